This design comes from an exercise in tuning for small area on the open sky130 flow, not from production work. Where RTL was checked, it was by simulation tests only, not by an equivalence proof against the original. Runs are listed by start time; runs that overlapped did not see each other's results, and the first one shown may already differ from the original design. The series may have gaps, and a smaller design here may also do less where the tests do not look. Only the layout flow was run in run 4; the RTL was not checked for function there. No driver is modelled on the clock port, so clocking that relies on it looks cheaper here than on a real chip.

==> flow/design.v <==
module Binary2BCD #( parameter W = 18)(input [W-1:0]val, output reg [W+(W-4)/3:0]bcd);
	integer i, j;
	always @(val) begin
		for (i = 0; i <= W+(W-4)/3; i = i + 1) bcd[i] = 0;
		bcd[W-1:0] = val;
		for (i = 0; i <= W-4; i = i + 1)
			for (j = 0; j <= i / 3; j = j + 1)
				if (bcd[W - i + 4 * j -: 4] > 4)
					bcd[W - i + 4 * j -: 4] = bcd[W - i + 4 * j -: 4] + 4'd3;
	end
endmodule
module BCD2SevenSegment(input [3:0] bcd, output reg [6:0] out);
	always @(bcd) begin
		case (bcd)
			4'h0   : out = 7'b1000000;
			4'h1   : out = 7'b1111001;
			4'h2   : out = 7'b0100100;
			4'h3   : out = 7'b0110000;
			4'h4   : out = 7'b0011001;
			4'h5   : out = 7'b0010010;
			4'h6   : out = 7'b0000010;
			4'h7   : out = 7'b1111000;
			4'h8   : out = 7'b0000000;
			4'h9   : out = 7'b0011000;
			default: out = 7'bXXXXXXX;
		endcase
	end
endmodule
module DistanceSensor(input CLOCK_50, input reset, input echo, output reg trig, output [6:0] HEX3, HEX2, HEX1, HEX0);
	reg [21:0]counter;
	reg [21:0]distanceCounter;
	reg [21:0]distance;
	wire [15:0]bcd;
	always @(posedge CLOCK_50) begin
		if (reset) begin
			counter <= 0;
			distanceCounter <= 0;
			distance <= 0;
			trig <= 0;
		end else begin
			counter <= counter + 1;
			if (counter == 500) trig <= 0;
			if (echo) distanceCounter <= distanceCounter + 1;
			if (counter == 24'b1111111111111111111111) begin
				distance <= distanceCounter;
				counter <= 0;
				distanceCounter <= 0;
				trig <= 1;
			end
		end
	end
	Binary2BCD #(14) b2bcd(distance/50 >= 38000 ? 9999 : distance/50/58, bcd);
	BCD2SevenSegment seg3(bcd[15:12], HEX3);
	BCD2SevenSegment seg2(bcd[11:8], HEX2);
	BCD2SevenSegment seg1(bcd[7:4], HEX1);
	BCD2SevenSegment seg0(bcd[3:0], HEX0);
endmodule
==> flow/run.sh <==
#!/bin/bash
# synth_recipe.tcl (not shown) runs the flow's synth.tcl, then flattens the netlist and writes it again
# the make line also repeats each setting of config.mk as NAME=value (left out here)
make -C /OpenROAD-flow-scripts/flow DESIGN_CONFIG=/design/flow/config.mk WORK_HOME=/design/flow/orfs CLKGATE_MAP_FILE= SYNTH_SCRIPT=/design/flow/synth_recipe.tcl finish
==> flow/config.mk <==
export PLATFORM = sky130hd
export DESIGN_NAME = DistanceSensor
export DESIGN_NICKNAME = DistanceSensor
export VERILOG_FILES = /design/flow/design.v
export SDC_FILE = /design/flow/constraint.sdc
export NUM_CORES = 4
export LEC_CHECK = 0
export CAP_MARGIN = 20
export CORE_MARGIN = 2
export CORE_UTILIZATION = 40
export SLEW_MARGIN = 20
==> flow/constraint.sdc <==
create_clock -name core_clock -period 30.0 [get_ports {CLOCK_50}]
set_input_delay 6.0000 -clock core_clock [delete_from_list [all_inputs] [get_ports {CLOCK_50}]]
set_output_delay 6.0000 -clock core_clock [all_outputs]
set_load 0.01 [all_outputs]
==> flow_summary.rst, run 1 <==
.. list-table::
   :header-rows: 1

   * - Metric
     - Value
   * - Run status
     - finished clean
   * - Number of max-slew violations in the final report
     - 0
   * - Length of routed wiring on met1
     - about 15000 um
   * - Total standard cell area after synthesis
     - approximately 12000 sq um
   * - Number of filler cells placed in the layout
     - 2928
   * - Path depth of the worst reg2reg path
     - 9
   * - Floorplan die height
     - roughly 180 um
   * - Cell type with the highest aggregate area in the netlist
     - dfxtp_1
   * - CTS HTree Levels
     - 3
   * - Initial core utilization
     - about two fifths
   * - Average footprint of a synthesized cell
     - approximately 7 sq um
   * - Number of setup buffers added after CTS
     - 0
   * - Register clock-pin slew on the reported worst setup and hold paths
     - about 0.05 ns
   * - Maximum number of pins on one net before global-route repair
     - 27
   * - Count of antenna-violating nets left after detailed routing
     - 0
   * - Global-route wire length before repair
     - between 50000 and 60000 um
   * - Setup TNS
     - 0 ns
   * - Post-route clock skew
     - 0.00552 ns
   * - Hold violation count in the final report
     - 0
   * - Width of the die
     - 175 um
   * - Crit path time final
     - 24.56 ns
   * - Synth unique cells
     - around 130
   * - Number of global-route vias before repair
     - 10900
   * - Maximum capacitance violations
     - 0
   * - Clock net sink count
     - 66
   * - Maximum fanout encountered on the critical timing path
     - 26
   * - CTS Root Buffer Type
     - clkbuf_16
   * - Last element of the critical path
     - HEX1[4]
   * - Routed length per placed instance
     - 14.9 um
   * - Required time at the endpoint of the critical path
     - between 20 and 25 ns
   * - Clock latency at the later pin of the worst-skew pair
     - about 0.33 ns
   * - Leading register cell type out of synthesis
     - dfxtp_1
   * - Number of stages on the worst setup path
     - 61
   * - Critical path's slowest cell
     - dfxtp_1
   * - First drt pass iteration count
     - 6
   * - Count of cells resized by post-cts repair
     - 0
   * - Antenna Cells
     - 0
   * - Syn Inst Count
     - 1622
   * - Worst path setup slack after routing
     - about 5.4 ns
   * - Number of buffers inserted for hold repair after clock tree synthesis
     - 0
   * - P&R area growth vs syn
     - 6.95%
   * - Final setup violating endpoints
     - 0
   * - Endpoint of the lowest-slack register-to-register path
     - distanceCounter[1]
   * - Data arrival time of the critical path
     - 18.56 ns
   * - Worst rel slew slack
     - roughly 30%
   * - Category of the worst setup path launch point
     - flip-flop
   * - Area of all placed cells without fillers
     - approximately 13000 sq um
   * - Synth area leaders
     - dfxtp_1, ha_1, a21oi_1
   * - Worst-case hold slack
     - between 0.4 and 0.5 ns
   * - Number of top-level design ports
     - 32
   * - Class of the tightest hold or removal check
     - flip-flop to flip-flop
   * - Fmax
     - ~0.041 GHz
   * - Post-synthesis sequential area ratio
     - between 10% and 20%
   * - Initial antenna violation count
     - 0
   * - Transition at the pin with the smallest max-transition slack
     - 1.05 ns
   * - Synth async-reset ratio
     - 0%
   * - Fraction of post-synthesis cell area in the top cell type by area
     - between 10% and 20%
   * - Minimum setup slack after placement
     - 6.00 ns
   * - Largest delay share family, worst path
     - compound AO/OA/AOI/OAI gates
   * - Launch point of the critical path
     - distance[21]
   * - Total detailed-routing wirelength
     - 29700 um
   * - # rows
     - 62
   * - Share of layout cells above drive strength 1
     - under 10%
   * - Overall routing resource usage
     - a little under a fifth
   * - CP max stage delay
     - around 0.84 ns
   * - Post-synthesis register bit count
     - between 60 and 70
   * - Final nets
     - about 1700
   * - Total length of routed met3 wires
     - roughly 1400 um
   * - Via density per instance
     - 5.99
   * - Remaining global-route overflow
     - 0
   * - Synthesis warning total
     - 5
   * - Post-DP HPWL
     - ~23000 um
   * - Post-synth EDFFs
     - 0
   * - Clock tree from TritonCTS
     - done
   * - Via count
     - between 10000 and 15000
   * - Worst path bufs/invs
     - 5
   * - DIE AREA
     - between 30000 and 40000 sq um
   * - Number of remaining DRC errors
     - 0
   * - Unrepaired setup endpoints after global routing
     - no
   * - Crit path kind
     - flip-flop to output port
   * - Placeable Area
     - 28800 sq um
   * - Final GP Congestion
     - about 0.87
   * - Highest routed metal layer
     - met4
   * - Standard cell area after detailed placement
     - about 12000 sq um
   * - Maximum buffer depth of the clock tree
     - 2
   * - Drt initial violations
     - a little over 800
   * - Cts bufs inserted
     - 9
   * - Launching point of the worst reg2reg path
     - counter[4]
   * - Internal reg-to-reg setup slack
     - around 27 ns
   * - Nature of the critical path endpoint
     - output port
   * - Most used cell, CP
     - ha_1
   * - Share of the cycle needed by the critical path after routing
     - between 80 and 90%
   * - Length of routed met2 wiring
     - around 13000 um
   * - Port bufs
     - 31
per-layer routing:
metal,vias up,global-route usage (%)
li1,6038,-
met1,5514,26.8
met2,310,31.4
met3,52,2.05
met4,0,4.06
met5,-,0
flip-flops by register name, indices dropped and copies added (netlist names):
register and count:
counter 22, distance 21, distanceCounter 22, trig 1
metrics by stage:
stage	cells	utilization, %
finish	1989	43.5
floorplan	1627	-
global route	1989	43.5
global placement	1973	42.4
detailed placement	1973	42.4
CTS	1989	43.5
worst reg2reg max path, cell delays in order, from the launching register on:
cell	delay (ns)
dfxtp_1	0.37
and3_1	0.21
and3_1	0.29
nand3_1	0.22
nor2_1	0.33
nand4_1	0.13
buf_4	0.24
nand2b_1	0.58
buf_4	0.39
nor2_1	0.09
cell type report:
type                    instances  area [sq um]  area share, %
multi-input cells            1420          9800           78.3
flip-flops and latches         66          1320           10.6
well taps                     384           480           3.84
repair buffers                 34           333           2.66
clock buffers                  13           270           2.16
inverters                      69           259           2.07
clock inverters                 3          46.3          0.370
how the worst min path moves through the flow:
| stage | start | endpoint | slack (ns) | cells past startpoint |
|---|---|---|---|---|
| 2_1_floorplan | counter[0] | counter[0] | 0.43 | 1 |
| 3_3_place_gp | counter[0] | counter[0] | 0.45 | 1 |
| 3_5_place_dp | counter[0] | counter[0] | 0.46 | 1 |
| 4_1_cts | counter[0] | counter[0] | 0.47 | 1 |
| 5_1_grt | counter[0] | counter[0] | 0.48 | 1 |
| 6_report | counter[0] | counter[0] | 0.47 | 1 |
synthesized netlist by cell type (16+ instances only):
cell type and count:
a21oi_1 136, and2_1 21, nand4_1 16, and3_1 27
o21a_1 28, dfxtp_1 66, a31oi_1 24, nor2_1 174
o21ai_0 54, nor3_1 41, ha_1 73, xnor2_1 46
or3_1 16, clkbuf_1 43, a21o_1 22, xor2_1 38
a211oi_1 24, nand3_1 51, o211ai_1 26, inv_1 67
nand2_1 158, o21ai_1 16, mux2i_1 57, nand2b_1 19
placed cells by master (no fill, tap or decap), types with 46 or more instances in the layout:
master / Yosys / routed
mux2i_1: 57 / 57
ha_1: 73 / 73
nand2_1: 158 / 158
a21oi_1: 136 / 136
dfxtp_1: 66 / 66
nand3_1: 51 / 51
inv_1: 67 / 67
o21ai_0: 54 / 54
nor2_1: 174 / 174
xnor2_1: 46 / 46
logic make-up after synthesis:
kind of cell / after synthesis / synth area share [%]
xor+xnor: 85 / 6.52
simple gates: 608 / 25.4
buf+inv: 141 / 5.08
mux: 76 / 6.88
flops: 66 / 11.3
other cells: 2 / 0.0642
compound gates: 563 / 36.3
fa+ha+maj: 81 / 8.50
Power of run 1 is not shown: the default activity estimate is doubtful for this run.
==> inputs of run 2 (changes only) <==
--- a/flow/design.v
+++ b/flow/design.v
@@ -27,31 +27,80 @@
 	end
 endmodule
 module DistanceSensor(input CLOCK_50, input reset, input echo, output reg trig, output [6:0] HEX3, HEX2, HEX1, HEX0);
-	reg [21:0]counter;
-	reg [21:0]distanceCounter;
-	reg [21:0]distance;
-	wire [15:0]bcd;
+	reg [21:0] w;         
+	reg [11:0] p;         
+	reg [3:0] u, t;       
+	reg [2:0] h;          
+	reg [3:0] du, dt;     
+	reg [2:0] dh;
+	wire z20 = ~|w[20:1];
+	wire z21 = z20 & ~w[0];
+	wire wrap = z21 & w[21];                  
+	wire first = z20 & w[0] & ~w[21] & ~trig;  
+	wire fb = w[21] ^ w[20] ^ z21;
+	wire end500 = w[21] & w[16] & w[10] & ~w[18];  
+	wire sat = &h;
+	wire pend = p[11] & p[9] & p[8] & p[6] & p[4] & p[1] & p[0];                    
+	wire p499 = p[8] & p[7] & p[6] & p[5] & p[4] & p[1] & p[0];                     
+	wire q655 = h[2] & h[1] & t[2] & t[0] & u[2] & u[0];                             
 	always @(posedge CLOCK_50) begin
 		if (reset) begin
-			counter <= 0;
-			distanceCounter <= 0;
-			distance <= 0;
+			w <= 0;
 			trig <= 0;
 		end else begin
-			counter <= counter + 1;
-			if (counter == 500) trig <= 0;
-			if (echo) distanceCounter <= distanceCounter + 1;
-			if (counter == 24'b1111111111111111111111) begin
-				distance <= distanceCounter;
-				counter <= 0;
-				distanceCounter <= 0;
-				trig <= 1;
-			end
+			w <= {w[20:0], fb};
+			if (wrap) trig <= 1;
+			else if (end500) trig <= 0;
+		end
+		if (z21) begin
+			p <= {11'b0, echo & ~w[21]};
+			u <= 0; t <= 0; h <= 0;
+		end else if (echo && !sat) begin
+			if (q655 && p499) begin
+				h <= 7; t <= 9; u <= 9;
+			end else if (pend) begin
+				p <= 0;
+				if (u == 9) begin
+					u <= 0;
+					if (t == 9) begin
+						t <= 0;
+						h <= h + 1;
+					end else t <= t + 1;
+				end else u <= u + 1;
+			end else p <= p + 1;
+		end
+		if (wrap || first) begin
+			du <= u; dt <= t; dh <= h;
 		end
 	end
-	Binary2BCD #(14) b2bcd(distance/50 >= 38000 ? 9999 : distance/50/58, bcd);
-	BCD2SevenSegment seg3(bcd[15:12], HEX3);
-	BCD2SevenSegment seg2(bcd[11:8], HEX2);
-	BCD2SevenSegment seg1(bcd[7:4], HEX1);
-	BCD2SevenSegment seg0(bcd[3:0], HEX0);
+	wire dsat = &dh;
+	assign HEX2 = seg3b(dh);
+	assign HEX1 = segbcd(dt);
+	assign HEX0 = segbcd(du);
+	assign HEX3 = {~dsat, 1'b0, dsat, dsat, 3'b000};
+	function [6:0] segbcd(input [3:0] x);
+		reg A, B, C, D;
+		begin
+			{A, B, C, D} = x;
+			segbcd[0] = (~A & ~B & ~C & D) | (B & ~C & ~D);
+			segbcd[1] = B & (C ^ D);
+			segbcd[2] = ~B & C & ~D;
+			segbcd[3] = (~C & (B ^ D)) | (B & C & D);
+			segbcd[4] = D | (B & ~C);
+			segbcd[5] = (~A & ~B & (C | D)) | (B & C & D);
+			segbcd[6] = (~A & ~B & ~C) | (B & C & D);
+		end
+	endfunction
+	function [6:0] seg3b(input [2:0] x);
+		case (x)
+			3'd0: seg3b = 7'b1000000;
+			3'd1: seg3b = 7'b1111001;
+			3'd2: seg3b = 7'b0100100;
+			3'd3: seg3b = 7'b0110000;
+			3'd4: seg3b = 7'b0011001;
+			3'd5: seg3b = 7'b0010010;
+			3'd6: seg3b = 7'b0000010;
+			default: seg3b = 7'b0011000;
+		endcase
+	endfunction
 endmodule
==> run 2 against run 1 <==
  * First-iteration DRC count fell by 84%
  * Core utilization rose by 5.4 points
  * Register-to-register slack improved by 0.56 ns
  * Hold slack got worse by 0.0083 ns
  * Cell count fell by 81%
  * Critical path type unchanged
  * Sequential share of layout area rose by 30 points
  * Critical endpoint is now HEX0[5]
  * Global-route usage fell by 4.8 points
==> flow_summary.rst, run 2 <==
.. list-table::
   :header-rows: 1

   * - Metric
     - Value
   * - Run status
     - finished clean
   * - Top cell types by occurrence after synthesis
     - dfxtp_1, nor2_1, nor2b_1, nor3_1
   * - Overall routing resource usage
     - between 10% and 20%
   * - Number of buffers inserted for hold repair after clock tree synthesis
     - 0
   * - Post-synthesis sequential area ratio
     - around half
   * - Clock latency at the later pin of the worst-skew pair
     - 0.34 ns
   * - Total standard cell area after synthesis
     - roughly 2600 sq um
   * - Nature of the critical path endpoint
     - output port
   * - Synth area leaders
     - dfxtp_1, edfxtp_1, nor2b_1
   * - Clock net sink count
     - 57
   * - Cell with the most instances after synthesis
     - dfxtp_1
   * - Setup TNS
     - 0 ns
   * - Worst path setup slack after routing
     - around 22 ns
   * - Count of cells resized by post-cts repair
     - 0
   * - Average footprint of a synthesized cell
     - about 9.5 sq um
   * - Launching point of the worst reg2reg path
     - p[6]
   * - Fmax
     - roughly 0.13 GHz
   * - Category of the worst setup path launch point
     - flip-flop
   * - Crit path kind
     - flip-flop to output port
   * - Width of the die
     - 84.4 um
   * - Maximum buffer depth of the clock tree
     - 2
   * - Layer with the highest usage after global routing
     - met2
   * - Drt initial violations
     - 130
   * - Remaining global-route overflow
     - 0
   * - CP max stage delay
     - ~0.57 ns
   * - Largest delay share family, worst path
     - buffers and inverters
   * - Final nets
     - 311
   * - Maximum fanout encountered on the critical timing path
     - 5
   * - First drt pass iteration count
     - 4
   * - Post-synthesis register bit count
     - 57
   * - Post-synth EDFFs
     - 12
   * - Biggest regs
     - w (22), p (12)
   * - Total detailed-routing wirelength
     - between 4000 and 5000 um
   * - Hold Crit Start
     - w[2]
   * - Met3 GRT Util
     - ~3.8%
   * - Final setup violating endpoints
     - 0
   * - DIE AREA
     - 7120 sq um
   * - Initial core utilization
     - 40.9%
   * - Placeable Area
     - approximately 6300 sq um
   * - Crit path time final
     - slightly below 8 ns
   * - Final GP Congestion
     - around 0.80
   * - Path depth of the worst reg2reg path
     - 5
   * - Worst path bufs/invs
     - 2
   * - Via count
     - about 2000
   * - Via density per instance
     - 5.14
   * - Register clock-pin slew on the reported worst setup and hold paths
     - 0.07 ns
   * - Unrepaired setup endpoints after global routing
     - no
   * - Critical path's slowest cell
     - clkdlybuf4s50_1
   * - Maximum capacitance violations
     - 0
   * - Transition at the pin with the smallest max-transition slack
     - 1.10 ns
   * - Number of max-slew violations in the final report
     - 0
   * - Number of flip-flops in the largest register
     - 22
   * - Number of setup buffers added after CTS
     - 0
   * - CTS Root Buffer Type
     - clkbuf_8
   * - Cts bufs inserted
     - 9
   * - Clock tree from TritonCTS
     - done
   * - Syn Inst Count
     - 273
   * - Endpoint of the lowest-slack register-to-register path
     - h[2]
   * - Post-route clock skew
     - about 0.0085 ns
   * - Synthesis warning total
     - 1
   * - Number of global-route vias before repair
     - 1827
   * - Post-DP HPWL
     - between 3000 and 4000 um
   * - Share of layout cells above drive strength 1
     - between 8 and 9%
   * - Synth unique cells
     - 51
   * - Internal reg-to-reg setup slack
     - approximately 28 ns
   * - Global-route wire length before repair
     - between 8000 and 9000 um
   * - Floorplan die height
     - approximately 84 um
   * - Synth async-reset ratio
     - 0%
   * - Data arrival time of the critical path
     - between 1.5 and 2 ns
   * - Hold violation count in the final report
     - 0
   * - # rows
     - 29
   * - Required time at the endpoint of the critical path
     - between 20 and 25 ns
   * - Number of remaining DRC errors
     - 0
   * - Count of antenna-violating nets left after detailed routing
     - 0
   * - Routed length per placed instance
     - 12.1 um
   * - Minimum setup slack after placement
     - 22.19 ns
   * - Class of the tightest hold or removal check
     - flip-flop to flip-flop
   * - Critical Path, Cell by Cell
     - inv_1 -> ha_1 -> o31ai_1 -> clkdlybuf4s50_1
   * - Number of instances on the worst hold path
     - 1
   * - Sink of the worst hold path
     - w[3]
   * - Met2 routing resource usage after global routing
     - between 20% and 30%
   * - Final core area utilization
     - roughly half
   * - Worst rel slew slack
     - between 20% and 30%
   * - Port bufs
     - 27
   * - Antenna Cells
     - 0
   * - Cell type with the highest aggregate area in the netlist
     - dfxtp_1
   * - Number of top-level design ports
     - 32
   * - Most frequent standard cell in the layout excluding fill and tap cells
     - dfxtp_1
   * - Register with the highest flop count
     - w
   * - Share of the cycle needed by the critical path after routing
     - about a quarter
   * - Worst-case hold slack
     - around 0.46 ns
   * - Maximum number of pins on one net before global-route repair
     - 24
   * - Initial antenna violation count
     - 0
   * - P&R area growth vs syn
     - 19.5%
   * - GR Util met1
     - between 10% and 20%
   * - Leading cell types in the layout, fill and taps excluded
     - dfxtp_1, nor2_1, clkdlybuf4s50_1
   * - Leading register cell type out of synthesis
     - dfxtp_1
   * - Fraction of post-synthesis cell area in the top cell type by area
     - between 30% and 40%
   * - CTS HTree Levels
     - 3
-- run 2: cell types whose count changed in the layout (fill, tap and decap cells not counted), moves of 33 or more --
cell	previous run	this run
nand3_1	51	8
ha_1	73	9
inv_1	67	13
nor2_1	174	28
xor2_1	38	2
xnor2_1	46	13
nand2_1	158	11
a21oi_1	136	9
o21ai_0	54	8
mux2i_1	57	1
-- run 2: worst max path at each step --
stage	start	end	slack (ns)	cells past startpoint
final	du[0]	HEX0[5]	22.20	4
after global routing	du[0]	HEX0[5]	22.07	4
after CTS	du[0]	HEX0[5]	22.17	4
after detailed placement	echo	t[1]	22.19	5
after global placement	echo	t[1]	22.21	5
after floorplan	echo	t[1]	22.81	5
-- run 2: cell type report --
cell class	count	area, sq um
clock inverters	7	75.1
inverters	13	48.8
well taps	77	96.3
fillers	589	3230
repair buffers	29	285
clock buffers	9	124
multi-input cells	189	1200
flip-flops and latches	57	1260
-- run 2: cells by family after synthesis --
kind of cell    count (synthesis)  share of synthesized area [%]
simple gates                  119                           25.2
flops                          57                           48.8
compound gates                 41                           10.7
buf+inv                        30                           5.32
xor+xnor                       15                           5.08
fa+ha+maj                       9                           4.36
other cells                     1                          0.145
mux                             1                          0.387
-- run 2: metrics by stage --
stage	area, sq um	std cells
finish	3090	381
global route	3090	381
CTS	3090	381
detailed placement	2890	365
global placement	2890	365
floorplan	2600	276
-- run 2: per-layer routing --
| metal | wire length, um | vias up | part of all wire (%) |
|---|---|---|---|
| li1 | - | 1010 | - |
| met2 | 1950 | 43 | 42 |
| met1 | 2360 | 895 | 51 |
| met3 | 212 | 11 | 4.6 |
| met5 | 0 | - | 0 |
| met4 | 112 | 0 | 2.4 |
Power of run 2 is not shown: the default activity estimate is doubtful for this run.
==> inputs of run 3 (changes only) <==
--- a/flow/design.v
+++ b/flow/design.v
@@ -40,8 +40,9 @@
 	wire fb = w[21] ^ w[20] ^ z21;
 	wire end500 = w[21] & w[16] & w[10] & ~w[18];  
 	wire sat = &h;
-	wire pend = p[11] & p[9] & p[8] & p[6] & p[4] & p[1] & p[0];                    
-	wire p499 = p[8] & p[7] & p[6] & p[5] & p[4] & p[1] & p[0];                     
+	wire pfb = ~(p[11] ^ p[10]);
+	wire pend = ~p[0] & p[1] & ~p[2] & p[3] & p[4] & ~p[5] & p[6] & ~p[8] & p[9] & p[11];  
+	wire p499 = p[0] & ~p[3] & p[4] & ~p[5] & ~p[6] & p[9] & ~p[11];                   
 	wire q655 = h[2] & h[1] & t[2] & t[0] & u[2] & u[0];                             
 	always @(posedge CLOCK_50) begin
 		if (reset) begin
@@ -67,7 +68,7 @@
 						h <= h + 1;
 					end else t <= t + 1;
 				end else u <= u + 1;
-			end else p <= p + 1;
+			end else p <= {p[10:0], pfb};
 		end
 		if (wrap || first) begin
 			du <= u; dt <= t; dh <= h;
==> flow/flow/run.sh (new file) <==
#!/bin/bash
# Own layout flow: the standard synthesis, then a stronger area-oriented
# re-mapping of the combinational logic only (every flip-flop instance of the
# standard synthesis is kept as it is, with its name and cell type), then the
# standard ORFS layout with small port buffers and a small clock tree.
set -euo pipefail
HERE=$(pwd)
LIB=$FLOW_HOME/platforms/sky130hd/lib/sky130_fd_sc_hd__tt_025C_1v80.lib
RES=$HERE/orfs/results/$FLOW_PLATFORM/DistanceSensor/base

bash standard.sh synth > synth.log 2>&1

cp $RES/1_2_yosys.v $HERE/std_synth.v
sed -e "s#@LIB@#$LIB#g" -e "s#@IN@#$HERE/std_synth.v#" -e "s#@TOP@#$FLOW_TOP#g" \
    -e "s#@ABC@#$HERE/flow/deep.abc#" -e "s#@OUT@#$HERE/resyn.v#" flow/resyn.ys.in > resyn.ys
if yosys -l resyn.log resyn.ys > /dev/null 2>&1 && \
   yosys -l resyn_check.log -p "read_liberty -lib $LIB; read_verilog $HERE/resyn.v; hierarchy -top $FLOW_TOP; check -assert -mapped" > /dev/null 2>&1; then
  cp $HERE/resyn.v $RES/1_2_yosys.v
  rm -f $RES/1_synth.odb $RES/1_synth.sdc
else
  echo "re-mapping failed; keeping the standard synthesis" > resyn_failed.txt
fi

bash standard.sh \
  BUFFER_PORTS_ARGS="-buffer_cell sky130_fd_sc_hd__buf_1" \
  CTS_ARGS="-sink_clustering_enable -repair_clock_nets -dont_use_dummy_load -buf_list {sky130_fd_sc_hd__clkbuf_2 sky130_fd_sc_hd__clkbuf_4 sky130_fd_sc_hd__clkbuf_8} -root_buf sky130_fd_sc_hd__clkbuf_4 -sink_clustering_size 20" \
  finish > layout.log 2>&1
==> flow/flow/deep.abc (new file) <==
strash
&get -n
&deepsyn -T 30
&put
strash
&get -n
&dch -f
&nf -a
&put
topo
==> flow/flow/resyn.ys.in (new file) <==
read_liberty -ignore_miss_func @LIB@
read_verilog @IN@
hierarchy -top @TOP@
setattr -mod -set blackbox 1 sky130_fd_sc_hd__df* sky130_fd_sc_hd__edf* sky130_fd_sc_hd__sdf* sky130_fd_sc_hd__sedf* sky130_fd_sc_hd__dl*
flatten
opt_clean -purge
opt -fast
abc -liberty @LIB@ -dont_use sky130_fd_sc_hd__probe_p_8 -dont_use sky130_fd_sc_hd__probec_p_8 -dont_use sky130_fd_sc_hd__lpflow_* -script @ABC@
opt_clean -purge
hilomap -singleton -hicell sky130_fd_sc_hd__conb_1 HI -locell sky130_fd_sc_hd__conb_1 LO
insbuf -buf sky130_fd_sc_hd__buf_4 A X
opt_clean -purge
rename -hide w:*:*
rename -hide w:*/*
select -module @TOP@
stat -liberty @LIB@
write_verilog -noattr -nohex -nodec -selected @OUT@
==> flow/standard.sh (new file) <==
#!/bin/bash
# synth_recipe.tcl (not shown) runs the flow's synth.tcl, then flattens the netlist and writes it again
# the make line also repeats each setting of config.mk as NAME=value (left out here)
make -C /OpenROAD-flow-scripts/flow DESIGN_CONFIG=/design/flow/config.mk WORK_HOME=/design/flow/orfs CLKGATE_MAP_FILE= SYNTH_SCRIPT=/design/flow/synth_recipe.tcl "${@:-finish}"
removed: flow/run.sh
==> run 3 against run 2 <==
  * Worst setup slack better by 0.068 ns
  * Core utilization decreased by 2.1 points
  * Die area is 15% lower
  * Critical endpoint unchanged
  * Via count is 18% lower
  * Global-route usage shrank 0.68 points
  * First-iteration DRC count decreased by 24%
  * Maximum frequency increased by 0.88%
  * Synthesized area fell by 15%
  * Sequential cell count is the same
  * Count of clock-buffer cells in the layout stayed put
  * Cell count decreased by 17%
==> flow_summary.rst, run 3 <==
.. list-table::
   :header-rows: 1

   * - Metric
     - Value
   * - First drt pass iteration count
     - 4
   * - Global-route wire length before repair
     - between 6000 and 7000 um
   * - CP max stage delay
     - 0.46 ns
   * - Final nets
     - 252
   * - Routed length per placed instance
     - around 12 um
   * - Required time at the endpoint of the critical path
     - 24.00 ns
   * - Class of the tightest hold or removal check
     - flip-flop to flip-flop
   * - Critical Path, Cell by Cell
     - xor2_1 -> nand2_1 -> clkinv_1 -> nor2_1 -> nand2_1 -> a21oi_1 -> buf_1
   * - Internal reg-to-reg setup slack
     - approximately 27 ns
   * - Run status
     - finished clean
   * - Post-DP HPWL
     - between 2000 and 3000 um
   * - DIE AREA
     - between 6000 and 7000 sq um
   * - Placeable Area
     - 5200 sq um
   * - CTS Root Buffer Type
     - clkbuf_4
   * - Largest delay share family, worst path
     - flip-flops
   * - Register with the highest flop count
     - w
   * - Area taken by multi-input logic gates
     - 880 sq um
   * - Average footprint of a synthesized cell
     - approximately 10 sq um
   * - Most frequent standard cell in the layout excluding fill and tap cells
     - dfxtp_1
   * - Number of buffers inserted for hold repair after clock tree synthesis
     - 0
   * - Number of flip-flops in the largest register
     - 22
   * - Data arrival time of the critical path
     - around 1.7 ns
   * - CTS HTree Levels
     - 3
   * - Number of global-route vias before repair
     - 1428
   * - Syn Inst Count
     - about 210
   * - Most used cell, CP
     - nand2_1
   * - Port bufs
     - 27
   * - Initial core utilization
     - a little over two fifths
   * - Path depth of the worst reg2reg path
     - 7
   * - Number of filler cells placed in the layout
     - between 500 and 600
   * - Sink of the worst hold path
     - w[2]
   * - Count of cells resized by post-cts repair
     - 0
   * - Clock latency at the later pin of the worst-skew pair
     - 0.39 ns
   * - Maximum fanout encountered on the critical timing path
     - 6
   * - # rows
     - 26
   * - Via density per instance
     - between 5 and 6
   * - Final non-filler cell total
     - about 320
   * - Clock net sink count
     - 57
   * - Leading cell types in the layout, fill and taps excluded
     - dfxtp_1, buf_1, nor2b_1
   * - Clock tree from TritonCTS
     - done
   * - Transition at the pin with the smallest max-transition slack
     - between 0.9 and 1 ns
   * - Cts bufs inserted
     - 9
   * - Count of antenna-violating nets left after detailed routing
     - 0
   * - Highest routed metal layer
     - met4
   * - Total detailed-routing wirelength
     - 3690 um
   * - Share of the cycle needed by the critical path after routing
     - between 20 and 30%
   * - Hold Crit Start
     - w[1]
   * - Total standard cell area after synthesis
     - 2190 sq um
   * - Crit path time final
     - just under 8 ns
   * - Number of setup buffers added after CTS
     - 0
   * - Initial antenna violation count
     - 0
   * - Total length of routed met3 wires
     - about 200 um
   * - Floorplan die height
     - 77.9 um
   * - Unrepaired setup endpoints after global routing
     - no
   * - Via count
     - 1600
   * - Antenna Cells
     - 0
   * - P&R area growth vs syn
     - 11.6%
   * - Nature of the critical path endpoint
     - output port
   * - Length of routed met2 wiring
     - around 1500 um
   * - Category of the worst setup path launch point
     - flip-flop
   * - Worst rel slew slack
     - around 34%
   * - Maximum buffer depth of the clock tree
     - 2
   * - Final GP Congestion
     - around 0.76
   * - Launch point of the critical path
     - du[0]
   * - Post-route clock skew
     - around 0.021 ns
   * - Remaining global-route overflow
     - 0
   * - Endpoint of the lowest-slack register-to-register path
     - h[1]
   * - Fmax
     - 0.129 GHz
   * - Worst path bufs/invs
     - 2
   * - Maximum capacitance violations
     - 0
   * - Final setup violating endpoints
     - 0
   * - Maximum number of pins on one net before global-route repair
     - 24
   * - Number of instances on the worst hold path
     - 1
   * - Launching point of the worst reg2reg path
     - p[0]
   * - Number of remaining DRC errors
     - 0
   * - Number of top-level design ports
     - 32
   * - Cells after DPL
     - between 300 and 400
   * - Area of all placed cells without fillers
     - between 2000 and 2500 sq um
   * - Crit path kind
     - flip-flop to output port
   * - Share of layout cells above drive strength 1
     - 4.45%
   * - Worst path setup slack after routing
     - around 22 ns
   * - Number of max-slew violations in the final report
     - 0
   * - Register clock-pin slew on the reported worst setup and hold paths
     - around 0.08 ns
   * - Width of the die
     - just under 80 um
   * - Length of routed wiring on met1
     - about 1900 um
   * - Setup TNS
     - 0 ns
   * - Critical path's slowest cell
     - edfxtp_1
   * - Hold violation count in the final report
     - 0
   * - Biggest regs
     - w (22), p (12)
   * - Overall routing resource usage
     - 13.5%
   * - Standard cell area after detailed placement
     - between 2000 and 2500 sq um
   * - Drt initial violations
     - around 100
   * - Synthesis warning total
     - 1
   * - Reg area
     - roughly 1300 sq um
   * - Minimum setup slack after placement
     - approximately 22 ns
==> run 3: cell type report <==
cell class / instances / share of cell area, %
tap: 70 / 3.59
clock buffer: 9 / 2.77
inverter: 9 / 1.39
multi-input combinational: 144 / 36.1
sequential: 57 / 51.7
timing repair buffer: 28 / 4.46
==> run 3: per-layer routing <==
metal | global-route usage (%) | up-vias
met3 | 4.53 | 8
met5 | 0 | -
met4 | 8.42 | 0
li1 | - | 834
met2 | 17.5 | 44
met1 | 19.2 | 714
==> run 3: worst max-delay path by stage <==
stage	cells past startpoint	slack, ns	to
after floorplan	6	22.60	HEX0[5]
after global placement	7	22.41	h[1]
after detailed placement	7	22.38	h[1]
after CTS	7	22.24	HEX0[5]
after global routing	7	22.06	HEX0[5]
final	7	22.26	HEX0[5]
==> run 3: worst reg2reg max path, delay by kind of cell, from the launching register on <==
kind	cells	cell delay [ns]
AOI/OAI and AO/OA	2	0.26
DFF	1	0.43
and+or+nand+nor	5	1.87
==> run 3: stage by stage <==
step / utilization (%) / hold WS (ns)
CTS: 46.7 / 0.456
finish: 46.9 / 0.454
global route: 46.9 / 0.480
detailed placement: 45.4 / 0.449
global placement: 45.4 / 0.439
floorplan: - / 0.429
Power of run 3 is not shown: the default activity estimate is doubtful for this run.
==> inputs of run 4 (changes only) <==
--- a/flow/design.v
+++ b/flow/design.v
@@ -27,18 +27,18 @@
 	end
 endmodule
 module DistanceSensor(input CLOCK_50, input reset, input echo, output reg trig, output [6:0] HEX3, HEX2, HEX1, HEX0);
-	reg [21:0] w;         
+	reg [21:0] r;         
 	reg [11:0] p;         
 	reg [3:0] u, t;       
 	reg [2:0] h;          
 	reg [3:0] du, dt;     
 	reg [2:0] dh;
-	wire z20 = ~|w[20:1];
-	wire z21 = z20 & ~w[0];
-	wire wrap = z21 & w[21];                  
-	wire first = z20 & w[0] & ~w[21] & ~trig;  
-	wire fb = w[21] ^ w[20] ^ z21;
-	wire end500 = w[21] & w[16] & w[10] & ~w[18];  
+	wire ones21 = &r[20:0];
+	wire wrap = ones21 & ~r[21];              
+	wire first = ones21 & r[21] & ~trig;      
+	wire z21 = ~|(r[20:0] ^ 21'h0AAAAA);      
+	wire fb = ~(r[21] ^ r[20]) ^ z21;
+	wire end500 = r[10] & r[11] & ~r[13] & ~r[19];  
 	wire sat = &h;
 	wire pfb = ~(p[11] ^ p[10]);
 	wire pend = ~p[0] & p[1] & ~p[2] & p[3] & p[4] & ~p[5] & p[6] & ~p[8] & p[9] & p[11];  
@@ -46,15 +46,15 @@
 	wire q655 = h[2] & h[1] & t[2] & t[0] & u[2] & u[0];                             
 	always @(posedge CLOCK_50) begin
 		if (reset) begin
-			w <= 0;
+			r <= 0;
 			trig <= 0;
 		end else begin
-			w <= {w[20:0], fb};
+			r <= {~r[20:0], fb};
 			if (wrap) trig <= 1;
 			else if (end500) trig <= 0;
 		end
-		if (z21) begin
-			p <= {11'b0, echo & ~w[21]};
+		if (wrap || reset) begin
+			p <= 0;
 			u <= 0; t <= 0; h <= 0;
 		end else if (echo && !sat) begin
 			if (q655 && p499) begin
--- a/flow/flow/run.sh
+++ b/flow/flow/run.sh
@@ -23,5 +23,5 @@
 
 bash standard.sh \
   BUFFER_PORTS_ARGS="-buffer_cell sky130_fd_sc_hd__buf_1" \
-  CTS_ARGS="-sink_clustering_enable -repair_clock_nets -dont_use_dummy_load -buf_list {sky130_fd_sc_hd__clkbuf_2 sky130_fd_sc_hd__clkbuf_4 sky130_fd_sc_hd__clkbuf_8} -root_buf sky130_fd_sc_hd__clkbuf_4 -sink_clustering_size 20" \
+  CTS_ARGS="$(cat flow/cts.args)" \
   finish > layout.log 2>&1
==> flow/flow/cts.args (new file) <==
-sink_clustering_enable -repair_clock_nets -dont_use_dummy_load -buf_list {sky130_fd_sc_hd__clkbuf_8} -root_buf sky130_fd_sc_hd__clkbuf_8 -sink_clustering_size 30 -sink_clustering_max_diameter 200
==> run 4 against run 3 <==
  * First-iteration DRC count fell by 22%
  * Largest cell class unchanged
  * Register-to-register slack improved by 0.04 ns
  * Cell count increased by 4.1%
  * Design area rose by 0.15%
  * Clock skew increased by 0.0059 ns
  * Die area is 1.6% lower
  * Core utilization up 0.67 points
  * Global-route usage is 0.77 points higher
  * Synthesized area is 1.7% lower
  * Highest routed layer unchanged
  * Maximum frequency grew 1.2%
  * Hold slack got worse by 0.055 ns
  * Critical path depth is 3 lower
==> flow_summary.rst, run 4 <==
.. list-table::
   :header-rows: 1

   * - Metric
     - Value
   * - Required time at the endpoint of the critical path
     - 24.00 ns
   * - Biggest regs
     - r (22), p (12)
   * - Met2 routing resource usage after global routing
     - between 20% and 30%
   * - GR Util met1
     - 17.9%
   * - Setup TNS
     - 0 ns
   * - Maximum number of pins on one net before global-route repair
     - 25
   * - # rows
     - 26
   * - Number of flip-flops in the largest register
     - 22
   * - Transition at the pin with the smallest max-transition slack
     - roughly 1.0 ns
   * - Cts bufs inserted
     - 9
   * - Final GP Congestion
     - 0.782
   * - Run status
     - finished clean
   * - Crit path time final
     - between 7 and 8 ns
   * - DIE AREA
     - 5970 sq um
   * - Count of cells resized by post-cts repair
     - 0
   * - Maximum fanout encountered on the critical timing path
     - 5
   * - Overall routing resource usage
     - ~14%
   * - Unrepaired setup endpoints after global routing
     - no
   * - Layer with the highest usage after global routing
     - met2
   * - Routed length per placed instance
     - ~12 um
   * - Port bufs
     - 27
   * - Nature of the critical path endpoint
     - output port
   * - CTS HTree Levels
     - 3
   * - Category of the worst setup path launch point
     - flip-flop
   * - Post-DP HPWL
     - ~2700 um
   * - Clock tree from TritonCTS
     - done
   * - Number of top-level design ports
     - 32
   * - Share of the cycle needed by the critical path after routing
     - roughly a quarter
   * - Initial core utilization
     - a little over two fifths
   * - Minimum setup slack after placement
     - between 20 and 25 ns
   * - Standard cell area after detailed placement
     - about 2300 sq um
   * - Via count
     - between 1500 and 2000
   * - Worst rel slew slack
     - between 30 and 40%
   * - Placeable Area
     - 5140 sq um
   * - Hold violation count in the final report
     - 0
   * - Data arrival time of the critical path
     - 1.64 ns
   * - Worst path setup slack after routing
     - 22.36 ns
   * - Global-route wire length before repair
     - ~6600 um
   * - Antenna Cells
     - 0
   * - CTS Root Buffer Type
     - clkbuf_8
   * - Clock net sink count
     - 57
   * - Maximum buffer depth of the clock tree
     - 2
   * - Most frequent standard cell in the layout excluding fill and tap cells
     - nor2_1
   * - Class of the tightest hold or removal check
     - flip-flop to flip-flop
   * - Synthesis warning total
     - 1
   * - Register with the highest flop count
     - r
   * - Width of the die
     - just under 80 um
   * - Area of all placed cells without fillers
     - 2440 sq um
   * - Number of remaining DRC errors
     - 0
   * - Clock latency at the later pin of the worst-skew pair
     - 0.34 ns
   * - Total standard cell area after synthesis
     - 2150 sq um
   * - Number of global-route vias before repair
     - ~1400
   * - Maximum capacitance violations
     - 0
   * - Number of buffers inserted for hold repair after clock tree synthesis
     - 0
   * - Total detailed-routing wirelength
     - ~3800 um
   * - Final nets
     - between 200 and 300
   * - Via density per instance
     - 4.98
   * - Share of layout cells above drive strength 1
     - ~3.8%
   * - Count of antenna-violating nets left after detailed routing
     - 0
   * - P&R area growth vs syn
     - 13.7%
   * - Number of max-slew violations in the final report
     - 0
   * - Fmax
     - between 0.1 and 0.15 GHz
   * - Remaining global-route overflow
     - 0
   * - Final non-filler cell total
     - 330
   * - Floorplan die height
     - around 77 um
   * - Leading cell types in the layout, fill and taps excluded
     - nor2_1, dfxtp_1, buf_1
   * - Initial antenna violation count
     - 0
   * - Met3 GRT Util
     - just under 5%
   * - Post-route clock skew
     - roughly 0.026 ns
   * - Register clock-pin slew on the reported worst setup and hold paths
     - ~0.050 ns
   * - Cells after DPL
     - 321
   * - Drt initial violations
     - between 70 and 80
   * - First drt pass iteration count
     - 4
   * - Final setup violating endpoints
     - 0
   * - Average footprint of a synthesized cell
     - between 9 and 10 sq um
   * - Number of setup buffers added after CTS
     - 0
   * - Crit path kind
     - flip-flop to output port
   * - Syn Inst Count
     - around 230
==> run 4: cell count changes in the layout (fill, tap and decap cells not counted), moves of 3 or more <==
cell	delta
nor2b_1	-19
xor2_1	-3
a211oi_1	-3
clkbuf_4	-9
o21ai_0	-3
nor4b_1	-3
a31oi_1	+4
clkbuf_8	+9
nor3_1	+5
clkinv_1	+3
nor2_1	+35
o21bai_1	+3
==> run 4: area by class of cell <==
| type | instances | area [sq um] |
|---|---|---|
| fillers | 494 | 2700 |
| flip-flops and latches | 57 | 1250 |
| multi-input cells | 154 | 826 |
| clock buffers | 9 | 124 |
| repair buffers | 28 | 109 |
| well taps | 70 | 87.6 |
| inverters | 12 | 45.0 |
==> run 4: worst max-delay path: stages (launching register included) <==
cell,delay [ns]
edfxtp_1,0.43
and2_0,0.19
or3_1,0.40
and3_1,0.18
buf_1,0.12
==> run 4: final timing paths <==
path,from,end,slack (ns),cells after the start
setup / recovery,dh[2],HEX2[1],22.36,4
setup reg to reg,t[0],t[3],27.41,6
hold reg to reg,r[17],r[18],0.40,1
hold / removal,r[17],r[18],0.40,1
==> run 4: routing by layer <==
metal | routed length (um) | share of wire [%]
met3 | 174 | 4.5
met1 | 1860 | 49
met5 | 0 | 0
met4 | 124 | 3.2
met2 | 1670 | 44
==> run 4: metrics by stage <==
stage                     hold slack, ns  utilization [%]
final                              0.399             47.5
after global routing               0.417             47.5
after CTS                          0.399             47.5
after detailed placement           0.391             45.1
after global placement             0.394             45.1
after floorplan                    0.385                -
Power of run 4 is not shown: the default activity estimate is doubtful for this run.
==> inputs of run 5 (changes only) <==
--- a/flow/design.v
+++ b/flow/design.v
@@ -58,7 +58,7 @@
 			u <= 0; t <= 0; h <= 0;
 		end else if (echo && !sat) begin
 			if (q655 && p499) begin
-				h <= 7; t <= 9; u <= 9;
+				h <= 7;
 			end else if (pend) begin
 				p <= 0;
 				if (u == 9) begin
@@ -76,8 +76,8 @@
 	end
 	wire dsat = &dh;
 	assign HEX2 = seg3b(dh);
-	assign HEX1 = segbcd(dt);
-	assign HEX0 = segbcd(du);
+	assign HEX1 = dsat ? 7'b0011000 : segbcd(dt);
+	assign HEX0 = dsat ? 7'b0011000 : segbcd(du);
 	assign HEX3 = {~dsat, 1'b0, dsat, dsat, 3'b000};
 	function [6:0] segbcd(input [3:0] x);
 		reg A, B, C, D;
==> flow/flow/run.sh (replaced) <==
#!/bin/bash
# Own layout flow: the standard synthesis, then a stronger area-oriented
# re-mapping of the combinational logic only (every flip-flop instance of the
# standard synthesis is kept as it is, with its name and cell type), then the
# standard ORFS layout with small port buffers and clock buffers.
set -euo pipefail
HERE=$(pwd)
PLAT=$FLOW_HOME/platforms/$FLOW_PLATFORM
LIB=$PLAT/lib/sky130_fd_sc_hd__tt_025C_1v80.lib
RES=$HERE/orfs/results/$FLOW_PLATFORM/DistanceSensor/base
PORTBUF="BUFFER_PORTS_ARGS=-buffer_cell sky130_fd_sc_hd__buf_1"

bash standard.sh synth > synth.log 2>&1
cp $RES/1_2_yosys.v $HERE/std_synth.v

# Re-map with a few random seeds in parallel; keep the smallest netlist that
# passes yosys's check.
for S in 0 1 2 3; do
  sed -e "s#@T@#60#" -e "s#@S@#$S#" flow/deep.abc.in > deep_$S.abc
  sed -e "s#@LIB@#$LIB#g" -e "s#@IN@#$HERE/std_synth.v#" -e "s#@TOP@#$FLOW_TOP#g" \
      -e "s#@ABC@#$HERE/deep_$S.abc#" -e "s#@OUT@#$HERE/resyn_$S.v#" flow/resyn.ys.in > resyn_$S.ys
  ( yosys -l resyn_$S.log resyn_$S.ys > /dev/null 2>&1 || true ) &
done
wait
BEST=""; BESTA=""
for S in 0 1 2 3; do
  [[ -f resyn_$S.v ]] || continue
  if yosys -l resyn_check_$S.log -p "read_liberty -lib $LIB; read_verilog $HERE/resyn_$S.v; hierarchy -top $FLOW_TOP; check -assert -mapped" > /dev/null 2>&1; then
    A=$(grep 'Chip area' resyn_$S.log | awk '{print $NF}')
    if [[ -z "$BEST" ]] || awk "BEGIN{exit !($A < $BESTA)}"; then BEST=$S; BESTA=$A; fi
  fi
done
echo "best seed: ${BEST:-none} area ${BESTA:-}" > resyn_choice.txt
if [[ -n "$BEST" ]]; then
  cp $HERE/resyn_$BEST.v $RES/1_2_yosys.v
  rm -f $RES/1_synth.odb $RES/1_synth.sdc
fi

bash standard.sh "$PORTBUF" CTS_ARGS="$(cat flow/cts.args)" finish > layout.log 2>&1
==> flow/flow/cts.args (replaced) <==
-sink_clustering_enable -repair_clock_nets -dont_use_dummy_load -buf_list {sky130_fd_sc_hd__clkbuf_4} -root_buf sky130_fd_sc_hd__clkbuf_4 -sink_clustering_size 20
==> flow/flow/deep.abc.in (new file) <==
strash
&get -n
&deepsyn -T @T@ -S @S@
&put
strash
&get -n
&dch -f
&nf -a
&put
topo
removed: flow/flow/deep.abc
==> run 5 against run 4 <==
  * Critical path type unchanged
  * Sequential share of layout area grew 1.7 points
  * First-iteration DRC count shrank 2.6%
  * Critical endpoint is now HEX1[2]
  * Die area shrank 0.94%
  * Cell count shrank 3.6%
  * Synthesized cell count shrank 5.3%
  * Register-to-register slack gained 0.10 ns
  * Maximum frequency shrank 1.8%
==> flow_summary.rst, run 5 <==
.. list-table::
   :header-rows: 1

   * - Metric
     - Value
   * - Remaining global-route overflow
     - 0
   * - Setup TNS
     - 0 ns
   * - Number of flip-flops in the largest register
     - 22
   * - Number of remaining DRC errors
     - 0
   * - Sink of the worst hold path
     - r[10]
   * - Routed length per placed instance
     - around 11 um
   * - Final core area utilization
     - between 40% and 50%
   * - Clock latency at the later pin of the worst-skew pair
     - 0.38 ns
   * - Drt initial violations
     - 75
   * - Minimum setup slack after placement
     - around 22 ns
   * - Category of the worst setup path launch point
     - flip-flop
   * - Maximum capacitance violations
     - 0
   * - Crit path kind
     - flip-flop to output port
   * - Maximum number of pins on one net before global-route repair
     - 25
   * - Maximum fanout encountered on the critical timing path
     - 9
   * - Register with the highest flop count
     - r
   * - Clock net sink count
     - 57
   * - Final GP Congestion
     - between 0.7 and 0.8
   * - Area of all placed cells without fillers
     - 2360 sq um
   * - Number of global-route vias before repair
     - around 1300
   * - Fmax
     - approximately 0.13 GHz
   * - Most frequent standard cell in the layout excluding fill and tap cells
     - dfxtp_1
   * - Share of layout cells above drive strength 1
     - 4.03%
   * - Number of filler cells placed in the layout
     - just over 500
   * - Critical Path, Cell by Cell
     - and3_1 -> clkinv_1 -> nand2_1 -> or2_0 -> nor2_1 -> buf_1
   * - Register clock-pin slew on the reported worst setup and hold paths
     - 0.09 ns
   * - Count of antenna-violating nets left after detailed routing
     - 0
   * - Biggest regs
     - r (22), p (12)
   * - Maximum buffer depth of the clock tree
     - 2
   * - Via density per instance
     - roughly 5
   * - CTS HTree Levels
     - 3
   * - Class of the tightest hold or removal check
     - flip-flop to flip-flop
   * - Floorplan die height
     - between 70 and 80 um
   * - First drt pass iteration count
     - 4
   * - # rows
     - 26
   * - Critical path's slowest cell
     - edfxtp_1
   * - Hold Crit Start
     - r[9]
   * - Required time at the endpoint of the critical path
     - about 24 ns
   * - CTS Root Buffer Type
     - clkbuf_4
   * - DIE AREA
     - a little under 6000 sq um
   * - Cts bufs inserted
     - 9
   * - Overall routing resource usage
     - about an eighth
   * - Average footprint of a synthesized cell
     - roughly 10 sq um
   * - Antenna Cells
     - 0
   * - Port bufs
     - 27
   * - Total detailed-routing wirelength
     - 3650 um
   * - Via count
     - between 1500 and 2000
   * - Initial core utilization
     - between 40% and 50%
   * - Number of instances on the worst hold path
     - 1
   * - Number of max-slew violations in the final report
     - 0
   * - Unrepaired setup endpoints after global routing
     - no
   * - Total standard cell area after synthesis
     - between 2000 and 2500 sq um
   * - Transition at the pin with the smallest max-transition slack
     - 0.962 ns
   * - Nature of the critical path endpoint
     - output port
   * - Run status
     - finished clean
   * - Initial antenna violation count
     - 0
   * - CP max stage delay
     - approximately 0.47 ns
   * - Worst path setup slack after routing
     - approximately 22 ns
   * - Path depth of the worst reg2reg path
     - 7
   * - Worst rel slew slack
     - between 30% and 40%
   * - Count of cells resized by post-cts repair
     - 0
   * - Width of the die
     - between 70 and 80 um
   * - Final setup violating endpoints
     - 0
   * - Endpoint of the lowest-slack register-to-register path
     - p[4]
   * - Worst path bufs/invs
     - 2
   * - Standard cell area after detailed placement
     - 2300 sq um
   * - Internal reg-to-reg setup slack
     - ~28 ns
   * - Number of setup buffers added after CTS
     - 0
   * - P&R area growth vs syn
     - 11.2%
   * - Launching point of the worst reg2reg path
     - r[18]
   * - Number of top-level design ports
     - 32
   * - Synthesis warning total
     - 1
   * - Global-route wire length before repair
     - roughly 6000 um
   * - Placeable Area
     - approximately 5000 sq um
   * - Crit path time final
     - roughly 7.8 ns
   * - Final nets
     - approximately 250
   * - Post-route clock skew
     - between 0.02 and 0.025 ns
   * - Share of the cycle needed by the critical path after routing
     - between 20% and 30%
   * - Post-DP HPWL
     - 2620 um
   * - Leading cell types in the layout, fill and taps excluded
     - dfxtp_1, nor2_1, buf_1
   * - Hold violation count in the final report
     - 0
   * - Syn Inst Count
     - roughly 210
   * - Largest delay share family, worst path
     - simple AND/OR/NAND/NOR gates
   * - Number of buffers inserted for hold repair after clock tree synthesis
     - 0
   * - Data arrival time of the critical path
     - between 1.5 and 2 ns
   * - Clock tree from TritonCTS
     - done
run 5: how the worst max path moves through the flow:
stage / from / end / slack [ns] / cells after the start
3_5_place_dp: echo / h[1] / 21.97 / 8
4_1_cts: dh[2] / HEX0[2] / 22.18 / 6
5_1_grt: dh[2] / HEX0[2] / 22.02 / 6
2_1_floorplan: echo / h[1] / 22.37 / 7
6_report: dh[2] / HEX1[2] / 22.22 / 6
3_3_place_gp: echo / h[1] / 22.00 / 8
run 5: layer usage:
metal,vias up,share of wire (%),track usage [%],wire [um]
met5,-,0,0,0
met4,0,1.1,6.91,40
met3,4,6.6,6.47,240
met2,42,39,17.7,1420
met1,717,54,16.8,1950
li1,838,-,-,-
run 5: final cells by class:
| class | instances | area, sq um | share of cell area (%) |
|---|---|---|---|
| Clock buffer | 9 | 67.6 | 2.86 |
| Inverter | 7 | 26.3 | 1.11 |
| Multi-Input combinational cell | 147 | 823 | 34.8 |
| Sequential cell | 57 | 1250 | 52.9 |
| Tap cell | 70 | 87.6 | 3.70 |
| Timing Repair Buffer | 28 | 109 | 4.60 |
run 5: stage by stage:
step / instances / hold WS (ns)
2_1_floorplan: 216 / 0.386
3_3_place_gp: 309 / 0.390
5_1_grt: 318 / 0.429
4_1_cts: 318 / 0.398
6_report: 318 / 0.400
3_5_place_dp: 309 / 0.399
Power of run 5 is not shown: the default activity estimate is doubtful for this run.
==> inputs of run 6 (changes only) <==
==> flow/design.v (replaced) <==
module Binary2BCD #( parameter W = 18)(input [W-1:0]val, output reg [W+(W-4)/3:0]bcd);
	integer i, j;
	always @(val) begin
		for (i = 0; i <= W+(W-4)/3; i = i + 1) bcd[i] = 0;
		bcd[W-1:0] = val;
		for (i = 0; i <= W-4; i = i + 1)
			for (j = 0; j <= i / 3; j = j + 1)
				if (bcd[W - i + 4 * j -: 4] > 4)
					bcd[W - i + 4 * j -: 4] = bcd[W - i + 4 * j -: 4] + 4'd3;
	end
endmodule
module BCD2SevenSegment(input [3:0] bcd, output reg [6:0] out);
	always @(bcd) begin
		case (bcd)
			4'h0   : out = 7'b1000000;
			4'h1   : out = 7'b1111001;
			4'h2   : out = 7'b0100100;
			4'h3   : out = 7'b0110000;
			4'h4   : out = 7'b0011001;
			4'h5   : out = 7'b0010010;
			4'h6   : out = 7'b0000010;
			4'h7   : out = 7'b1111000;
			4'h8   : out = 7'b0000000;
			4'h9   : out = 7'b0011000;
			default: out = 7'bXXXXXXX;
		endcase
	end
endmodule
module DistanceSensor(input CLOCK_50, input reset, input echo, output reg trig, output [6:0] HEX3, HEX2, HEX1, HEX0);
	reg [21:0] r;
	reg [11:0] p;
	reg [3:0] u, t;
	reg [2:0] h;
	reg [3:0] du, dt;
	reg [2:0] dh;
	wire ones21 = &r[20:0];
	wire wrap = ones21 & ~r[21];              
	wire first = ones21 & r[21] & ~trig;      
	wire splice = ~|(r[20:0] ^ 21'h0AAAAA);   
	wire fb = ~(r[21] ^ r[20]) ^ splice;
	wire end500 = r[10] & r[11] & ~r[13] & ~r[19];  
	wire pfb = ~(p[11] ^ p[10]);
	wire pend = ~p[0] & p[1] & ~p[2] & p[3] & p[4] & ~p[5] & p[6] & ~p[8] & p[9] & p[11];  
	wire p499 = p[0] & ~p[3] & p[4] & ~p[5] & ~p[6] & p[9] & ~p[11];                   
	wire [3:0] un, tn;
	wire [2:0] hn;
	assign un = {((u[0] & u[1]) | (~u[1] & ~u[2] & u[3]) | (u[1] & u[2])), ((~u[0] & ~u[2]) | (~u[0] & ~u[3])), ((~u[1] & ~u[2] & ~u[3]) | (u[1] & u[2])), ((u[0] & ~u[1]) | (~u[1] & u[2] & ~u[3]))};
	assign tn = {((t[0] & t[1]) | (~t[1] & ~t[2] & t[3]) | (t[1] & t[2])), ((~t[0] & ~t[2]) | (~t[0] & ~t[3])), ((~t[1] & ~t[2] & ~t[3]) | (t[1] & t[2])), ((t[0] & ~t[1]) | (~t[1] & t[2] & ~t[3]))};
	assign hn = {((h[0] & h[1]) | (h[2])), ((~h[0] & h[1]) | (h[0] & ~h[1])), ((~h[0]))};
	wire u9 = (~u[1] & u[2] & u[3]);
	wire t9 = (~t[1] & t[2] & t[3]);
	wire sat = (h[0] & h[1] & h[2]);
	wire q655 = ((h[1] & h[2])) & ((t[0])) & ((u[0]));  
	always @(posedge CLOCK_50) begin
		if (reset) begin
			r <= 0;
			trig <= 0;
		end else begin
			r <= {~r[20:0], fb};
			if (wrap) trig <= 1;
			else if (end500) trig <= 0;
		end
		if (wrap || reset) begin
			p <= 0;
			u <= 4'd0; t <= 4'd0; h <= 3'd0;
		end else if (echo && !sat) begin
			if (q655 && p499) begin
				h <= 3'd7;
			end else if (pend) begin
				p <= 0;
				u <= un;
				if (u9) begin
					t <= tn;
					if (t9) h <= hn;
				end
			end else p <= {p[10:0], pfb};
		end
		if (wrap || first) begin
			du <= u; dt <= t; dh <= h;
		end
	end
	wire dsat = (dh[0] & dh[1] & dh[2]);
	wire [6:0] su, st, sh;
	assign su[0] = (~du[0] & du[2] & ~du[3]);
	assign su[1] = (du[0] & ~du[1]);
	assign su[2] = (du[1] & du[2] & du[3]);
	assign su[3] = (~du[0] & ~du[1] & du[2]) | (du[1] & ~du[3]);
	assign su[4] = (~du[1] & du[2]) | (du[1] & ~du[2]) | (du[1] & ~du[3]);
	assign su[5] = (du[1]);
	assign su[6] = (~du[0] & ~du[2] & ~du[3]) | (du[1] & ~du[3]);
	assign st[0] = (~dt[0] & dt[2] & ~dt[3]);
	assign st[1] = (dt[0] & ~dt[1]);
	assign st[2] = (dt[1] & dt[2] & dt[3]);
	assign st[3] = (~dt[0] & ~dt[1] & dt[2]) | (dt[1] & ~dt[3]);
	assign st[4] = (~dt[1] & dt[2]) | (dt[1] & ~dt[2]) | (dt[1] & ~dt[3]);
	assign st[5] = (dt[1]);
	assign st[6] = (~dt[0] & ~dt[2] & ~dt[3]) | (dt[1] & ~dt[3]);
	assign sh[0] = (~dh[0] & ~dh[1] & dh[2]) | (dh[0] & ~dh[1] & ~dh[2]);
	assign sh[1] = (~dh[0] & dh[1] & dh[2]) | (dh[0] & ~dh[1] & dh[2]);
	assign sh[2] = (~dh[0] & dh[1] & ~dh[2]);
	assign sh[3] = (~dh[0] & ~dh[1] & dh[2]) | (dh[0] & ~dh[1] & ~dh[2]) | (dh[0] & dh[1] & dh[2]);
	assign sh[4] = (dh[0]) | (~dh[1] & dh[2]);
	assign sh[5] = (dh[0] & ~dh[2]) | (dh[1] & ~dh[2]);
	assign sh[6] = (~dh[1] & ~dh[2]);
	assign HEX3 = {~dsat, 1'b0, dsat, dsat, 3'b000};
	assign HEX2 = sh;
	assign HEX1 = dsat ? 7'b0011000 : st;
	assign HEX0 = dsat ? 7'b0011000 : su;
endmodule
==> flow/flow/run.sh (replaced) <==
#!/bin/bash
# Own layout flow: the standard synthesis, then a stronger area-oriented
# re-mapping of the combinational logic only (every flip-flop instance of the
# standard synthesis is kept as it is, with its name and cell type), then the
# standard ORFS layout with small port buffers and clock buffers.
set -euo pipefail
HERE=$(pwd)
PLAT=$FLOW_HOME/platforms/$FLOW_PLATFORM
LIB=$PLAT/lib/sky130_fd_sc_hd__tt_025C_1v80.lib
RES=$HERE/orfs/results/$FLOW_PLATFORM/DistanceSensor/base
PORTBUF="BUFFER_PORTS_ARGS=-buffer_cell sky130_fd_sc_hd__buf_1"

bash standard.sh synth > synth.log 2>&1
cp $RES/1_2_yosys.v $HERE/std_synth.v

# Re-map with several random seeds and two mappings, four at a time; keep
# the smallest netlist that passes yosys's check.
VARIANTS=""
for S in 0 1 2 3 4 5 6 7; do for D in 0 1; do VARIANTS="$VARIANTS ${S}_${D}"; done; done
run_one() {
  local V=$1 S=${1%_*} D=${1#*_} DCH=""
  [[ $D == 1 ]] && DCH="\&dch -f"
  sed -e "s#@T@#30#" -e "s#@S@#$S#" -e "s#@DCH@#$DCH#" flow/deep.abc.in > deep_$V.abc
  sed -e "s#@LIB@#$LIB#g" -e "s#@IN@#$HERE/std_synth.v#" -e "s#@TOP@#$FLOW_TOP#g" \
      -e "s#@ABC@#$HERE/deep_$V.abc#" -e "s#@OUT@#$HERE/resyn_$V.v#" flow/resyn.ys.in > resyn_$V.ys
  yosys -l resyn_$V.log resyn_$V.ys > /dev/null 2>&1 || true
}
N=0
for V in $VARIANTS; do
  run_one $V &
  N=$((N + 1))
  if (( N % 4 == 0 )); then wait; fi
done
wait
BEST=""; BESTA=""
for V in $VARIANTS; do
  [[ -f resyn_$V.v ]] || continue
  if yosys -l resyn_check_$V.log -p "read_liberty -lib $LIB; read_verilog $HERE/resyn_$V.v; hierarchy -top $FLOW_TOP; check -assert -mapped" > /dev/null 2>&1; then
    A=$(grep 'Chip area' resyn_$V.log | awk '{print $NF}')
    echo "$V $A" >> resyn_areas.txt
    if [[ -z "$BEST" ]] || awk "BEGIN{exit !($A < $BESTA)}"; then BEST=$V; BESTA=$A; fi
  fi
done
echo "best seed: ${BEST:-none} area ${BESTA:-}" > resyn_choice.txt
if [[ -n "$BEST" ]]; then
  cp $HERE/resyn_$BEST.v $RES/1_2_yosys.v
  rm -f $RES/1_synth.odb $RES/1_synth.sdc
fi

bash standard.sh "$PORTBUF" CTS_ARGS="$(cat flow/cts.args)" finish > layout.log 2>&1
==> flow/flow/deep.abc.in (replaced) <==
strash
&get -n
&deepsyn -T @T@ -S @S@
&put
strash
&get -n
@DCH@
&nf -a -R 1000
&put
topo
--- a/flow/flow/resyn.ys.in
+++ b/flow/flow/resyn.ys.in
@@ -8,7 +8,7 @@
 abc -liberty @LIB@ -dont_use sky130_fd_sc_hd__probe_p_8 -dont_use sky130_fd_sc_hd__probec_p_8 -dont_use sky130_fd_sc_hd__lpflow_* -script @ABC@
 opt_clean -purge
 hilomap -singleton -hicell sky130_fd_sc_hd__conb_1 HI -locell sky130_fd_sc_hd__conb_1 LO
-insbuf -buf sky130_fd_sc_hd__buf_4 A X
+insbuf -buf sky130_fd_sc_hd__buf_1 A X
 opt_clean -purge
 rename -hide w:*:*
 rename -hide w:*/*
==> run 6 against run 5 <==
  * Via count fell by 3.9%
  * Design area down 2.0%
  * Sequential share of layout area rose by 1.1 points
  * Highest routed layer unchanged
==> flow_summary.rst, run 6 <==
.. list-table::
   :header-rows: 1

   * - Metric
     - Value
   * - Via density per instance
     - approximately 4.9
   * - First drt pass iteration count
     - 4
   * - Maximum number of pins on one net before global-route repair
     - 25
   * - Floorplan die height
     - around 76 um
   * - Reg area
     - 1250 sq um
   * - Crit path kind
     - flip-flop to output port
   * - P&R area growth vs syn
     - 12.2%
   * - CTS HTree Levels
     - 3
   * - Area taken by multi-input logic gates
     - 792 sq um
   * - Transition at the pin with the smallest max-transition slack
     - 0.907 ns
   * - Width of the die
     - between 70 and 80 um
   * - Number of global-route vias before repair
     - between 1000 and 1500
   * - Count of antenna-violating nets left after detailed routing
     - 0
   * - Syn Inst Count
     - around 210
   * - Number of buffers inserted for hold repair after clock tree synthesis
     - 0
   * - Final core area utilization
     - 46.0%
   * - Global-route wire length before repair
     - about 5600 um
   * - Biggest regs
     - r (22), p (12)
   * - Port bufs
     - 27
   * - Final GP Congestion
     - slightly below 0.8
   * - Class of the tightest hold or removal check
     - flip-flop to flip-flop
   * - Initial antenna violation count
     - 0
   * - CTS Root Buffer Type
     - clkbuf_4
   * - Unrepaired setup endpoints after global routing
     - no
   * - Final setup violating endpoints
     - 0
   * - Post-route clock skew
     - approximately 0.023 ns
   * - Hold violation count in the final report
     - 0
   * - Clock latency at the later pin of the worst-skew pair
     - around 0.38 ns
   * - Crit path time final
     - ~8 ns
   * - Maximum fanout encountered on the critical timing path
     - 11
   * - Count of cells resized by post-cts repair
     - 0
   * - Overall routing resource usage
     - roughly 14%
   * - Data arrival time of the critical path
     - 2.18 ns
   * - Total standard cell area after synthesis
     - between 2000 and 2500 sq um
   * - Most frequent standard cell in the layout excluding fill and tap cells
     - dfxtp_1
   * - Initial core utilization
     - roughly two fifths
   * - Remaining global-route overflow
     - 0
   * - Cts bufs inserted
     - 9
   * - Placeable Area
     - around 5000 sq um
   * - Number of setup buffers added after CTS
     - 0
   * - Maximum capacitance violations
     - 0
   * - Final nets
     - between 200 and 250
   * - Fmax
     - 0.122 GHz
   * - Register with the highest flop count
     - r
   * - Post-DP HPWL
     - 2460 um
   * - Worst-case hold slack
     - 0.418 ns
   * - Via count
     - 1539
   * - Drt initial violations
     - 61
   * - Nature of the critical path endpoint
     - output port
   * - Register clock-pin slew on the reported worst setup and hold paths
     - about 0.09 ns
   * - Category of the worst setup path launch point
     - flip-flop
   * - Number of max-slew violations in the final report
     - 0
   * - # rows
     - 26
   * - Share of layout cells above drive strength 1
     - 4.12%
   * - Average footprint of a synthesized cell
     - between 9 and 10 sq um
   * - Number of filler cells placed in the layout
     - between 500 and 600
   * - DIE AREA
     - ~5800 sq um
   * - Required time at the endpoint of the critical path
     - 24.00 ns
   * - Routed length per placed instance
     - between 10 and 15 um
   * - Number of remaining DRC errors
     - 0
   * - Share of the cycle needed by the critical path after routing
     - between 20% and 30%
   * - Antenna Cells
     - 0
   * - Total detailed-routing wirelength
     - roughly 3400 um
   * - Leading cell types in the layout, fill and taps excluded
     - dfxtp_1, nor2_1, buf_1
   * - Worst rel slew slack
     - 39.1%
   * - Synthesis warning total
     - 1
   * - Run status
     - finished clean
   * - Clock tree from TritonCTS
     - done
   * - Number of flip-flops in the largest register
     - 22
   * - Setup TNS
     - 0 ns
   * - Number of top-level design ports
     - 32
   * - Clock net sink count
     - 57
   * - Maximum buffer depth of the clock tree
     - 2
[run 6: critical path, stage by stage (launching register included)]
cell,delay (ns)
edfxtp_1,0.44
and3_1,0.42
clkinv_1,0.24
and2_0,0.24
and3_1,0.20
nor2_1,0.10
buf_1,0.15
[run 6: worst paths after layout]
| path | from | endpoint | slack, ns | depth (start not counted) |
|---|---|---|---|---|
| worst max register to register | p[0] | h[1] | 27.29 | 10 |
| worst min-delay path | r[17] | r[18] | 0.42 | 1 |
| worst max-delay path | dh[2] | HEX0[4] | 21.82 | 6 |
| worst min register to register | r[17] | r[18] | 0.42 | 1 |
[run 6: area by class of cell]
type / instances / area share, %
Timing Repair Buffer: 27 / 4.37
Tap cell: 70 / 3.78
Clock buffer: 9 / 2.91
Multi-Input combinational cell: 145 / 34.2
Sequential cell: 57 / 54.0
Inverter: 5 / 0.809
[run 6: metal layers]
layer	vias to the layer above	track usage [%]	wire [um]
li1	818	-	-
met3	9	5.56	181
met4	0	8.77	101
met1	675	15.4	1670
met5	-	0	0
met2	37	20.9	1490
[run 6: per-stage QoR]
step / setup WS (ns) / instances / area, sq um
4_1_cts: 21.77 / 313 / 2310
2_1_floorplan: 22.25 / 212 / 2080
5_1_grt: 21.57 / 313 / 2320
3_5_place_dp: 21.94 / 304 / 2250
3_3_place_gp: 21.96 / 304 / 2250
6_report: 21.82 / 313 / 2320
Power of run 6 is not shown: the default activity estimate is doubtful for this run.
==> inputs of run 7 (changes only) <==
--- a/flow/flow/run.sh
+++ b/flow/flow/run.sh
@@ -47,4 +47,4 @@
   rm -f $RES/1_synth.odb $RES/1_synth.sdc
 fi
 
-bash standard.sh "$PORTBUF" CTS_ARGS="$(cat flow/cts.args)" finish > layout.log 2>&1
+bash standard.sh "$PORTBUF" SKIP_REPAIR_TIE_FANOUT=1 CTS_ARGS="$(cat flow/cts.args)" finish > layout.log 2>&1
==> run 7 against run 6 <==
  * Cell count fell by 0.64%
  * Synthesized area did not move
  * Count of clock-buffer cells in the layout did not move
  * Sequential cell count did not move
  * Non-clock buffer count rose by 1
  * Maximum frequency rose by 0.46%
  * Synthesized cell count did not move
  * Highest routed layer unchanged
==> flow_summary.rst, run 7 <==
.. list-table::
   :header-rows: 1

   * - Metric
     - Value
   * - Run status
     - finished clean
   * - Most frequent standard cell in the layout excluding fill and tap cells
     - dfxtp_1
   * - Count of antenna-violating nets left after detailed routing
     - 0
   * - Clock net sink count
     - 57
   * - Via density per instance
     - 4.99
   * - Number of setup buffers added after CTS
     - 0
   * - Critical path's slowest cell
     - edfxtp_1
   * - Class of the tightest hold or removal check
     - flip-flop to flip-flop
   * - Total detailed-routing wirelength
     - between 3000 and 4000 um
   * - Hold violation count in the final report
     - 0
   * - Register clock-pin slew on the reported worst setup and hold paths
     - approximately 0.1 ns
   * - Maximum buffer depth of the clock tree
     - 2
   * - Number of flip-flops in the largest register
     - 22
   * - Final setup violating endpoints
     - 0
   * - First drt pass iteration count
     - 4
   * - Register with the highest flop count
     - r
   * - Number of remaining DRC errors
     - 0
   * - Overall routing resource usage
     - 13.4%
   * - Initial core utilization
     - just over 40%
   * - # rows
     - 26
   * - Number of buffers inserted for hold repair after clock tree synthesis
     - 0
   * - Clock latency at the later pin of the worst-skew pair
     - a little under 0.4 ns
   * - Remaining global-route overflow
     - 0
   * - Global-route wire length before repair
     - between 5000 and 6000 um
   * - Number of top-level design ports
     - 32
   * - Routed length per placed instance
     - about 11 um
   * - Number of global-route vias before repair
     - between 1000 and 1500
   * - Crit path time final
     - between 8 and 9 ns
   * - Via count
     - 1553
   * - Leading cell types in the layout, fill and taps excluded
     - dfxtp_1, nor2_1, buf_1
   * - Post-route clock skew
     - between 0.03 and 0.04 ns
   * - Antenna Cells
     - 0
   * - Transition at the pin with the smallest max-transition slack
     - about 0.9 ns
   * - Total standard cell area after synthesis
     - 2070 sq um
   * - Final nets
     - approximately 250
   * - Final GP Congestion
     - about 0.83
   * - Biggest regs
     - r (22), p (12)
   * - CTS Root Buffer Type
     - clkbuf_4
   * - Count of cells resized by post-cts repair
     - 0
   * - Most used cell, CP
     - and3_1
   * - Clock tree from TritonCTS
     - done
   * - CTS HTree Levels
     - 3
   * - Nature of the critical path endpoint
     - output port
   * - Port bufs
     - 27
   * - Maximum capacitance violations
     - 0
   * - Cts bufs inserted
     - 9
   * - Post-DP HPWL
     - roughly 2500 um
   * - CP max stage delay
     - around 0.43 ns
   * - Number of max-slew violations in the final report
     - 0
   * - Share of the cycle needed by the critical path after routing
     - between 20 and 30%
   * - Placeable Area
     - 5040 sq um
   * - Data arrival time of the critical path
     - 2.14 ns
   * - Unrepaired setup endpoints after global routing
     - no
   * - P&R area growth vs syn
     - 12.1%
   * - Worst rel slew slack
     - between 30% and 40%
   * - Required time at the endpoint of the critical path
     - 24.00 ns
   * - Setup TNS
     - 0 ns
   * - Crit path kind
     - flip-flop to output port
   * - Synthesis warning total
     - 1
   * - Initial antenna violation count
     - 0
   * - Maximum number of pins on one net before global-route repair
     - 25
   * - Drt initial violations
     - 86
   * - Critical Path, Cell by Cell
     - and3_1 -> clkinv_1 -> and2_0 -> and3_1 -> nor2_1 -> buf_1
   * - Category of the worst setup path launch point
     - flip-flop
   * - Syn Inst Count
     - roughly 210
   * - Width of the die
     - around 76 um
   * - Average footprint of a synthesized cell
     - ~9.9 sq um
   * - Floorplan die height
     - about 76 um
   * - Share of layout cells above drive strength 1
     - approximately 4.6%
   * - DIE AREA
     - 5760 sq um
   * - Maximum fanout encountered on the critical timing path
     - 11
   * - Fmax
     - about 0.12 GHz
==> run 7: stage by stage <==
step / worst slack [ns] / hold slack [ns] / utilization [%] / std cells / instance area, sq um
finish: 21.86 / 0.403 / 45.9 / 311 / 2310
global route: 21.62 / 0.410 / 45.9 / 311 / 2310
CTS: 21.80 / 0.404 / 45.8 / 311 / 2310
detailed placement: 22.16 / 0.401 / 44.5 / 302 / 2240
global placement: 22.14 / 0.398 / 44.5 / 302 / 2240
floorplan: 22.25 / 0.386 / - / 209 / 2070
==> run 7: final cells by class <==
type / instances / area, sq um
Clock buffer: 9 / 67.6
Fill cell: 500 / 2730
Inverter: 5 / 18.8
Multi-Input combinational cell: 142 / 781
Sequential cell: 57 / 1250
Tap cell: 70 / 87.6
Timing Repair Buffer: 28 / 109
==> run 7: routing by layer <==
layer	global-route usage, %	share of wire (%)
met3	6.75	6.1
met5	0	0
met4	7.80	2.7
met2	19.7	43
met1	15.8	48
==> run 7: worst max-delay path: cells and delay by family (launching register included) <==
kind                   cells  cell delay (ns)
and+or+nand+nor            4             0.94
buffers and inverters      2             0.38
DFF                        1             0.43
==> run 7: worst paths after layout <==
path / depth (start not counted) / slack (ns) / end / startpoint
max: 6 / 21.86 / HEX0[4] / dh[2]
min: 1 / 0.40 / r[10] / r[9]
max reg2reg: 10 / 27.38 / h[1] / p[0]
min reg2reg: 1 / 0.40 / r[10] / r[9]
Power of run 7 is not shown: the default activity estimate is doubtful for this run.
==> inputs of run 8 (changes only) <==
--- a/flow/flow/run.sh
+++ b/flow/flow/run.sh
@@ -13,10 +13,10 @@
 bash standard.sh synth > synth.log 2>&1
 cp $RES/1_2_yosys.v $HERE/std_synth.v
 
-# Re-map with several random seeds and two mappings, four at a time; keep
+# Re-map with 16 random seeds and two mappings, four at a time; keep
 # the smallest netlist that passes yosys's check.
 VARIANTS=""
-for S in 0 1 2 3 4 5 6 7; do for D in 0 1; do VARIANTS="$VARIANTS ${S}_${D}"; done; done
+for S in $(seq 0 15); do for D in 0 1; do VARIANTS="$VARIANTS ${S}_${D}"; done; done
 run_one() {
   local V=$1 S=${1%_*} D=${1#*_} DCH=""
   [[ $D == 1 ]] && DCH="\&dch -f"
==> run 8 against run 7 <==
  * Still clean
  * Count of clock-buffer cells in the layout is the same
  * Non-clock buffer count is the same
  * Register-to-register slack is essentially flat
  * Hold slack is the same
  * Die area is the same
  * Global-route usage is the same
  * Cell count is the same
  * Critical path type unchanged
  * Critical endpoint unchanged
  * Largest cell class unchanged
==> flow_summary.rst, run 8 <==
.. list-table::
   :header-rows: 1

   * - Metric
     - Value
   * - Run status
     - finished clean
   * - Remaining global-route overflow
     - 0
   * - Width of the die
     - between 70 and 80 um
   * - CTS HTree Levels
     - 3
   * - Share of layout cells above drive strength 1
     - 4.56%
   * - Syn Inst Count
     - between 200 and 250
   * - Initial antenna violation count
     - 0
   * - Nature of the critical path endpoint
     - output port
   * - P&R area growth vs syn
     - 12.1%
   * - Count of antenna-violating nets left after detailed routing
     - 0
   * - Worst rel slew slack
     - 38.3%
   * - Number of remaining DRC errors
     - 0
   * - Category of the worst setup path launch point
     - flip-flop
   * - Drt initial violations
     - 86
   * - # rows
     - 26
   * - Via count
     - roughly 1600
   * - Port bufs
     - 27
   * - Post-DP HPWL
     - 2470 um
   * - Routed length per placed instance
     - between 10 and 15 um
   * - Unrepaired setup endpoints after global routing
     - no
   * - DIE AREA
     - ~5800 sq um
   * - Number of flip-flops in the largest register
     - 22
   * - Placeable Area
     - 5040 sq um
   * - CTS Root Buffer Type
     - clkbuf_4
   * - Antenna Cells
     - 0
   * - Cts bufs inserted
     - 9
   * - First drt pass iteration count
     - 4
   * - Maximum number of pins on one net before global-route repair
     - 25
   * - Total standard cell area after synthesis
     - between 2000 and 2500 sq um
   * - Fmax
     - roughly 0.12 GHz
   * - Transition at the pin with the smallest max-transition slack
     - 0.919 ns
   * - Required time at the endpoint of the critical path
     - between 20 and 25 ns
   * - Final GP Congestion
     - 0.826
   * - Synthesis warning total
     - 1
   * - Most frequent standard cell in the layout excluding fill and tap cells
     - dfxtp_1
   * - Share of the cycle needed by the critical path after routing
     - between 20 and 30%
   * - Setup TNS
     - 0 ns
   * - Crit path kind
     - flip-flop to output port
   * - Number of buffers inserted for hold repair after clock tree synthesis
     - 0
   * - Leading cell types in the layout, fill and taps excluded
     - dfxtp_1, nor2_1, buf_1
   * - Class of the tightest hold or removal check
     - flip-flop to flip-flop
   * - Total detailed-routing wirelength
     - ~3500 um
   * - Average footprint of a synthesized cell
     - roughly 9.9 sq um
   * - Crit path time final
     - 8.14 ns
   * - Data arrival time of the critical path
     - 2.14 ns
   * - Maximum fanout encountered on the critical timing path
     - 11
   * - Number of max-slew violations in the final report
     - 0
   * - Final setup violating endpoints
     - 0
   * - Register clock-pin slew on the reported worst setup and hold paths
     - approximately 0.1 ns
   * - Maximum buffer depth of the clock tree
     - 2
   * - Post-route clock skew
     - ~0.032 ns
   * - Floorplan die height
     - approximately 76 um
   * - Count of cells resized by post-cts repair
     - 0
   * - Number of top-level design ports
     - 32
   * - Register with the highest flop count
     - r
   * - Clock tree from TritonCTS
     - done
   * - Clock net sink count
     - 57
   * - Overall routing resource usage
     - about 13%
   * - Clock latency at the later pin of the worst-skew pair
     - about 0.4 ns
   * - Hold violation count in the final report
     - 0
   * - Final nets
     - around 250
   * - Global-route wire length before repair
     - between 5000 and 6000 um
   * - Maximum capacitance violations
     - 0
   * - Via density per instance
     - 4.99
   * - Initial core utilization
     - between 40% and 50%
   * - Number of global-route vias before repair
     - roughly 1300
   * - Biggest regs
     - r (22), p (12)
   * - Number of setup buffers added after CTS
     - 0
-- run 8: stage by stage --
step           utilization (%)  std cells  hold WS (ns)  worst slack [ns]  area, sq um
6_report                  45.9        311         0.403             21.86         2310
5_1_grt                   45.9        311         0.410             21.62         2310
4_1_cts                   45.8        311         0.404             21.80         2310
3_3_place_gp              44.5        302         0.398             22.14         2240
2_1_floorplan                -        209         0.386             22.25         2070
3_5_place_dp              44.5        302         0.401             22.16         2240
-- run 8: final cells by class --
cell class	count	area [sq um]
inverter	5	18.8
multi-input combinational	142	781
fill	500	2730
sequential	57	1250
timing repair buffer	28	109
tap	70	87.6
clock buffer	9	67.6
-- run 8: path summary, 6_finish.rpt --
kind / from / to / slack [ns] / cells past startpoint
max: dh[2] / HEX0[4] / 21.86 / 6
min: r[9] / r[10] / 0.40 / 1
max reg2reg: p[0] / h[1] / 27.38 / 10
min reg2reg: r[9] / r[10] / 0.40 / 1
-- run 8: worst max-delay path, cell delays in order, from the launching register on --
cell and delay (ns):
edfxtp_1 0.43, and3_1 0.41, clkinv_1 0.23, and2_0 0.23
and3_1 0.20, nor2_1 0.10, buf_1 0.15
-- run 8: layer usage --
layer  wire length (um)  up-vias  share of wire, %  GRT usage, %
met1               1700      687                48          15.8
met3                216        9               6.1          6.75
met4                 97        0               2.7          7.80
met2               1530       44                43          19.7
li1                   -      813                 -             -
met5                  0        -                 0             0
Power of run 8 is not shown: the default activity estimate is doubtful for this run.
==> inputs of run 9 (changes only) <==
--- a/flow/flow/run.sh
+++ b/flow/flow/run.sh
@@ -13,10 +13,10 @@
 bash standard.sh synth > synth.log 2>&1
 cp $RES/1_2_yosys.v $HERE/std_synth.v
 
-# Re-map with 16 random seeds and two mappings, four at a time; keep
+# Re-map with 8 random seeds and two mappings, four at a time; keep
 # the smallest netlist that passes yosys's check.
 VARIANTS=""
-for S in $(seq 0 15); do for D in 0 1; do VARIANTS="$VARIANTS ${S}_${D}"; done; done
+for S in $(seq 0 7); do for D in 0 1; do VARIANTS="$VARIANTS ${S}_${D}"; done; done
 run_one() {
   local V=$1 S=${1%_*} D=${1#*_} DCH=""
   [[ $D == 1 ]] && DCH="\&dch -f"
@@ -47,4 +47,4 @@
   rm -f $RES/1_synth.odb $RES/1_synth.sdc
 fi
 
-bash standard.sh "$PORTBUF" SKIP_REPAIR_TIE_FANOUT=1 CTS_ARGS="$(cat flow/cts.args)" finish > layout.log 2>&1
+bash standard.sh "$PORTBUF" SKIP_REPAIR_TIE_FANOUT=1 POST_CTS_TCL=$HERE/flow/downsize_clk.tcl CTS_ARGS="$(cat flow/cts.args)" finish > layout.log 2>&1
==> flow/flow/downsize_clk.tcl (new file) <==
# Runs after clock tree synthesis (POST_CTS_TCL).
# Downsize clock buffers while every flip-flop clock pin keeps a slew under
# the limit (estimated from placement).
proc worst_clk_slew {} {
  set worst 0
  foreach pin [get_pins -hierarchical */CLK] {
    set s [get_property $pin slew_max]
    if {$s > $worst} { set worst $s }
  }
  return $worst
}
set limit 0.110
estimate_parasitics -placement
puts "downsize_clk: start worst clock slew [worst_clk_slew]"
set smaller {sky130_fd_sc_hd__clkbuf_4 sky130_fd_sc_hd__clkbuf_2 sky130_fd_sc_hd__clkbuf_1}
foreach inst [get_cells *] {
  set m [get_property $inst ref_name]
  set idx [lsearch $smaller $m]
  if {$idx < 0} continue
  set out [get_pins -of_objects $inst -filter "direction == output"]
  set net [get_nets -of_objects $out]
  if {![string match "clknet*" [get_property $net name]]} continue
  while {$idx + 1 < [llength $smaller]} {
    set cand [lindex $smaller [expr {$idx + 1}]]
    replace_cell $inst $cand
    estimate_parasitics -placement
    set w [worst_clk_slew]
    if {$w > $limit} {
      replace_cell $inst [lindex $smaller $idx]
      estimate_parasitics -placement
      break
    }
    puts "downsize_clk: [get_property $inst name] -> $cand (worst $w)"
    incr idx
  }
}
puts "downsize_clk: end worst clock slew [worst_clk_slew]"
check_placement -verbose
==> run 9 against run 8 <==
  * Cell count did not move
  * Count of clock-buffer cells in the layout did not move
  * Maximum frequency fell by 0.79%
  * Synthesized area did not move
  * Routed wire length barely moved
==> flow_summary.rst, run 9 <==
.. list-table::
   :header-rows: 1

   * - Metric
     - Value
   * - Run status
     - finished clean
   * - Leading cell types in the layout, fill and taps excluded
     - dfxtp_1, nor2_1, buf_1
   * - Biggest regs
     - r (22), p (12)
   * - Unrepaired setup endpoints after global routing
     - no
   * - Transition at the pin with the smallest max-transition slack
     - 0.904 ns
   * - Clock latency at the later pin of the worst-skew pair
     - about 0.46 ns
   * - CP max stage delay
     - 0.44 ns
   * - Clock tree from TritonCTS
     - done
   * - Category of the worst setup path launch point
     - flip-flop
   * - Crit path time final
     - slightly above 8 ns
   * - Antenna Cells
     - 0
   * - Length of routed met2 wiring
     - roughly 1500 um
   * - P&R area growth vs syn
     - 11.4%
   * - Global-route wire length before repair
     - ~5500 um
   * - Maximum fanout encountered on the critical timing path
     - 11
   * - Width of the die
     - roughly 76 um
   * - Via density per instance
     - 4.98
   * - Most frequent standard cell in the layout excluding fill and tap cells
     - dfxtp_1
   * - Crit path kind
     - flip-flop to output port
   * - Number of max-slew violations in the final report
     - 0
   * - Initial antenna violation count
     - 0
   * - DIE AREA
     - 5760 sq um
   * - Nature of the critical path endpoint
     - output port
   * - Total detailed-routing wirelength
     - 3540 um
   * - Placeable Area
     - approximately 5000 sq um
   * - Highest routed metal layer
     - met4
   * - Register with the highest flop count
     - r
   * - Synthesis warning total
     - 1
   * - Setup TNS
     - 0 ns
   * - Final GP Congestion
     - approximately 0.83
   * - Most used cell, CP
     - and3_1
   * - Number of flip-flops in the largest register
     - 22
   * - Largest delay share family, worst path
     - simple AND/OR/NAND/NOR gates
   * - First drt pass iteration count
     - 4
   * - Average footprint of a synthesized cell
     - a little under 10 sq um
   * - Number of remaining DRC errors
     - 0
   * - Post-DP HPWL
     - about 2500 um
   * - # rows
     - 26
   * - Critical Path, Cell by Cell
     - and3_1 -> clkinv_1 -> and2_0 -> and3_1 -> nor2_1 -> buf_1
   * - Class of the tightest hold or removal check
     - flip-flop to flip-flop
   * - Count of antenna-violating nets left after detailed routing
     - 0
   * - Fmax
     - approximately 0.12 GHz
   * - Final setup violating endpoints
     - 0
   * - Remaining global-route overflow
     - 0
   * - Hold violation count in the final report
     - 0
   * - Overall routing resource usage
     - between 10% and 20%
   * - Syn Inst Count
     - between 200 and 250
   * - Clock net sink count
     - 57
   * - Port bufs
     - 27
   * - Share of the cycle needed by the critical path after routing
     - between 20% and 30%
   * - Worst rel slew slack
     - 39.3%
   * - Register clock-pin slew on the reported worst setup and hold paths
     - ~0.1 ns
   * - Floorplan die height
     - around 76 um
   * - Drt initial violations
     - 86
   * - Final nets
     - about 250
   * - Initial core utilization
     - between 40% and 50%
   * - Total standard cell area after synthesis
     - between 2000 and 2500 sq um
   * - Critical path's slowest cell
     - edfxtp_1
   * - Total length of routed met3 wires
     - approximately 220 um
   * - Maximum capacitance violations
     - 0
   * - Worst path bufs/invs
     - 2
   * - Number of global-route vias before repair
     - roughly 1300
   * - Length of routed wiring on met1
     - roughly 1700 um
   * - Number of top-level design ports
     - 32
   * - Routed length per placed instance
     - roughly 11 um
   * - Via count
     - about 1500
   * - Share of layout cells above drive strength 1
     - about 4.6%
   * - Post-route clock skew
     - roughly 0.047 ns
   * - Required time at the endpoint of the critical path
     - about 24 ns
   * - Data arrival time of the critical path
     - 2.20 ns
   * - Maximum number of pins on one net before global-route repair
     - 25
## run 9: cell types whose count changed in the layout (fill, tap and decap cells not counted)
| cell | previous run | this run |
|---|---|---|
| clkbuf_2 | 0 | 5 |
| clkbuf_4 | 9 | 4 |
## run 9: worst reg2reg max path: stages, from the launching register on
cell	delay [ns]
dfxtp_1	0.35
or3_1	0.37
nor3_1	0.25
nand3_1	0.27
nor3_1	0.35
and2_0	0.29
nand2_1	0.12
nor2_1	0.13
and3_1	0.23
a21oi_1	0.08
o21a_1	0.13
## run 9: per-layer routing
metal | track usage (%) | vias to the layer above
met5 | 0 | -
li1 | - | 811
met3 | 6.75 | 7
met1 | 15.8 | 688
met4 | 7.80 | 0
met2 | 19.7 | 42
## run 9: cell type report
class,count,area (sq um)
Fill cell,504,2740
Sequential cell,57,1250
Multi-Input combinational cell,142,781
Timing Repair Buffer,28,109
Tap cell,70,87.6
Clock buffer,9,55.1
Inverter,5,18.8
## run 9: worst paths after layout
kind / cells after the start / slack (ns) / from / to
hold / removal: 1 / 0.40 / r[9] / r[10]
hold reg to reg: 1 / 0.40 / r[9] / r[10]
setup reg to reg: 10 / 27.39 / p[0] / h[1]
setup / recovery: 6 / 21.80 / dh[2] / HEX0[4]
## run 9: per-stage QoR
stage          setup WS [ns]  instance area [sq um]  std cells  util (%)  hold slack (ns)
3_3_place_gp           22.14                   2240        302      44.5            0.398
6_report               21.80                   2300        311      45.7            0.401
5_1_grt                21.52                   2300        311      45.7            0.410
2_1_floorplan          22.25                   2070        209         -            0.386
3_5_place_dp           22.16                   2240        302      44.5            0.401
Power of run 9 is not shown: the default activity estimate is doubtful for this run.
==> inputs of run 10 (changes only) <==
--- a/flow/config.mk
+++ b/flow/config.mk
@@ -5,7 +5,7 @@
 export SDC_FILE = /design/flow/constraint.sdc
 export NUM_CORES = 4
 export LEC_CHECK = 0
-export CAP_MARGIN = 20
+export CAP_MARGIN = 0
 export CORE_MARGIN = 2
 export CORE_UTILIZATION = 40
-export SLEW_MARGIN = 20
+export SLEW_MARGIN = 0
==> run 10 against run 9 <==
  * Maximum frequency about the same
  * Sequential share of layout area increased by 0.089 points
  * Die area unchanged
  * Synthesized cell count unchanged
  * Cell count unchanged
  * Count of clock-buffer cells in the layout unchanged
  * Register-to-register slack about the same
  * Clock skew about the same
  * Worst setup slack improved by 0.0018 ns
  * Design area decreased by 0.16%
  * Non-clock buffer count unchanged
==> flow_summary.rst, run 10 <==
.. list-table::
   :header-rows: 1

   * - Metric
     - Value
   * - CP max stage delay
     - 0.43 ns
   * - Number of global-route vias before repair
     - around 1300
   * - Share of layout cells above drive strength 1
     - roughly 4.1%
   * - Via count
     - ~1500
   * - Unrepaired setup endpoints after global routing
     - no
   * - Crit path time final
     - just over 8 ns
   * - Final setup violating endpoints
     - 0
   * - Post-route clock skew
     - between 0.04 and 0.05 ns
   * - Critical Path, Cell by Cell
     - and3_1 -> clkinv_1 -> and2_0 -> and3_1 -> nor2_1 -> buf_1
   * - Nature of the critical path endpoint
     - output port
   * - Global-route wire length before repair
     - roughly 5500 um
   * - Final GP Congestion
     - around 0.83
   * - Transition at the pin with the smallest max-transition slack
     - a little over 1 ns
   * - Critical path's slowest cell
     - edfxtp_1
   * - Share of the cycle needed by the critical path after routing
     - between 20% and 30%
   * - Most used cell, CP
     - and3_1
   * - # rows
     - 26
   * - Via density per instance
     - 4.96
   * - Remaining global-route overflow
     - 0
   * - Width of the die
     - 75.9 um
   * - Post-DP HPWL
     - around 2500 um
   * - Count of antenna-violating nets left after detailed routing
     - 0
   * - Clock tree from TritonCTS
     - done
   * - Clock latency at the later pin of the worst-skew pair
     - between 0.4 and 0.5 ns
   * - Number of top-level design ports
     - 32
   * - Crit path kind
     - flip-flop to output port
   * - Maximum number of pins on one net before global-route repair
     - 25
   * - Drt initial violations
     - 86
   * - Required time at the endpoint of the critical path
     - around 24 ns
   * - Layer with the highest usage after global routing
     - met2
   * - Maximum fanout encountered on the critical timing path
     - 11
   * - Initial antenna violation count
     - 0
   * - GR Util met1
     - around 16%
   * - Number of remaining DRC errors
     - 0
   * - Overall routing resource usage
     - 13.4%
   * - Clock net sink count
     - 57
   * - Syn Inst Count
     - 209
   * - Number of max-slew violations in the final report
     - 0
   * - Floorplan die height
     - about 76 um
   * - Register clock-pin slew on the reported worst setup and hold paths
     - 0.10 ns
   * - Synthesis warning total
     - 1
   * - Worst-case hold slack
     - 0.402 ns
   * - Most frequent standard cell in the layout excluding fill and tap cells
     - dfxtp_1
   * - Number of flip-flops in the largest register
     - 22
   * - Worst rel slew slack
     - about a third
   * - P&R area growth vs syn
     - 11.3%
   * - Category of the worst setup path launch point
     - flip-flop
   * - Hold violation count in the final report
     - 0
   * - Register with the highest flop count
     - r
   * - Final nets
     - around 250
   * - Class of the tightest hold or removal check
     - flip-flop to flip-flop
   * - Met3 GRT Util
     - around 6.7%
   * - Placeable Area
     - ~5000 sq um
   * - Leading cell types in the layout, fill and taps excluded
     - dfxtp_1, nor2_1, buf_1
   * - Setup TNS
     - 0 ns
   * - Total detailed-routing wirelength
     - ~3600 um
   * - Run status
     - finished clean
   * - Maximum capacitance violations
     - 0
   * - DIE AREA
     - roughly 5800 sq um
   * - Initial core utilization
     - 41.0%
   * - Data arrival time of the critical path
     - 2.20 ns
   * - Total standard cell area after synthesis
     - 2070 sq um
   * - Biggest regs
     - r (22), p (12)
   * - Fmax
     - ~0.12 GHz
   * - Port bufs
     - 27
   * - Average footprint of a synthesized cell
     - about 9.9 sq um
   * - Antenna Cells
     - 0
   * - First drt pass iteration count
     - 4
   * - Routed length per placed instance
     - 11.4 um
   * - Met2 routing resource usage after global routing
     - between 10% and 20%
==> run 10: final timing paths <==
check / end / from / slack (ns) / cells past startpoint
max reg2reg: h[1] / p[0] / 27.40 / 10
max: HEX0[4] / dh[2] / 21.80 / 6
min reg2reg: r[10] / r[9] / 0.40 / 1
min: r[10] / r[9] / 0.40 / 1
==> run 10: cell type report <==
cell class,count,area [sq um]
inverters,5,18.8
multi-input cells,142,777
flip-flops and latches,57,1250
fillers,506,2740
repair buffers,28,109
clock buffers,9,55.1
well taps,70,87.6
==> run 10: per-layer routing <==
metal,wire length (um),part of all wire (%)
met4,79,2.2
met3,200,5.6
met5,0,0
met1,1720,49
met2,1550,44
==> run 10: stage by stage <==
| step | cell area [sq um] | util (%) | instances | setup slack (ns) |
|---|---|---|---|---|
| finish | 2300 | 45.6 | 311 | 21.80 |
| detailed placement | 2240 | 44.5 | 302 | 22.16 |
| global route | 2300 | 45.6 | 311 | 21.52 |
| global placement | 2240 | 44.5 | 302 | 22.14 |
| floorplan | 2070 | - | 209 | 22.25 |
==> run 10: critical path, delay by kind of cell, from the launching register on <==
family / cells / cell delay [ns]
buf+inv: 2 / 0.38
flops: 1 / 0.43
simple gates: 4 / 0.94
Power of run 10 is not shown: the default activity estimate is doubtful for this run.
==> inputs of run 11 (changes only) <==
--- a/flow/flow/run.sh
+++ b/flow/flow/run.sh
@@ -47,4 +47,4 @@
   rm -f $RES/1_synth.odb $RES/1_synth.sdc
 fi
 
-bash standard.sh "$PORTBUF" SKIP_REPAIR_TIE_FANOUT=1 POST_CTS_TCL=$HERE/flow/downsize_clk.tcl CTS_ARGS="$(cat flow/cts.args)" finish > layout.log 2>&1
+bash standard.sh "$PORTBUF" SKIP_REPAIR_TIE_FANOUT=1 POST_CTS_TCL=$HERE/flow/post_cts.tcl CTS_ARGS="$(cat flow/cts.args)" finish > layout.log 2>&1
==> flow/flow/post_cts.tcl (new file) <==
# Runs after clock tree synthesis (POST_CTS_TCL): two small area clean-ups.

# 1. Fold a buffer that repair_design put right after an input port buffer
#    into a larger port buffer (buf_2), then let repair_design fix anything left.
estimate_parasitics -placement
set block [ord::get_db_block]
foreach bterm [$block getBTerms] {
  if {[$bterm getIoType] != "INPUT"} continue
  set pnet [$bterm getNet]
  foreach it [$pnet getITerms] {
    set pbuf [$it getInst]
    if {![string match "*buf*" [[$pbuf getMaster] getName]]} continue
    set onet [[$pbuf findITerm X] getNet]
    if {$onet == "NULL"} continue
    set loads [$onet getITerms]
    if {[llength $loads] != 2} continue
    foreach l $loads {
      set li [$l getInst]
      if {$li == $pbuf} continue
      if {[$li getMaster] != "NULL" && [string match "sky130_fd_sc_hd__buf_*" [[$li getMaster] getName]] && [[$l getMTerm] getName] == "A"} {
        puts "fold_inbuf: [$bterm getName]: removing [$li getName] after [$pbuf getName]"
        remove_buffers [get_cells [$li getName]]
        replace_cell [get_cells [$pbuf getName]] sky130_fd_sc_hd__buf_2
      }
    }
  }
}
estimate_parasitics -placement
repair_design -slew_margin 20 -cap_margin 20 -verbose
report_check_types -max_slew -max_capacitance -violators
detailed_placement
check_placement -verbose

# 2. Downsize clock buffers while every flip-flop clock pin keeps a slew
#    under the limit (estimated from placement).
proc worst_clk_slew {} {
  set worst 0
  foreach pin [get_pins -hierarchical */CLK] {
    set s [get_property $pin slew_max]
    if {$s > $worst} { set worst $s }
  }
  return $worst
}
set limit 0.110
estimate_parasitics -placement
puts "downsize_clk: start worst clock slew [worst_clk_slew]"
set smaller {sky130_fd_sc_hd__clkbuf_4 sky130_fd_sc_hd__clkbuf_2 sky130_fd_sc_hd__clkbuf_1}
foreach inst [get_cells *] {
  set m [get_property $inst ref_name]
  set idx [lsearch $smaller $m]
  if {$idx < 0} continue
  set out [get_pins -of_objects $inst -filter "direction == output"]
  set net [get_nets -of_objects $out]
  if {![string match "clknet*" [get_property $net name]]} continue
  while {$idx + 1 < [llength $smaller]} {
    set cand [lindex $smaller [expr {$idx + 1}]]
    replace_cell $inst $cand
    estimate_parasitics -placement
    set w [worst_clk_slew]
    if {$w > $limit} {
      replace_cell $inst [lindex $smaller $idx]
      estimate_parasitics -placement
      break
    }
    puts "downsize_clk: [get_property $inst name] -> $cand (worst $w)"
    incr idx
  }
}
puts "downsize_clk: end worst clock slew [worst_clk_slew]"
check_placement -verbose
--- a/flow/config.mk
+++ b/flow/config.mk
@@ -5,7 +5,7 @@
 export SDC_FILE = /design/flow/constraint.sdc
 export NUM_CORES = 4
 export LEC_CHECK = 0
-export CAP_MARGIN = 0
+export CAP_MARGIN = 20
 export CORE_MARGIN = 2
 export CORE_UTILIZATION = 40
-export SLEW_MARGIN = 0
+export SLEW_MARGIN = 20
removed: flow/flow/downsize_clk.tcl
==> run 11 against run 10 <==
  * Still clean
  * Non-clock buffer count decreased by 1
  * Routed wire length decreased by 0.11%
  * Core utilization about the same
  * Critical endpoint unchanged
  * Largest cell class unchanged
  * Highest routed layer unchanged
==> flow_summary.rst, run 11 <==
.. list-table::
   :header-rows: 1

   * - Metric
     - Value
   * - Transition at the pin with the smallest max-transition slack
     - roughly 0.9 ns
   * - Syn Inst Count
     - 209
   * - DIE AREA
     - 5760 sq um
   * - Via density per instance
     - between 4 and 5
   * - Initial antenna violation count
     - 0
   * - Required time at the endpoint of the critical path
     - 24.00 ns
   * - Share of the cycle needed by the critical path after routing
     - 27.3%
   * - Run status
     - finished clean
   * - Antenna Cells
     - 0
   * - Maximum fanout encountered on the critical timing path
     - 11
   * - Number of global-route vias before repair
     - around 1300
   * - Port bufs
     - 27
   * - Routed length per placed instance
     - ~11 um
   * - Post-DP HPWL
     - about 2500 um
   * - Largest delay share family, worst path
     - simple AND/OR/NAND/NOR gates
   * - P&R area growth vs syn
     - 11.1%
   * - Worst-case hold slack
     - approximately 0.40 ns
   * - Fmax
     - between 0.1 and 0.15 GHz
   * - Total standard cell area after synthesis
     - just over 2000 sq um
   * - Total detailed-routing wirelength
     - between 3000 and 4000 um
   * - Nature of the critical path endpoint
     - output port
   * - Critical Path, Cell by Cell
     - and3_1 -> clkinv_1 -> and2_0 -> and3_1 -> nor2_1 -> buf_1
   * - Initial core utilization
     - between 40% and 50%
   * - Number of stages on the worst setup path
     - 6
   * - Number of instances on the worst hold path
     - 1
   * - Register clock-pin slew on the reported worst setup and hold paths
     - approximately 0.10 ns
   * - Placeable Area
     - a little over 5000 sq um
   * - Overall routing resource usage
     - roughly 13%
   * - Biggest regs
     - r (22), p (12)
   * - Worst rel slew slack
     - 39.3%
   * - Number of remaining DRC errors
     - 0
   * - Number of flip-flops in the largest register
     - 22
   * - Unrepaired setup endpoints after global routing
     - no
   * - CP max stage delay
     - ~0.44 ns
   * - Crit path time final
     - around 8.2 ns
   * - Maximum number of pins on one net before global-route repair
     - 25
   * - Count of antenna-violating nets left after detailed routing
     - 0
   * - Final setup violating endpoints
     - 0
   * - Category of the worst setup path launch point
     - flip-flop
   * - Synthesis warning total
     - 1
   * - Floorplan die height
     - roughly 76 um
   * - Number of max-slew violations in the final report
     - 0
   * - Clock tree from TritonCTS
     - done
   * - Class of the tightest hold or removal check
     - flip-flop to flip-flop
   * - Maximum capacitance violations
     - 0
   * - Leading cell types in the layout, fill and taps excluded
     - dfxtp_1, nor2_1, buf_1
   * - First drt pass iteration count
     - 4
   * - Most frequent standard cell in the layout excluding fill and tap cells
     - dfxtp_1
   * - Crit path kind
     - flip-flop to output port
   * - Number of top-level design ports
     - 32
   * - Register with the highest flop count
     - r
   * - # rows
     - 26
   * - Critical path's slowest cell
     - edfxtp_1
   * - Setup TNS
     - 0 ns
   * - Post-route clock skew
     - ~0.046 ns
   * - Final nets
     - ~250
   * - Worst path bufs/invs
     - 2
   * - Width of the die
     - roughly 76 um
   * - Most used cell, CP
     - and3_1
   * - Average footprint of a synthesized cell
     - roughly 9.9 sq um
   * - Via count
     - approximately 1500
   * - Hold violation count in the final report
     - 0
   * - Remaining global-route overflow
     - 0
   * - Clock net sink count
     - 57
   * - Share of layout cells above drive strength 1
     - around 4.6%
   * - Data arrival time of the critical path
     - around 2.2 ns
   * - Global-route wire length before repair
     - around 5500 um
   * - Drt initial violations
     - 64
   * - Final GP Congestion
     - a little over 0.8
   * - Path depth of the worst reg2reg path
     - 10
   * - Clock latency at the later pin of the worst-skew pair
     - 0.46 ns
-- run 11: worst paths after layout --
kind         slack, ns  startpoint  endpoint
min reg2reg       0.40        r[9]     r[10]
max reg2reg      27.39        p[0]      h[1]
min               0.40        r[9]     r[10]
max              21.80       dh[2]   HEX0[4]
-- run 11: layout make-up --
class,count,area (sq um)
Fill cell,503,2750
Sequential cell,57,1250
Timing Repair Buffer,27,103
Inverter,5,18.8
Tap cell,70,87.6
Multi-Input combinational cell,142,781
Clock buffer,9,55.1
-- run 11: stage by stage --
step                      setup slack [ns]  std cells  util [%]  area, sq um
after global placement               22.14        302      44.5         2240
after detailed placement             22.16        302      44.5         2240
final                                21.80        310      45.5         2300
after floorplan                      22.25        209         -         2070
after global routing                 21.52        310      45.5         2300
-- run 11: routing by layer --
layer | wire length, um | global-route usage (%)
met1 | 1710 | 15.8
met2 | 1540 | 19.7
met3 | 215 | 6.75
met4 | 79 | 7.80
met5 | 0 | 0
Power of run 11 is not shown: the default activity estimate is doubtful for this run.
==> inputs of run 12 (changes only) <==
--- a/flow/flow/run.sh
+++ b/flow/flow/run.sh
@@ -13,14 +13,15 @@
 bash standard.sh synth > synth.log 2>&1
 cp $RES/1_2_yosys.v $HERE/std_synth.v
 
-# Re-map with 8 random seeds and two mappings, four at a time; keep
+# Re-map with 12 random seeds and four mapping settings, four at a time; keep
 # the smallest netlist that passes yosys's check.
 VARIANTS=""
-for S in $(seq 0 7); do for D in 0 1; do VARIANTS="$VARIANTS ${S}_${D}"; done; done
+for S in $(seq 0 11); do for D in 0 1; do for Q in 0 10; do VARIANTS="$VARIANTS ${S}_${D}_${Q}"; done; done; done
 run_one() {
-  local V=$1 S=${1%_*} D=${1#*_} DCH=""
+  local V=$1 S D Q DCH=""
+  IFS=_ read S D Q <<< "$1"
   [[ $D == 1 ]] && DCH="\&dch -f"
-  sed -e "s#@T@#30#" -e "s#@S@#$S#" -e "s#@DCH@#$DCH#" flow/deep.abc.in > deep_$V.abc
+  sed -e "s#@T@#30#" -e "s#@S@#$S#" -e "s#@DCH@#$DCH#" -e "s#@Q@#$Q#" flow/deep.abc.in > deep_$V.abc
   sed -e "s#@LIB@#$LIB#g" -e "s#@IN@#$HERE/std_synth.v#" -e "s#@TOP@#$FLOW_TOP#g" \
       -e "s#@ABC@#$HERE/deep_$V.abc#" -e "s#@OUT@#$HERE/resyn_$V.v#" flow/resyn.ys.in > resyn_$V.ys
   yosys -l resyn_$V.log resyn_$V.ys > /dev/null 2>&1 || true
==> flow/flow/deep.abc.in (replaced) <==
strash
&get -n
&deepsyn -T @T@ -S @S@
&put
strash
&get -n
@DCH@
&nf -a -R 1000 -Q @Q@
&put
topo
==> run 12 against run 11 <==
  * Still clean on timing, DRC and antenna
  * Routed wire length grew 5.6%
  * Hold slack better by 0.018 ns
  * Synthesized area down 0.12%
  * Maximum frequency decreased by 2.8%
  * Count of clock-buffer cells in the layout stayed put
  * Sequential cell count unchanged
  * Synthesized cell count fell by 0.96%
  * First-iteration DRC count up 83%
  * Worst setup slack got worse by 0.24 ns
  * Non-clock buffer count increased by 1
  * Critical endpoint unchanged
  * Largest cell class unchanged
==> flow_summary.rst, run 12 <==
.. list-table::
   :header-rows: 1

   * - Metric
     - Value
   * - Run status
     - finished clean
   * - Final nets
     - roughly 240
   * - Final setup violating endpoints
     - 0
   * - Clock latency at the later pin of the worst-skew pair
     - about 0.65 ns
   * - Average footprint of a synthesized cell
     - roughly 10 sq um
   * - Launching point of the worst reg2reg path
     - p[0]
   * - Number of filler cells placed in the layout
     - between 400 and 500
   * - Critical Path, Cell by Cell
     - and3_1 -> clkinv_1 -> and2_0 -> and3_1 -> nor2_1 -> buf_1
   * - Post-route clock skew
     - 0.0570 ns
   * - Maximum capacitance violations
     - 0
   * - Class of the tightest hold or removal check
     - flip-flop to flip-flop
   * - Drt initial violations
     - roughly 120
   * - Reg area
     - between 1000 and 1500 sq um
   * - CP max stage delay
     - about 0.45 ns
   * - Most used cell, CP
     - and3_1
   * - Share of the cycle needed by the critical path after routing
     - between 20% and 30%
   * - Register with the highest flop count
     - r
   * - Initial antenna violation count
     - 0
   * - Initial core utilization
     - around 41%
   * - Count of antenna-violating nets left after detailed routing
     - 0
   * - Hold violation count in the final report
     - 0
   * - Width of the die
     - 75.8 um
   * - Total standard cell area after synthesis
     - just over 2000 sq um
   * - Syn Inst Count
     - 207
   * - Number of max-slew violations in the final report
     - 0
   * - First drt pass iteration count
     - 4
   * - Via density per instance
     - around 5.1
   * - Critical path's slowest cell
     - and3_1
   * - Number of flip-flops in the largest register
     - 22
   * - Leading cell types in the layout, fill and taps excluded
     - dfxtp_1, nor2_1, buf_1
   * - Crit path time final
     - about 8.4 ns
   * - Placeable Area
     - ~5000 sq um
   * - Nature of the critical path endpoint
     - output port
   * - Final GP Congestion
     - between 0.8 and 0.9
   * - Total detailed-routing wirelength
     - around 3700 um
   * - Port bufs
     - 27
   * - Antenna Cells
     - 0
   * - Fmax
     - ~0.12 GHz
   * - Number of global-route vias before repair
     - 1393
   * - Worst path bufs/invs
     - 2
   * - P&R area growth vs syn
     - 11.5%
   * - Overall routing resource usage
     - 14.3%
   * - DIE AREA
     - around 5700 sq um
   * - Largest delay share family, worst path
     - simple AND/OR/NAND/NOR gates
   * - Biggest regs
     - r (22), p (12)
   * - Area taken by multi-input logic gates
     - ~780 sq um
   * - Share of layout cells above drive strength 1
     - between 3 and 4%
   * - Clock tree from TritonCTS
     - done
   * - Transition at the pin with the smallest max-transition slack
     - about 0.93 ns
   * - Global-route wire length before repair
     - between 5000 and 6000 um
   * - Maximum fanout encountered on the critical timing path
     - 13
   * - Worst rel slew slack
     - between 30 and 40%
   * - Most frequent standard cell in the layout excluding fill and tap cells
     - dfxtp_1
   * - Floorplan die height
     - ~76 um
   * - Data arrival time of the critical path
     - 2.44 ns
   * - Category of the worst setup path launch point
     - flip-flop
   * - Required time at the endpoint of the critical path
     - between 20 and 25 ns
   * - Crit path kind
     - flip-flop to output port
   * - Synthesis warning total
     - 1
   * - Post-DP HPWL
     - roughly 2600 um
   * - Via count
     - about 1600
   * - Maximum number of pins on one net before global-route repair
     - 25
   * - Setup TNS
     - 0 ns
   * - Register clock-pin slew on the reported worst setup and hold paths
     - approximately 0.10 ns
   * - Unrepaired setup endpoints after global routing
     - no
   * - Number of top-level design ports
     - 32
   * - Number of remaining DRC errors
     - 0
   * - # rows
     - 26
   * - Hold Crit Start
     - r[15]
   * - Clock net sink count
     - between 50 and 60
   * - Launch point of the critical path
     - dh[2]
   * - Routed length per placed instance
     - 12.1 um
   * - Remaining global-route overflow
     - 0
## run 12: area by class of cell
class | count | area share (%)
sequential | 57 | 54.4
multi-input combinational | 141 | 33.8
timing repair buffer | 28 | 4.73
tap | 70 | 3.81
clock buffer | 9 | 2.56
inverter | 4 | 0.653
## run 12: worst paths after layout
check / cells after the start / slack, ns / to
max reg2reg: 8 / 27.20 / h[1]
min reg2reg: 1 / 0.42 / r[16]
max: 6 / 21.56 / HEX0[4]
min: 1 / 0.42 / r[16]
## run 12: stage by stage
stage	hold WS, ns	std cells	setup WS [ns]	util [%]	cell area (sq um)
after floorplan	0.386	207	22.21	-	2060
after global placement	0.403	299	22.02	44.3	2230
after detailed placement	0.405	299	21.97	44.3	2230
after global routing	0.432	309	21.25	45.6	2300
final	0.418	309	21.56	45.6	2300
## run 12: metal layers
layer	up-vias	routed length, um	track usage, %
met5	-	0	0
met4	0	25	9.36
met3	2	200	5.56
met2	42	1710	22.3
met1	717	1810	16.1
li1	811	-	-
Power of run 12 is not shown: the default activity estimate is doubtful for this run.

[afterwards: timing with drivers on the ports]
No port has a modelled driver above. Below, the same layouts with a new extraction and two added sets of constraints.
Step 1, drivers: a clkbuf_16 drives CLOCK_50 and a buf_2 each remaining input, both assumed.
Step 2 moves the port delays by t, midway between the first and last clock arrival at a register: inputs arrive t later, outputs are due t later. That takes back most of the time a late clock gives input paths.
Slacks: ideal ports / drivers / drivers and shift; pairs: ideal ports / drivers.
| run | shift t [ns] | setup WS [ns] | worst setup path after step 2 | worst data-port slew with drivers (ns) | pins driven straight from the clock port |
|---|---|---|---|---|---|
| run 1 | 0.350 | 5.439 / 5.412 / 5.762 | register to output | 0.05 | 1 |
| run 2 | 0.368 | 22.196 / 22.169 / 22.168 | input to register | 0.03 | 1 |
| run 3 | 0.400 | 22.264 / 22.241 / 22.355 | input to register | 0.03 | 1 |
| run 4 | 0.350 | 22.359 / 22.334 / 22.363 | input to register | 0.03 | 1 |
| run 5 | 0.396 | 22.216 / 22.189 / 21.948 | input to register | 0.04 | 1 |
| run 6 | 0.395 | 21.825 / 21.802 / 21.935 | input to register | 0.03 | 1 |
| run 7 | 0.404 | 21.862 / 21.837 / 22.129 | input to register | 0.03 | 1 |
| run 8 | 0.404 | 21.862 / 21.837 / 22.129 | input to register | 0.03 | 1 |
| run 9 | 0.460 | 21.798 / 21.773 / 22.137 | input to register | 0.03 | 1 |
| run 10 | 0.461 | 21.800 / 21.775 / 22.125 | input to register | 0.03 | 1 |
| run 11 | 0.460 | 21.798 / 21.773 / 22.142 | input to register | 0.03 | 1 |
| run 12 | 0.649 | 21.560 / 21.535 / 21.979 | input to register | 0.03 | 1 |
After both steps every run listed still meets setup and hold. For run 5, which loses most, drivers alone change the setup slack by -0.027 ns; drivers and shift together by -0.268 ns.
